This design comes from an exercise in tuning for small area on the open sky130 flow, not from production work. In this exercise RTL edits were held to simulation tests only and were not proved equivalent to the original. Order is by start time. A run may have started before the one above it ended, and the first run may already hold edits. Some runs may be left out. An edit can pass the tests and still lose a function that they never use. The clock cells of runs 4 to 8 come from the design's own scripts or RTL, not from TritonCTS. The flow treats the clock pin as an ideal source. Dropping or thinning the clock tree relies on that and would not hold on a real chip. Power is estimated from default activity; no workload was simulated.

==> flow/design.v <==
module pingpang (rst,play1,play2,light,sel,dig,HSE);
input rst;          			 
input play1,play2;  			 
input HSE;              	 
output [7:0]sel;   			 
output [7:0]dig; 				 
output [15:0]light;       	 
localparam DIV_SYS  = 3;	 
localparam DIV_SCAN = 0;	 
reg [7:0]sel;
reg [7:0]dig;
wire rst,HSE;
wire play1,play2;
reg clk;					 
reg clk_1khz;			 
reg [15:0]light;
reg [3:0]sum1,sum2;	 
reg [2:0]counter;	 
reg [0:0]counter1;	 
reg [6:0]cnt1,cnt2; 	 
reg [7:0]led_p11,led_p12,led_p21,led_p22;		 
reg [7:0]led_j1,led_j2;								 
reg [2:0]jushu_p1,jushu_p2;						 
reg [2:0]cnt;                                 
wire clk_tick  = (counter  > DIV_SYS)  & ~clk;		 
wire scan_tick = (counter1 > DIV_SCAN) & ~clk_1khz;	 
always@(posedge HSE or negedge rst)  
begin
	if(!rst)
		begin counter<=0; clk<=1'b0; end
	else
	begin
		if(counter>DIV_SYS)
			begin counter<=0; clk<=~clk;end
		else
			counter<=counter+1;
	end
end
always@(posedge HSE or negedge rst) 
begin
	if(!rst)
		begin counter1<=0; clk_1khz<=1'b0; end
	else if(counter1 > DIV_SCAN)
		begin counter1<=0;clk_1khz<=~clk_1khz; end
	else counter1<=counter1+1;
end
always @ (posedge HSE or negedge rst)    
if (!rst)
   cnt1<=0;
else if (clk_tick) 
   begin 
	if(cnt1>7'b010_0111) 
		cnt1<=0;
	else 
		cnt1<=cnt1+1'b1;
	end 
always @ (posedge HSE or negedge rst)    
if (!rst)
   cnt2<=0;
else if (clk_tick) 
   begin 
	if(cnt2>7'b100_1111) 
	cnt2<=0;
	else 
	cnt2<=cnt2+1'b1;
	end 
parameter
s_0=4'b0000,
s_1=4'b0001,
s_2=4'b0010, 
s_3=4'b0011, 
s_4=4'b0100,
s_5=4'b0101, 
s_6=4'b0110, 
s_7=4'b0111,
s_8=4'b1000,
s_9=4'b1001,
s_10=4'b1010,
s_11=4'b1011,
s_12=4'b1100;
reg [3:0]stage;
always @ (posedge HSE or negedge rst)
if (!rst)
   begin 
	stage<=s_0;
	sum1<=0;
	sum2<=0;
	jushu_p1<=0;
	jushu_p2<=0;
	light<=16'b0000_0000_0000_0000;
	end 
else if (clk_tick) case(stage)
s_0:begin
   light<=16'b1000_0000_0000_0001;
	if(!play1)
   stage<=s_1;
   else if (!play2)
   stage<=s_8;
   else stage<=s_0;
   end 
s_1:begin 
   light<=16'b0000_0000_0000_0001;
   stage<=s_2;
   end 
s_2:if(cnt1==7'b010_0111)	 
   light<=(light<<1);
    else if(light==16'b0000_0000_0000_1000)
	stage<=s_3;
    else stage<=s_2;
s_3:if(cnt2==7'b100_1111)	 
   light<=(light<<1);
	else if (light==16'b0000_1000_0000_0000)
	stage<=s_4;
	else stage<=s_3;
s_4:if(cnt1==7'b010_0111)	 
   light<=(light<<1);
	else if(light<=16'b1000_0000_0000_0000)
	begin 
	stage <=s_4;
	if (light<16'b1000_0000_0000_0000&&!play2)
	stage<=s_5;
	else if (light==16'b1000_0000_0000_0000)
	stage<=s_9;
	end 
s_5:if(cnt1==7'b010_0111)	 
   light<=(light>>1);
	else if (light==16'b0001_0000_0000_0000)
	stage<=s_6;
	else stage<=s_5;
s_6:if(cnt2==7'b100_0111)	 
   light<=(light>>1);
	else if(light==16'b0000_0000_0001_0000)
	stage<=s_7;
	else stage<=s_6;
s_7:if(cnt1==6'b010_0111)	 
   light<=(light>>1);
	else if (light>=16'b0000_0000_0000_0001)
	begin 
	stage<=s_7;
	if(light>16'b0000_0000_0000_0001&&!play1)
	stage<=s_2;
	else if (light==16'b0000_0000_0000_0001)
	stage<=s_10;
	end 
s_8:begin 
   light<=16'b1000_0000_0000_0000;
	stage<=s_5;
	end 
s_9:begin
   sum1<=sum1+1'b1;
		stage<=s_11;
	end 
s_10:begin 
   sum2<=sum2+1'b1;
	stage<=s_12;
	end 
s_11:begin 
  	if (sum1==4'b1011&sum2<4'b1001)
		begin jushu_p1<=jushu_p1+1'b1;sum1<=4'b0000; sum2<=4'b0000;stage<=s_0;end
	else if (sum2==4'b1011&sum1<4'b1001)
		begin	jushu_p2<=jushu_p2+1'b1;sum1<=4'b0000; sum2<=4'b0000;stage<=s_0;end
	else if(sum1>4'b1011&((sum1-sum2)>1))
		begin jushu_p1<=jushu_p1+1'b1;sum1<=4'b0000; sum2<=4'b0000;stage<=s_0;end
	else if(sum2>4'b1011&((sum2-sum1))>1)
		begin jushu_p2<=jushu_p2+1'b1;sum1<=4'b0000; sum2<=4'b0000;stage<=s_0;end
	else
	begin
	if(!play1)
		stage<=s_1;
	else
		 stage<=s_11;
	end
	end	
s_12:begin 
 	if (sum1==4'b1011&sum2<4'b1001)
		begin jushu_p1<=jushu_p1+1'b1;sum1<=4'b0000; sum2<=4'b0000;stage<=s_0;end
	else if (sum2==4'b1011&sum1<4'b1001)
		begin	jushu_p2<=jushu_p2+1'b1;sum1<=4'b0000; sum2<=4'b0000;stage<=s_0;end
	else if(sum1>4'b1011&((sum1-sum2)>1))
		begin jushu_p1<=jushu_p1+1'b1;sum1<=4'b0000; sum2<=4'b0000;stage<=s_0;end
	else if(sum2>4'b1011&((sum2-sum1))>1)
		begin jushu_p2<=jushu_p2+1'b1;sum1<=4'b0000; sum2<=4'b0000;stage<=s_0;end
	else 
  begin
	if(!play2)
		stage<=s_8;
	else
		 stage<=s_12;
	end
	end
endcase 
always@(posedge HSE or negedge rst) 
if (!rst)
	cnt<=0;
else if (scan_tick)
	cnt<=cnt+1'b1;
always @(*)  
case(cnt)
	3'b000:dig=8'b0111_1111;
	3'b001:dig=8'b1011_1111;
	3'b010:dig=8'b1101_1111;
	3'b011:dig=8'b1110_1111;
	3'b100:dig=8'b1111_0111;
	3'b101:dig=8'b1111_1011;
	3'b110:dig=8'b1111_1101;
	3'b111:dig=8'b1111_1110;	
endcase 
always@(*)
case (dig)
8'b0111_1111:sel=led_j1;  					 
8'b1011_1111:sel=led_j2;					 
8'b1101_1111:sel=8'b1111_1111;			 
8'b1110_1111:sel=led_p12;					 
8'b1111_0111:sel=led_p11;					 
8'b1111_1011:sel=8'b1111_1111;			 
8'b1111_1101:sel=led_p22;					 
8'b1111_1110:sel=led_p21;					 
default:sel=8'b1111_1111;				 
endcase
always@(posedge HSE or negedge rst)
if (!rst)
	led_j1<=8'b1100_0000;
else if (clk_tick)
case (jushu_p1)
3'b000:led_j1<=8'b1100_0000; 
3'b001:led_j1<=8'b1111_1001; 
3'b010:led_j1<=8'b1010_0100; 
3'b011:led_j1<=8'b1011_0000; 
3'b100:led_j1<=8'b1001_1001; 
endcase 
always@(posedge HSE or negedge rst)
if (!rst)
	led_j2<=8'b1100_0000;
else if (clk_tick)
case (jushu_p2)
3'b000:led_j2<=8'b1100_0000; 
3'b001:led_j2<=8'b1111_1001; 
3'b010:led_j2<=8'b1010_0100; 
3'b011:led_j2<=8'b1011_0000; 
3'b100:led_j2<=8'b1001_1001; 
endcase 
always@(*)
case (sum1)
4'b0000: 
begin
led_p11=8'b1100_0000; 
led_p12=8'b1100_0000; 
end 
4'b0001: 
begin
led_p11=8'b1111_1001; 
led_p12=8'b1100_0000; 
end 
4'b0010: 
begin
led_p11=8'b1010_0100; 
led_p12=8'b1100_0000; 
end 
4'b0011: 
begin
led_p11=8'b1011_0000; 
led_p12=8'b1100_0000; 
end 	
4'b0100: 
begin
led_p11=8'b1001_1001; 
led_p12=8'b1100_0000; 
end 	
4'b0101: 
begin
led_p11=8'b1001_0010; 
led_p12=8'b1100_0000; 
end 	
4'b0110: 
begin
led_p11=8'b1000_0010; 
led_p12=8'b1100_0000; 
end 	
4'b0111: 
begin
led_p11=8'b1111_1000; 
led_p12=8'b1100_0000; 
end 	
4'b1000: 
begin
led_p11=8'b1000_0000; 
led_p12=8'b1100_0000; 
end 	
4'b1001: 
begin
led_p11=8'b1001_0000; 
led_p12=8'b1100_0000; 
end
4'b1010: 
begin
led_p11=8'b1100_0000; 
led_p12=8'b1111_1001; 
end 	
4'b1011: 
begin
led_p11=8'b1111_1001; 
led_p12=8'b1111_1001; 
end 	
4'b1100: 
begin
led_p11=8'b1010_0100; 
led_p12=8'b1111_1001; 
end 
4'b1101: 
begin
led_p11=8'b1011_0000; 
led_p12=8'b1111_1001; 
end 		
4'b1110: 
begin
led_p11=8'b1001_1001; 
led_p12=8'b1111_1001; 
end 		
4'b1111: 
begin
led_p11=8'b1001_0010; 
led_p12=8'b1111_1001; 
end 		
endcase 
always@(*)
case (sum2)
4'b0000: 
begin
led_p21=8'b1100_0000; 
led_p22=8'b1100_0000; 
end 
4'b0001: 
begin
led_p21=8'b1111_1001; 
led_p22=8'b1100_0000; 
end 
4'b0010: 
begin
led_p21=8'b1010_0100; 
led_p22=8'b1100_0000; 
end 
4'b0011: 
begin
led_p21=8'b1011_0000; 
led_p22=8'b1100_0000; 
end 	
4'b0100: 
begin
led_p21=8'b1001_1001; 
led_p22=8'b1100_0000; 
end 	
4'b0101: 
begin
led_p21=8'b1001_0010; 
led_p22=8'b1100_0000; 
end 	
4'b0110: 
begin
led_p21=8'b1000_0010; 
led_p22=8'b1100_0000; 
end 	
4'b0111: 
begin
led_p21=8'b1111_1000; 
led_p22=8'b1100_0000; 
end 	
4'b1000: 
begin
led_p21=8'b1000_0000; 
led_p22=8'b1100_0000; 
end 	
4'b1001: 
begin
led_p21=8'b1001_0000; 
led_p22=8'b1100_0000; 
end 
4'b1010: 
begin
led_p21=8'b1100_0000; 
led_p22=8'b1111_1001; 
end 	
4'b1011: 
begin
led_p21=8'b1111_1001; 
led_p22=8'b1111_1001; 
end 	
4'b1100: 
begin
led_p21=8'b1010_0100; 
led_p22=8'b1111_1001; 
end 
4'b1101: 
begin
led_p21=8'b1011_0000; 
led_p22=8'b1111_1001; 
end 		
4'b1110: 
begin
led_p21=8'b1001_1001; 
led_p22=8'b1111_1001; 
end 		
4'b1111: 
begin
led_p21=8'b1001_0010; 
led_p22=8'b1111_1001; 
end 		
endcase 
endmodule 
==> flow/run.sh <==
#!/bin/bash
# synth_recipe.tcl (not shown) runs the flow's synth.tcl, then flattens the netlist and writes it again
# the make line also repeats each setting of config.mk as NAME=value (left out here)
make -C /OpenROAD-flow-scripts/flow DESIGN_CONFIG=/design/flow/config.mk WORK_HOME=/design/flow/orfs CLKGATE_MAP_FILE= SYNTH_SCRIPT=/design/flow/synth_recipe.tcl finish
==> flow/config.mk <==
export PLATFORM = sky130hd
export DESIGN_NAME = pingpang
export DESIGN_NICKNAME = pingpang
export VERILOG_FILES = /design/flow/design.v
export SDC_FILE = /design/flow/constraint.sdc
export NUM_CORES = 4
export LEC_CHECK = 0
export CAP_MARGIN = 20
export CORE_MARGIN = 2
export CORE_UTILIZATION = 35
export PLACE_DENSITY = 0.6
export SLEW_MARGIN = 20
==> flow/constraint.sdc <==
create_clock -name core_clock -period 10.0 [get_ports {HSE}]
set_input_delay 2.0000 -clock core_clock [delete_from_list [all_inputs] [get_ports {HSE}]]
set_output_delay 2.0000 -clock core_clock [all_outputs]
set_load 0.01 [all_outputs]
==> results of run 1 <==
## flip-flops by register name, indices dropped and copies added (netlist names)
| signal | count |
|---|---|
| light | 16 |
| cnt1 | 7 |
| cnt2 | 7 |
| led_j1 | 5 |
| led_j2 | 5 |
| stage | 4 |
| sum1 | 4 |
| sum2 | 4 |
| cnt | 3 |
| counter | 3 |
| jushu_p1 | 3 |
| jushu_p2 | 3 |
| clk | 1 |
| clk_1khz | 1 |
| counter1 | 1 |
## final timing paths
| kind | from | slack [ps] | depth (start not counted) | endpoint |
|---|---|---|---|---|
| worst max-delay path | cnt[1]$_DFFE_PN0P_ | 5210 | 7 | sel[5] |
| worst min-delay path | counter1$_DFF_PN0_ | 460 | 1 | counter1$_DFF_PN0_ |
| worst max register to register | sum1[2]$_DFFE_PN0P_ | 6620 | 9 | stage[2]$_DFFE_PN0P_ |
| worst min register to register | counter1$_DFF_PN0_ | 460 | 1 | counter1$_DFF_PN0_ |
| max in group asynchronous | rst | 7570 | 2 | sum2[0]$_DFFE_PN0P_ |
| min in group asynchronous | rst | 1850 | 2 | light[9]$_DFFE_PN0P_ |
## cells in the final DEF (no fill, tap or decap), types with 5 or more instances in the layout
master,instances
nand3_1,13
o221ai_1,5
o21ai_0,51
o31ai_1,6
and3_1,8
mux2i_1,5
mux2_2,5
a22oi_1,21
nor2_1,40
nand2_1,61
a21o_1,9
nand2b_1,15
nor3_1,19
o2bb2ai_1,7
clkbuf_16,9
a211oi_1,11
clkdlybuf4s50_1,33
ha_1,41
a31oi_1,6
nor2b_1,13
dfrtp_1,65
or3_1,7
inv_1,25
nor4_1,5
a21oi_1,48
## where the power goes
group | total, uW | switching, uW | internal, uW | leakage, uW
combinational | 266 | 151 | 114 | 0.00141
clock | 288 | 114 | 174 | 0.000133
sequential | 338 | 51.8 | 286 | 0.000847
total | 892 | 317 | 575 | 0.00239
## worst register-to-register path, stage by stage, from the launching register on
cell      delay, ps
dfrtp_1         620
clkinv_1        360
ha_1            460
nor2_1           60
a21oi_1         160
mux2_2          350
a211oi_1        450
nor2_1          200
a311o_1         360
mux2_2          260
## cell families (layout without fill, tap and decap cells)
group           count (synthesis)  in the layout  share of synthesized area [%]
simple gates                  208            208                           21.2
compound gates                198            198                           25.2
flops                          67             67                           33.2
buf+inv                        63             81                           5.83
fa+ha+maj                      43             43                           10.9
mux                            11             11                           2.40
xor+xnor                        7              7                           1.21
other cells                     1              1                         0.0741
## through the flow
step	power (uW)	worst slack (ps)
after floorplan	533	5990
after global placement	600	5600
after detailed placement	602	5570
after CTS	895	5200
after global routing	951	4980
final	892	5210
## layout make-up
type / count / area [sq um]
clock buffer: 12 / 246
fill: 1372 / 8240
timing repair buffer: 37 / 358
sequential: 67 / 1680
multi-input combinational: 468 / 3110
inverter: 28 / 105
tap: 180 / 225
clock inverter: 4 / 26.3
## metal layers
layer | share of wire (%) | wire length [um] | GRT usage [%] | vias to the layer above
met5 | 0 | 0 | 0 | -
met4 | 1.7 | 200 | 5.02 | 0
met3 | 3.6 | 425 | 3.05 | 16
met2 | 46 | 5470 | 24.7 | 102
met1 | 49 | 5760 | 21.7 | 2105
li1 | - | - | - | 2225
==> flow_summary.json, run 1 <==
{
  "outcome": "no timing/DRC/antenna violations",
  "clk_latency_ps": 330,
  "critPathTopFamily": "simple AND/OR/NAND/NOR gates",
  "ctsResizeCount": 0,
  "die_y_um": 124,
  "final-setup-viol-count": 0,
  "cp-end-kind": "output pin",
  "die_area_sq_um": 15400,
  "cts_tree": "done",
  "utilization_pct": 41.1,
  "synthCells": 598,
  "maxSlewViolCount": 0,
  "antenna_cells": 0,
  "leakage_uw": 0.00239,
  "fin_cells": 796,
  "fp-row-count": 43,
  "grt_pass1_wl_um": 20500,
  "clockBufferDepth": 2,
  "io_buffers": 34,
  "synthTopCellsByArea": "dfrtp_1 32%, ha_1 10%, o21ai_0 5.0%",
  "synthesis.area_sq_um": 5060,
  "placed_area_sq_um": 5470,
  "grt_max_degree": 68,
  "grt_setup_unrepaired": "false",
  "wl_per_cell_um": 14.9,
  "hold_path.class": "flop to flop",
  "critPathBufInv": 2,
  "ant_nets": 0,
  "first_pass_iters": 5,
  "vias": 4448,
  "pin_count": 36,
  "grt_antenna_before_repair": 0,
  "relSlewSlack_pct": 30.5,
  "drc_errors": 0,
  "whs_ps": 457,
  "finalSetupTns_ps": 0,
  "cts_setup_buffers": 0,
  "viasPerCell": 5.59,
  "timing.final.crit_period_ps": 4790,
  "peakVddDrop_v": 0.0000775,
  "ys_warn_count": 1,
  "tightest_slew_ps": 1040,
  "core_sq_um": 14000,
  "yosysSeqAreaShare_pct": 33.2,
  "max_stage_delay_ps": 590,
  "fin_crit_sh_pct": 47.9,
  "drive_gt1_share_pct": 6.17,
  "synthArstFlopShare_pct": 100,
  "cp_cell_sequence": "inv_1 > ha_1 > nor2b_1 > a22oi_1 > nor3_1 > or4_1 > clkdlybuf4s50_1",
  "gr-total-overflow": 0,
  "timing.fmax_ghz": 0.209,
  "cts_htree_levels": 3,
  "fin_nets": 658,
  "synth_cell_type_count": 66,
  "start_util_pct": 36.2,
  "hold_buffers": 0,
  "cp_slowest_cell": "dfrtp_1",
  "fin_worst_skew_ps": 7.72,
  "grt_pass1_vias": 4203,
  "synth.avg_cell_area_sq_um": 8.47,
  "place.gp.congestion": 0.884,
  "power_density_nw_per_um2": 155,
  "syn_nets": 645,
  "dpl.cell_count": 780,
  "wirelength_um": 11900,
  "ys_ff_latch": 67,
  "synthTopCellsByCount": "65 x dfrtp_1, 61 x nand2_1, 51 x o21ai_0",
  "critPathKind": "flop to output pin",
  "cp.arrival_ps": 2790,
  "clkTransAtPathRegs_ps": 50,
  "die_x_um": 124,
  "dp_hpwl_um": 8310,
  "finalHoldViolCount": 0,
  "numCtsBuffers": 9,
  "synth_top_area_share_pct": 32.1,
  "cts_num_sinks": 67,
  "drt_iter0_markers": 397,
  "synth_most_common_cell": "dfrtp_1",
  "cp.required_ps": 8000,
  "yosysTopAreaCell": "dfrtp_1",
  "cts_root_buf": "clkbuf_16",
  "syn_to_final_growth_pct": 13.6,
  "max_cap_violations": 0,
  "crit_path_max_fanout": 15,
  "synth-edff-count": 0,
  "synthFlopType": "dfrtp_1",
  "grt_usage_pct": 15.7,
  "startpoint_type": "flop",
  "fin_area_sq_um": 5750
}
==> run 2, diff against run 1 <==
==> flow/design.v (replaced) <==
module pingpang (rst,play1,play2,light,sel,dig,HSE);
input rst;
input play1,play2;
input HSE;
output [7:0] sel;
output [7:0] dig;
output [15:0] light;
reg [2:0] f5;
reg [1:0] q;
reg [2:0] cnt;
wire tick = f5[2] & ~f5[1] & ~(q[1] ^ q[0]);
wire scan = ~q[1] & q[0];
always @(posedge HSE or negedge rst)
if (!rst) begin
	f5 <= 3'b000;
	q <= 2'b00;
end
else begin
	f5 <= {f5[1], f5[0], ~(f5[1] | f5[2])};
	q <= {q[0], ~q[1]};
end
always @(posedge HSE or negedge rst)
if (!rst) cnt <= 3'd0;
else if (scan) cnt <= {cnt[2] ^ (cnt[1] & cnt[0]), cnt[1] ^ cnt[0], ~cnt[0]};
reg [5:0] cnt1;
reg [6:0] cnt2;
wire c1_39 = cnt1[5] & cnt1[2] & cnt1[1] & cnt1[0];
wire c1_40 = cnt1[5] & cnt1[3];
wire c2_lo = cnt2[6] & cnt2[2] & cnt2[1] & cnt2[0];
wire c2_79 = c2_lo & cnt2[3];
wire c2_71 = c2_lo & ~cnt2[3];
wire c2_80 = cnt2[6] & cnt2[4];
wire [5:0] c1_t = {&cnt1[4:0], &cnt1[3:0], &cnt1[2:0], &cnt1[1:0], cnt1[0], 1'b1};
wire [6:0] c2_t = {&cnt2[5:0], &cnt2[4:0], &cnt2[3:0], &cnt2[2:0], &cnt2[1:0], cnt2[0], 1'b1};
always @(posedge HSE or negedge rst)
if (!rst) cnt1 <= 6'd0;
else if (tick) cnt1 <= c1_40 ? 6'd0 : cnt1 ^ c1_t;
always @(posedge HSE or negedge rst)
if (!rst) cnt2 <= 7'd0;
else if (tick) cnt2 <= c2_80 ? 7'd0 : cnt2 ^ c2_t;
localparam [2:0] ID = 3'd0, SV = 3'd1, SC = 3'd2, CK = 3'd3, F1 = 3'd4, SL = 3'd5, W = 3'd6;
reg [2:0] ph;
reg dir;
reg off;             
reg [3:0] pos;       
reg [3:0] sum1, sum2;
reg [2:0] jushu_p1, jushu_p2;
wire [15:0] ball;
genvar gi;
generate for (gi = 0; gi < 16; gi = gi + 1) begin : g_ball
	assign ball[gi] = ~off & (pos == gi);
end endgenerate
wire [3:0] rel = pos ^ {4{dir}};
wire at_end = ~off & (&rel);
wire [3:0] stp_p = pos ^ {rel[2] & rel[1] & rel[0], rel[1] & rel[0], rel[0], 1'b1};
wire step = ~off & ((ph == SL) ? (dir ? c2_71 : c2_79) : c1_39);
wire to_sl = dir ? ball[12] : ball[3];
wire to_w  = dir ? ball[4] : ball[11];
wire hit   = dir ? ~play1 : ~play2;       
wire serve = dir ? ~play2 : ~play1;       
wire a11 = (sum1 == 4'd11), a12 = (sum1 == 4'd12), a13 = (sum1 == 4'd13);
wire b11 = (sum2 == 4'd11), b12 = (sum2 == 4'd12), b13 = (sum2 == 4'd13);
wire a_le8 = ~sum1[3] | (sum1 == 4'd8);
wire b_le8 = ~sum2[3] | (sum2 == 4'd8);
wire a_9_10 = (sum1 == 4'd9) | (sum1 == 4'd10);
wire b_9_10 = (sum2 == 4'd9) | (sum2 == 4'd10);
wire win1 = (a11 & b_le8) | (a12 & (b_9_10 | b13)) | (a13 & b11);
wire win2 = (b11 & a_le8) | (b12 & (a_9_10 | a13)) | (b13 & a11);
wire [3:0] s1_t = {&sum1[2:0], &sum1[1:0], sum1[0], 1'b1};
wire [3:0] s2_t = {&sum2[2:0], &sum2[1:0], sum2[0], 1'b1};
wire [2:0] j1_t = {&jushu_p1[1:0], jushu_p1[0], 1'b1};
wire [2:0] j2_t = {&jushu_p2[1:0], jushu_p2[0], 1'b1};
always @(posedge HSE or negedge rst)
if (!rst) begin
	ph <= ID;
	dir <= 1'b0;
	off <= 1'b1;
	pos <= 4'd0;
	sum1 <= 4'd0;
	sum2 <= 4'd0;
	jushu_p1 <= 3'd0;
	jushu_p2 <= 3'd0;
end
else if (tick) case (ph)
ID: begin
	if (!off) begin
		if (dir) jushu_p2 <= jushu_p2 ^ j2_t;
		else jushu_p1 <= jushu_p1 ^ j1_t;
	end
	off <= 1'b1;
	pos <= 4'd1;
	if (!play1) begin ph <= SV; dir <= 1'b0; end
	else if (!play2) begin ph <= SV; dir <= 1'b1; end
end
SV: begin
	off <= 1'b0;
	pos <= {4{dir}};
	ph <= F1;
end
F1: if (step) begin
		if (at_end) begin off <= 1'b1; pos <= 4'd0; end
		else pos <= stp_p;
	end
	else if (to_sl) ph <= SL;
SL: if (step) pos <= stp_p;
	else if (to_w) ph <= W;
W: if (step) pos <= stp_p;
	else if (at_end) ph <= SC;
	else if (hit) begin ph <= F1; dir <= ~dir; end
SC: begin
	if (dir) sum2 <= sum2 ^ s2_t;
	else sum1 <= sum1 ^ s1_t;
	ph <= CK;
end
CK: if (win1 | win2) begin
		sum1 <= 4'd0;
		sum2 <= 4'd0;
		ph <= ID;
		dir <= win2;
	end
	else if (serve) ph <= SV;
default: ;
endcase
assign light[14:1] = ball[14:1];
assign light[0]  = ball[0]  | (off & pos[0]);
assign light[15] = ball[15] | (off & pos[0]);
assign dig = ~(8'b1000_0000 >> cnt);
wire [2:0] jv1 = jushu_p1[2] ? 3'd4 : jushu_p1;
wire [2:0] jv2 = jushu_p2[2] ? 3'd4 : jushu_p2;
wire t1 = sum1[3] & (sum1[2] | sum1[1]);
wire t2 = sum2[3] & (sum2[2] | sum2[1]);
wire [3:0] u1 = t1 ? {2'b00, sum1[2], sum1[0]} : sum1;
wire [3:0] u2 = t2 ? {2'b00, sum2[2], sum2[0]} : sum2;
reg [3:0] v;
reg blank;
always @(*) begin
	blank = 1'b0;
	case (cnt)
	3'd0: v = {1'b0, jv1};
	3'd1: v = {1'b0, jv2};
	3'd3: v = {3'b000, t1};
	3'd4: v = u1;
	3'd6: v = {3'b000, t2};
	3'd7: v = u2;
	default: begin v = 4'd0; blank = 1'b1; end
	endcase
end
reg [6:0] seg;
always @(*)
case (v)
4'd0: seg = 7'b100_0000;
4'd1: seg = 7'b111_1001;
4'd2: seg = 7'b010_0100;
4'd3: seg = 7'b011_0000;
4'd4: seg = 7'b001_1001;
4'd5: seg = 7'b001_0010;
4'd6: seg = 7'b000_0010;
4'd7: seg = 7'b111_1000;
4'd8: seg = 7'b000_0000;
4'd9: seg = 7'b001_0000;
default: seg = 7'b111_1111;
endcase
assign sel = {1'b1, seg | {7{blank}}};
endmodule
==> run 2 against run 1 <==
  * Still clean on timing, DRC and antenna
  * Clock skew grew 11 ps
  * Sequential share of layout area is 0.36 points lower
  * Global-route usage fell by 0.42 points
  * Routed wire length fell by 36%
  * Die area down 33%
  * Total power decreased by 11%
  * Count of clock-buffer cells in the layout down 6
  * Synthesized cell count down 32%
  * Synthesized area shrank 34%
  * Critical path type unchanged
  * Largest power group is now combinational cells
==> flow_summary.json, run 2 <==
{
  "synthFlopType": "dfrtp_1",
  "synthArstFlopShare_pct": 100,
  "power_density_nw_per_um2": 206,
  "relSlewSlack_pct": 52.4,
  "clk_latency_ps": 300,
  "worst_slack_ps": 4740,
  "die_area_sq_um": 10300,
  "grt_setup_unrepaired": "false",
  "pin_count": 36,
  "cp_slowest_cell": "clkdlybuf4s50_1",
  "cts_root_buf": "clkbuf_8",
  "io_buffers": 34,
  "final_cell_mix": "64 x nand2_1, 43 x dfrtp_1, 40 x nor2_1",
  "top_register": "cnt2",
  "peakVddDrop_v": 0.0000588,
  "ys_ff_latch": 44,
  "hold_buffers": 0,
  "synth.avg_cell_area_sq_um": 8.23,
  "max_stage_delay_ps": 510,
  "grt_antenna_before_repair": 0,
  "start_util_pct": 36.0,
  "muxShareOfSynthArea_pct": 3.50,
  "cp_cell_sequence": "inv_1 > ha_1 > nor3b_1 > a22o_1 > a211oi_1 > or2_2 > inv_1 > ha_1 > or2_2 > a21oi_1 > o21ai_0 > clkdlybuf4s50_1",
  "core_sq_um": 9240,
  "viasPerCell": 5.24,
  "hold_path.class": "flop to flop",
  "startpoint": "cnt[0]$_DFFE_PN0P_",
  "syn_to_final_growth_pct": 15.0,
  "cts_num_sinks": 44,
  "gr-total-overflow": 0,
  "ys_warn_count": 1,
  "die_y_um": 101,
  "synth_top_area_share_pct": 32.4,
  "crit_path_max_fanout": 5,
  "largest_registers": "cnt2: 7 flops, cnt1: 6 flops",
  "synthAdderAreaFrac_pct": 11.3,
  "wirelength_um": 7570,
  "synth_compound_gate_area_share_pct": 19.2,
  "cp.required_ps": 8000,
  "fp-row-count": 35,
  "synth_most_common_cell": "nand2_1",
  "die_x_um": 101,
  "placed_area_sq_um": 3710,
  "largest_reg_flops": 7,
  "leakage_uw": 0.00164,
  "max_cap_violations": 0,
  "fin_crit_sh_pct": 52.6,
  "cp-end-kind": "output pin",
  "synthCells": 404,
  "grt_pass1_wl_um": 12900,
  "yosysSeqAreaShare_pct": 33.2,
  "timing.final.crit_period_ps": 5260,
  "fin_worst_skew_ps": 18.4,
  "cts_htree_levels": 2,
  "yosysTopAreaCell": "dfrtp_1",
  "dp_hpwl_um": 5460,
  "r2r_start": "sum1[1]$_DFFE_PN0P_",
  "whs_ps": 359,
  "maxSlewViolCount": 0,
  "cts_setup_buffers": 0,
  "wl_per_cell_um": 13.7,
  "first_pass_iters": 4,
  "drt_iter0_markers": 99,
  "vias": 2890,
  "startpoint_type": "flop",
  "layout_commonest_cell": "nand2_1",
  "numCtsBuffers": 5,
  "drc_errors": 0,
  "finalHoldViolCount": 0,
  "syn_nets": 438,
  "ant_nets": 0,
  "synth-edff-count": 0,
  "pre_cts_ws_ps": 5070,
  "synthTopCellsByArea": "dfrtp_1 32%, ha_1 11%, nand2_1 7.2%",
  "clkTransAtPathRegs_ps": 90,
  "timing.fmax_ghz": 0.190,
  "fin_area_sq_um": 3820,
  "hp-start": "f5[0]$_DFF_PN0_",
  "cp.arrival_ps": 3260,
  "place.gp.congestion": 0.827,
  "utilization_pct": 41.4,
  "outcome": "no timing/DRC/antenna violations",
  "critPathBufInv": 3,
  "synth_top_family_by_area": "simple AND/OR/NAND/NOR gates",
  "synth-xor-area-share_pct": 2.37,
  "tightest_slew_ps": 714,
  "ctsResizeCount": 0,
  "grt_max_degree": 45,
  "finalSetupTns_ps": 0,
  "synth_cell_type_count": 56,
  "critPathKind": "flop to output pin",
  "clockBufferDepth": 2,
  "cts_tree": "done",
  "synthTopCellsByCount": "64 x nand2_1, 43 x dfrtp_1, 40 x nor2_1",
  "final-setup-viol-count": 0,
  "antenna_cells": 0,
  "drive_gt1_share_pct": 5.67,
  "grt_pass1_vias": 2712,
  "synthSimpleGateAreaFrac_pct": 24.1,
  "synthesis.area_sq_um": 3320,
  "fin_nets": 456,
  "critPathTopFamily": "compound AO/OA/AOI/OAI gates",
  "grt_usage_pct": 15.2
}
==> run 2: changes by cell type in the layout (fill, tap and decap cells not counted), moves of 7 or more <==
cell / previous run / this run
a21oi_1: 48 / 13
a22oi_1: 21 / 2
clkbuf_16: 9 / 0
dfrtp_1: 65 / 43
ha_1: 41 / 30
nand2b_1: 15 / 8
nor2b_1: 13 / 6
nor3_1: 19 / 11
o211ai_1: 1 / 9
o21ai_0: 51 / 19
o2bb2ai_1: 7 / 0
==> run 2: power by group <==
group | switching [uW] | internal, uW
logic | 184 | 166
clock network | 62.5 | 74.3
registers | 93.8 | 209
==> run 2: worst reg2reg max path, cell delays in order (launching register included) <==
cell	delay, ps
dfrtp_1	490
inv_1	130
ha_1	240
nor2b_1	130
o2111ai_1	210
o211ai_1	200
o211ai_1	470
buf_4	270
nor4_1	60
a311o_1	290
==> run 2: path summary, 6_finish.rpt <==
| path | endpoint | slack (ps) | depth (start not counted) |
|---|---|---|---|
| max | sel[0] | 4740 | 12 |
| min | f5[1]$_DFF_PN0_ | 360 | 0 |
| max reg2reg | sum2[3]$_DFFE_PN0P_ | 7410 | 9 |
| min reg2reg | f5[1]$_DFF_PN0_ | 360 | 0 |
| max in group asynchronous | cnt[2]$_DFFE_PN0P_ | 7910 | 1 |
| min in group asynchronous | ph[0]$_DFFE_PN0P_ | 1690 | 1 |
==> run 2: per-stage QoR <==
step	total power (uW)	instances
2_1_floorplan	539	404
6_report	789	552
3_3_place_gp	645	543
3_5_place_dp	654	543
5_1_grt	855	552
4_1_cts	792	551
==> run 2: layout make-up <==
cell class	instances	area [sq um]
Inverter	23	86.3
Sequential cell	44	1100
Fill cell	945	5420
Clock buffer	6	72.6
Multi-Input combinational cell	312	2010
Tap cell	129	161
Clock inverter	2	35.0
Timing Repair Buffer	36	353
==> run 2: per-layer routing <==
layer,wire [um],GRT usage [%],up-vias
met5,0,0,-
met3,186,2.35,6
li1,-,-,1452
met4,65,4.26,0
met2,3670,25.6,44
met1,3650,20.4,1388
==> run 2: cells by family after synthesis <==
| family | count (synthesis) |
|---|---|
| AOI/OAI and AO/OA | 90 |
| xor gates and xnor gates | 9 |
| muxes | 11 |
| DFF | 44 |
| buffers and inverters | 48 |
| other | 1 |
| adders and majority gates | 30 |
| and+or+nand+nor | 171 |
==> run 3, diff against run 2 <==
==> flow/flow/run.sh (new file) <==
#!/bin/bash
# Layout flow: the standard ORFS flow (standard.sh) with
#  - synthesis: the standard script, but ABC maps with an area script and
#    Yosys's adder extraction is skipped (ADDER_MAP_FILE empty);
#  - port buffers: the smallest buffer, sky130_fd_sc_hd__buf_1.
# Each tool's output goes to flow.log here; ORFS's own per-step logs stay in orfs/logs.
set -euo pipefail
W=$(pwd)
export AREA_ABC_SCRIPT=$W/flow/area.abc
export FLOW_SYNTH_TCL=$W/synth_recipe.tcl
bash "$W/standard.sh" \
  SYNTH_SCRIPT="$W/flow/synth.tcl" \
  ADDER_MAP_FILE= \
  "BUFFER_PORTS_ARGS=-buffer_cell sky130_fd_sc_hd__buf_1" \
  finish > "$W/flow.log" 2>&1
==> flow/flow/area.abc (new file) <==
strash
&get -n
&fraig -x
&put
scorr
dc2
strash
&get -n
&deepsyn -T 60
&dch -f
&nf -R 1000
&put
==> flow/flow/synth.tcl (new file) <==
# The standard synthesis (synth_recipe.tcl) with one change: the final
# technology mapping runs ABC with an area-oriented script (area.abc).
proc abc {args} {
  set i [lsearch -exact $args -script]
  if {$i >= 0} {
    set args [lreplace $args $i [expr {$i + 1}] -script $::env(AREA_ABC_SCRIPT)]
  }
  yosys abc {*}$args
}
source $::env(FLOW_SYNTH_TCL)
==> flow/standard.sh (new file) <==
#!/bin/bash
# synth_recipe.tcl (not shown) runs the flow's synth.tcl, then flattens the netlist and writes it again
# the make line also repeats each setting of config.mk as NAME=value (left out here)
make -C /OpenROAD-flow-scripts/flow DESIGN_CONFIG=/design/flow/config.mk WORK_HOME=/design/flow/orfs CLKGATE_MAP_FILE= SYNTH_SCRIPT=/design/flow/synth_recipe.tcl "${@:-finish}"
removed: flow/run.sh
==> run 3 against run 2 <==
  * Critical path depth fell by 3
  * First-iteration DRC count increased by 120%
  * Hold slack worse by 4.7 ps
  * Cell area fell by 26%
  * Final cell count fell by 22%
==> flow_summary.json, run 3 <==
{
  "drt_iter0_markers": 217,
  "max_cap_violations": 0,
  "numCtsBuffers": 5,
  "synthesis.area_sq_um": 2470,
  "drc_errors": 0,
  "cts_setup_buffers": 0,
  "largest_registers": "cnt2: 7 flops, cnt1: 6 flops",
  "crit_path_max_fanout": 11,
  "cts_num_sinks": 44,
  "final-setup-viol-count": 0,
  "cts_tree": "done",
  "core_sq_um": 6790,
  "synth_cell_type_count": 42,
  "first_pass_iters": 4,
  "grt_antenna_before_repair": 0,
  "clkTransAtPathRegs_ps": 80,
  "die_y_um": 88.0,
  "timing.fmax_ghz": 0.213,
  "fill_cells": 662,
  "fin_crit_sh_pct": 46.8,
  "io_buffers": 34,
  "cp.arrival_ps": 2680,
  "antenna_cells": 0,
  "finalSetupTns_ps": 0,
  "synth-edff-count": 0,
  "r2r_cells": 11,
  "clockBufferDepth": 2,
  "largest_reg_flops": 7,
  "synthArstFlopShare_pct": 100,
  "grt_usage_pct": 14.9,
  "top_register": "cnt2",
  "grt_pass1_vias": 2060,
  "dpl.cell_count": 421,
  "ys_warn_count": 1,
  "critPathKind": "flop to output pin",
  "multiInputGateArea_sq_um": 1320,
  "maxSlewViolCount": 0,
  "cts_htree_levels": 2,
  "synth.avg_cell_area_sq_um": 8.48,
  "wl_per_cell_um": 12.6,
  "hold_buffers": 0,
  "startpoint_type": "flop",
  "hold_depth": 0,
  "dp_hpwl_um": 3890,
  "syn_nets": 295,
  "yosysTopAreaCell": "dfrtp_1",
  "place.gp.congestion": 0.851,
  "gr-total-overflow": 0,
  "cp-end-kind": "output pin",
  "synthCells": 291,
  "start_util_pct": 36.3,
  "finalHoldViolCount": 0,
  "relSlewSlack_pct": 55.5,
  "seq_area_sq_um": 1100,
  "tightest_slew_ps": 668,
  "grt_setup_unrepaired": "false",
  "final_cell_mix": "47 x nor2_1, 43 x dfrtp_1, 33 x buf_1",
  "die_area_sq_um": 7740,
  "outcome": "no timing/DRC/antenna violations",
  "cts_root_buf": "clkbuf_8",
  "timing.final.crit_period_ps": 4680,
  "vias": 2258,
  "grt_max_degree": 45,
  "layout_commonest_cell": "nor2_1",
  "clk_latency_ps": 290,
  "ctsResizeCount": 0,
  "viasPerCell": 5.26,
  "wirelength_um": 5420,
  "ys_ff_latch": 44,
  "hold_path.class": "flop to flop",
  "drive_gt1_share_pct": 3.30,
  "synthTopCellsByCount": "47 x nor2_1, 43 x dfrtp_1, 27 x nand2_1",
  "synth_top_area_share_pct": 43.6,
  "synthFlopType": "dfrtp_1",
  "synthTopCellsByArea": "dfrtp_1 44%, nor2_1 7.1%, xnor2_1 5.3%",
  "fp-row-count": 30,
  "pin_count": 36,
  "fin_nets": 336,
  "fin_cells": 429,
  "ant_nets": 0,
  "yosysSeqAreaShare_pct": 44.7,
  "synth_most_common_cell": "nor2_1",
  "fin_worst_skew_ps": 5.09,
  "die_x_um": 88.0,
  "syn_to_final_growth_pct": 15.0,
  "cp.required_ps": 8000,
  "grt_pass1_wl_um": 9430
}
## run 3: cell types whose count changed in the layout (fill, tap and decap cells not counted), moves of 5 or more
cell,before,now
xnor2_1,6,15
nand2_1,64,27
buf_1,0,33
nor3_1,11,18
and3_1,2,12
mux2i_1,6,0
a21oi_1,13,20
nor2_1,40,47
clkinv_1,0,11
clkdlybuf4s50_1,33,0
mux2_2,5,0
inv_1,23,0
ha_1,30,0
## run 3: layer usage
metal  vias up  track usage, %  wire, um
met5         -               0         0
met4         0            3.78        19
met3         2            2.73       181
met2        36            24.2      2650
met1      1090            20.8      2570
li1       1130               -         -
## run 3: stage by stage
stage	util [%]	setup WS [ps]	cell area, sq um	hold WS [ps]
after floorplan	-	5690	2470	331
after global placement	40.0	5710	2720	335
after detailed placement	40.0	5640	2720	338
after CTS	41.8	5300	2840	358
after global routing	41.8	5100	2840	363
final	41.8	5320	2840	354
## run 3: logic make-up after synthesis
family / Yosys count / share of synthesized area, %
compound gates: 65 / 16.6
xor+xnor: 18 / 6.39
buf+inv: 12 / 1.98
flops: 44 / 44.7
other cells: 1 / 0.152
simple gates: 151 / 30.3
## run 3: area by class of cell
cell class | instances | area share, %
clock inverter | 2 | 1.37
multi-input combinational | 235 | 46.4
tap | 96 | 4.23
sequential | 44 | 38.8
clock buffer | 6 | 2.91
timing repair buffer | 35 | 4.80
inverter | 11 | 1.45
## run 3: worst max-delay path, cell delays in order (launching register included)
cell and delay, ps:
dfrtp_1 480, or3_1 450, nor2_1 140, nand2_1 80, nand4_1 180, nor2_1 90, or4_1 520, a22oi_1 180
nand2b_1 130, buf_1 150
## run 3: worst paths after layout
kind	startpoint	endpoint	slack, ps
hold reg to reg	f5[0]$_DFF_PN0_	f5[1]$_DFF_PN0_	350
max in group asynchronous	rst	off$_DFFE_PN1P_	7840
setup / recovery	cnt[0]$_DFFE_PN0P_	sel[3]	5320
min in group asynchronous	rst	q[0]$_DFF_PN0_	1770
hold / removal	f5[0]$_DFF_PN0_	f5[1]$_DFF_PN0_	350
setup reg to reg	dir$_DFFE_PN0P_	pos[3]$_DFFE_PN0P_	7290
Power of run 3 is not shown: the default activity estimate is doubtful for this run.
==> run 4, diff against run 3 <==
--- a/flow/flow/run.sh
+++ b/flow/flow/run.sh
@@ -8,8 +8,12 @@
 W=$(pwd)
 export AREA_ABC_SCRIPT=$W/flow/area.abc
 export FLOW_SYNTH_TCL=$W/synth_recipe.tcl
+export FLOW_CLOCK_PORT=HSE
+export CLK_GROUPS=${CLK_GROUPS:-4}
+export CLK_BUF=${CLK_BUF:-sky130_fd_sc_hd__clkbuf_4}
 bash "$W/standard.sh" \
   SYNTH_SCRIPT="$W/flow/synth.tcl" \
   ADDER_MAP_FILE= \
+  PRE_CTS_TCL="$W/flow/cts.tcl" \
   "BUFFER_PORTS_ARGS=-buffer_cell sky130_fd_sc_hd__buf_1" \
-  finish > "$W/flow.log" 2>&1
+  "$@" ${TARGET:-finish} > "$W/flow.log" 2>&1
==> flow/flow/cts.tcl (new file) <==
proc clk_split {items axis n} {
  if {$n <= 1 || [llength $items] <= 1} { return [list $items] }
  set idx [expr {$axis eq "x" ? 1 : 2}]
  set sorted [lsort -integer -index $idx $items]
  set na [expr {$n / 2}]
  set cut [expr {int(round([llength $sorted] * double($na) / $n))}]
  set next [expr {$axis eq "x" ? "y" : "x"}]
  return [concat [clk_split [lrange $sorted 0 [expr {$cut - 1}]] $next $na] \
                 [clk_split [lrange $sorted $cut end] $next [expr {$n - $na}]]]
}

proc clock_tree_synthesis {args} {
  set block [ord::get_db_block]
  set db [ord::get_db]
  set n $::env(CLK_GROUPS)
  set master [$db findMaster $::env(CLK_BUF)]
  set port [$block findBTerm $::env(FLOW_CLOCK_PORT)]
  set clk [$port getNet]
  set items {}
  foreach it [$clk getITerms] {
    set inst [$it getInst]
    set loc [$inst getLocation]
    lappend items [list $it [lindex $loc 0] [lindex $loc 1]]
  }
  puts "manual clock tree: [llength $items] sinks, $n groups of $::env(CLK_BUF)"
  set g 0
  foreach grp [clk_split $items x $n] {
    set sx 0; set sy 0
    foreach e $grp { incr sx [lindex $e 1]; incr sy [lindex $e 2] }
    set cx [expr {$sx / [llength $grp]}]
    set cy [expr {$sy / [llength $grp]}]
    set buf [odb::dbInst_create $block $master "clkbuf_leaf_$g"]
    set net [odb::dbNet_create $block "clknet_leaf_$g"]
    $net setSigType CLOCK
    foreach e $grp {
      set it [lindex $e 0]
      $it disconnect
      $it connect $net
    }
    [$buf findITerm A] connect $clk
    [$buf findITerm X] connect $net
    $buf setLocation $cx $cy
    $buf setPlacementStatus PLACED
    puts "  clkbuf_leaf_$g: [llength $grp] sinks at ($cx, $cy)"
    incr g
  }
  $clk setSigType CLOCK
}
--- a/flow/config.mk
+++ b/flow/config.mk
@@ -7,6 +7,6 @@
 export LEC_CHECK = 0
 export CAP_MARGIN = 20
 export CORE_MARGIN = 2
-export CORE_UTILIZATION = 35
-export PLACE_DENSITY = 0.6
+export CORE_UTILIZATION = 60
+export PLACE_DENSITY = 0.75
 export SLEW_MARGIN = 20
==> run 4 against run 3 <==
  * Synthesized area is the same
  * Register-to-register slack is essentially flat
  * Sequential share of layout area grew 2.2 points
  * Global-route usage grew 7.2 points
  * Largest cell class unchanged
  * Utilization grew 26 points
  * Critical path type unchanged
  * Flip-flop and latch count is the same
  * Via count shrank 1.3%
  * Die area shrank 40%
  * Final cell count shrank 12%
  * Hold slack gained 8.8 ps
  * Clock skew grew 8.9 ps
==> flow_summary.json, run 4 <==
{
  "cp-end-kind": "output pin",
  "viasPerCell": 5.90,
  "multiInputGateArea_sq_um": 1320,
  "synthesis.area_sq_um": 2470,
  "outcome": "no timing/DRC/antenna violations",
  "hold_path.class": "flop to flop",
  "tightest_slew_ps": 711,
  "fin_crit_sh_pct": 45.9,
  "place.gp.congestion": 0.931,
  "r2r_cells": 11,
  "drc_errors": 0,
  "synth_most_common_cell": "nor2_1",
  "layout_commonest_cell": "nor2_1",
  "ant_nets": 0,
  "first_pass_iters": 5,
  "io_buffers": 34,
  "synth_cell_type_count": 42,
  "hold_buffers": 0,
  "grt_max_degree": 45,
  "synthTopCellsByCount": "47 x nor2_1, 43 x dfrtp_1, 27 x nand2_1",
  "syn_to_final_growth_pct": 8.77,
  "syn_nets": 295,
  "rrSetupSlack_ps": 7280,
  "clk_latency_ps": 170,
  "max_cap_violations": 0,
  "antenna_cells": 0,
  "hold_depth": 0,
  "synthFlopType": "dfrtp_1",
  "fin_worst_skew_ps": 14.0,
  "die_y_um": 68.1,
  "grt_usage_pct": 22.1,
  "placed_area_sq_um": 2650,
  "drt_iter0_markers": 128,
  "yosysTopAreaCell": "dfrtp_1",
  "fin_nets": 334,
  "synth.avg_cell_area_sq_um": 8.48,
  "cp.arrival_ps": 2590,
  "vias": 2229,
  "ys_ff_latch": 44,
  "synthTopCellsByArea": "dfrtp_1 44%, nor2_1 7.1%, xnor2_1 5.3%",
  "timing.fmax_ghz": 0.218,
  "relSlewSlack_pct": 52.2,
  "r2r_start": "dir$_DFFE_PN0P_",
  "hold_path_end": "f5[1]$_DFF_PN0_",
  "fill_cells": 332,
  "yosysSeqAreaShare_pct": 44.7,
  "seq_area_sq_um": 1100,
  "grt_setup_unrepaired": "false",
  "timing.final.crit_period_ps": 4590,
  "die_x_um": 68.1,
  "final-setup-viol-count": 0,
  "crit_path_max_fanout": 11,
  "hp-start": "f5[0]$_DFF_PN0_",
  "cts_setup_buffers": 0,
  "final_cell_mix": "47 x nor2_1, 43 x dfrtp_1, 33 x buf_1",
  "core_sq_um": 3970,
  "top_register": "cnt2",
  "clkTransAtPathRegs_ps": 120,
  "largest_reg_flops": 7,
  "drive_gt1_share_pct": 1.83,
  "reg2reg_to": "pos[3]$_DFFE_PN0P_",
  "synthCells": 291,
  "maxSlewViolCount": 0,
  "synth_top_area_share_pct": 43.6,
  "pin_count": 36,
  "ctsResizeCount": 0,
  "cp.required_ps": 8000,
  "synth-edff-count": 0,
  "fp-row-count": 23,
  "start_util_pct": 62.2,
  "wl_per_cell_um": 13.4,
  "grt_pass1_wl_um": 8280,
  "wirelength_um": 5070,
  "dp_hpwl_um": 3640,
  "ys_warn_count": 1,
  "critPathKind": "flop to output pin",
  "largest_registers": "cnt2: 7 flops, cnt1: 6 flops",
  "synthArstFlopShare_pct": 100,
  "gr-total-overflow": 0,
  "grt_pass1_vias": 1910,
  "grt_antenna_before_repair": 0,
  "die_area_sq_um": 4640,
  "fin_area_sq_um": 2690,
  "startpoint_type": "flop",
  "finalSetupTns_ps": 0,
  "finalHoldViolCount": 0
}
## run 4: cell counts after synthesis
No cell type changed its count.
## run 4: how the worst max path moves through the flow
stage,startpoint,to,depth (start not counted)
final,cnt[0]$_DFFE_PN0P_,sel[3],9
after global routing,cnt[0]$_DFFE_PN0P_,sel[3],9
after CTS,cnt[0]$_DFFE_PN0P_,sel[3],9
after detailed placement,cnt[0]$_DFFE_PN0P_,sel[3],9
after global placement,cnt[0]$_DFFE_PN0P_,sel[3],9
after floorplan,cnt[0]$_DFFE_PN0P_,sel[3],8
## run 4: critical path, stage by stage, from the launching register on
cell      delay, ps
dfrtp_1         500
or3_1           450
nor2_1          140
nand2_1          70
nand4_1         180
nor2_1           80
or4_1           530
a22oi_1         180
nand2b_1        130
buf_1           150
## run 4: final cells by class
cell class	instances	area share, %
Buffer	4	1.12
Inverter	11	1.54
Tap cell	50	2.33
Timing Repair Buffer	34	4.89
Multi-Input combinational cell	235	49.1
Sequential cell	44	41.1
## run 4: logic make-up after synthesis
logic type,after synthesis,share of synthesized area (%)
AND/OR/NAND/NOR,151,30.3
XOR/XNOR,18,6.39
AO/OA/AOI/OAI,65,16.6
flip-flops,44,44.7
other,1,0.152
buffers and inverters,12,1.98
## run 4: metrics by stage
step                hold WS (ps)  utilization (%)  worst slack [ps]  instances
floorplan                    331                -              5690        291
global placement             335             66.8              5710        374
detailed placement           340             66.8              5630        374
CTS                          340             67.5              5630        378
global route                 375             67.6              5230        378
finish                       363             67.6              5410        378
## run 4: layer usage
metal | global-route usage [%] | vias up | share of wire (%)
met5 | 0 | - | 0
met2 | 38.8 | 59 | 47
li1 | - | 1125 | -
met3 | 1.15 | 7 | 4.1
met1 | 30.6 | 1038 | 47
met4 | 4.25 | 0 | 1.5
Power of run 4 is not shown: the default activity estimate is doubtful for this run.
==> run 5, diff against run 4 <==
==> flow/design.v (replaced) <==
module pingpang (rst,play1,play2,light,sel,dig,HSE);
input rst;
input play1,play2;
input HSE;
output [7:0] sel;
output [7:0] dig;
output [15:0] light;
reg [2:0] f5;
reg [1:0] q;
reg [2:0] slot;
wire tick = f5[2] & ~f5[1] & ~(q[1] ^ q[0]);
wire scan = ~q[1] & q[0];
always @(posedge HSE or negedge rst)
if (!rst) begin
	f5 <= 3'b000;
	q <= 2'b00;
end
else begin
	f5 <= {f5[1], f5[0], ~(f5[1] | f5[2])};
	q <= {q[0], ~q[1]};
end
always @(posedge HSE or negedge rst)
if (!rst) slot <= 3'd0;
else if (scan) case (slot)
	3'd0: slot <= 3'd1;
	3'd1: slot <= 3'd7;
	3'd7: slot <= 3'd3;
	3'd3: slot <= 3'd6;
	3'd6: slot <= 3'd5;
	3'd5: slot <= 3'd2;
	3'd2: slot <= 3'd4;
	default: slot <= 3'd0;
endcase
reg [5:0] cnt1;
reg [6:0] cnt2;
wire c1_39 = cnt1[5] & cnt1[2] & cnt1[1] & cnt1[0];
wire c2_lo = cnt2[6] & cnt2[2] & cnt2[1] & cnt2[0];
wire c2_79 = c2_lo & cnt2[3];
wire c2_71 = c2_lo & ~cnt2[3];
wire w1 = tick & cnt1[5] & cnt1[3];
wire w2 = tick & cnt2[6] & cnt2[4];
wire [5:0] t1;
wire [6:0] t2;
assign t1[0] = tick;
assign t2[0] = tick;
genvar gi;
generate for (gi = 1; gi < 7; gi = gi + 1) begin : g_t
	if (gi < 6) begin : g_t1
		assign t1[gi] = t1[gi-1] & cnt1[gi-1];
	end
	assign t2[gi] = t2[gi-1] & cnt2[gi-1];
end endgenerate
always @(posedge HSE or negedge rst)
if (!rst) begin
	cnt1 <= 6'd0;
	cnt2 <= 7'd0;
end
else begin
	cnt1 <= cnt1 ^ {t1[5] | w1, t1[4], t1[3] | w1, t1[2], t1[1], t1[0] & ~w1};
	cnt2 <= cnt2 ^ {t2[6] | w2, t2[5], t2[4] | w2, t2[3], t2[2], t2[1], t2[0] & ~w2};
end
localparam [2:0] ID = 3'd0, SV = 3'd1, ST = 3'd2, SC = 3'd3, F1 = 3'd4, SL = 3'd5, W = 3'd6, CK = 3'd7;
reg [2:0] ph;
reg dir;
reg [3:0] pos;
reg [3:0] sum1, sum2;
reg [2:0] jushu_p1, jushu_p2;
wire [15:0] ball;
generate for (gi = 0; gi < 16; gi = gi + 1) begin : g_ball
	assign ball[gi] = (pos == gi);
end endgenerate
wire [3:0] rel = pos ^ {4{dir}};
wire at_end = &rel;
wire [3:0] stp_p = pos ^ {rel[2] & rel[1] & rel[0], rel[1] & rel[0], rel[0], 1'b1};
wire step = (ph == SL) ? (dir ? c2_71 : c2_79) : c1_39;
wire to_sl = dir ? ball[12] : ball[3];
wire to_w  = dir ? ball[4] : ball[11];
wire hit   = dir ? ~play1 : ~play2;       
wire serve = dir ? ~play2 : ~play1;       
wire hiA = sum1[3] & (sum1[2] | (sum1[1] & sum1[0]));     
wire hiB = sum2[3] & (sum2[2] | (sum2[1] & sum2[0]));
wire le8A = ~(sum1[3] & (sum1[1] | sum1[0]));             
wire le8B = ~(sum2[3] & (sum2[1] | sum2[0]));
wire a13 = sum1[2] & sum1[0];                             
wire b13 = sum2[2] & sum2[0];
wire win = hiA ? (hiB ? (a13 | b13) : (sum1[2] | le8B)) : (hiB & (sum2[2] | le8A));
wire win2 = win & (hiA ? (hiB & (b13 ? ~sum1[2] : sum2[2])) : 1'b1);
wire [3:0] s1_t = {&sum1[2:0], &sum1[1:0], sum1[0], 1'b1};
wire [3:0] s2_t = {&sum2[2:0], &sum2[1:0], sum2[0], 1'b1};
wire [2:0] j1_t = {&jushu_p1[1:0], jushu_p1[0], 1'b1};
wire [2:0] j2_t = {&jushu_p2[1:0], jushu_p2[0], 1'b1};
always @(posedge HSE or negedge rst)
if (!rst) begin
	ph <= ID;
	dir <= 1'b0;
	pos <= 4'd2;
	sum1 <= 4'd0;
	sum2 <= 4'd0;
	jushu_p1 <= 3'd0;
	jushu_p2 <= 3'd0;
end
else if (tick) case (ph)
ID: begin
	if (pos[0] == pos[1]) begin
		if (dir) jushu_p2 <= jushu_p2 ^ j2_t;
		else jushu_p1 <= jushu_p1 ^ j1_t;
	end
	pos <= 4'd1;
	if (!play1) begin ph <= SV; dir <= 1'b0; end
	else if (!play2) begin ph <= SV; dir <= 1'b1; end
end
SV: begin
	pos <= {4{dir}};
	ph <= F1;
end
F1: if (step) begin
		if (at_end) begin ph <= ST; pos <= 4'd2; end
		else pos <= stp_p;
	end
	else if (to_sl) ph <= SL;
SL: if (step) pos <= stp_p;
	else if (to_w) ph <= W;
W: if (step) pos <= stp_p;
	else if (at_end) ph <= SC;
	else if (hit) begin ph <= F1; dir <= ~dir; end
SC: begin
	if (dir) sum2 <= sum2 ^ s2_t;
	else sum1 <= sum1 ^ s1_t;
	ph <= CK;
end
CK: if (win) begin
		sum1 <= 4'd0;
		sum2 <= 4'd0;
		ph <= ID;
		dir <= win2;
	end
	else if (serve) ph <= SV;
default: ;
endcase
wire both = ((ph == ID) | (ph == SV)) & ball[1];
wire dark = (ph == ID) | (ph == ST);
assign light[14:3] = ball[14:3];
assign light[2] = ball[2] & ~dark;
assign light[1] = ball[1] & ~both;
assign light[0] = ball[0] | both;
assign light[15] = ball[15] | both;
reg [7:0] dig_r;
always @(*)
case (slot)
	3'd0: dig_r = 8'b0111_1111;
	3'd1: dig_r = 8'b1011_1111;
	3'd7: dig_r = 8'b1101_1111;
	3'd3: dig_r = 8'b1110_1111;
	3'd6: dig_r = 8'b1111_0111;
	3'd5: dig_r = 8'b1111_1011;
	3'd2: dig_r = 8'b1111_1101;
	default: dig_r = 8'b1111_1110;
endcase
assign dig = dig_r;
reg pl;
reg [1:0] kd;
always @(*)
case (slot)
	3'd0: begin pl = 1'b0; kd = 2'd0; end
	3'd1: begin pl = 1'b1; kd = 2'd0; end
	3'd7: begin pl = 1'b0; kd = 2'd3; end
	3'd3: begin pl = 1'b0; kd = 2'd1; end
	3'd6: begin pl = 1'b0; kd = 2'd2; end
	3'd5: begin pl = 1'b1; kd = 2'd3; end
	3'd2: begin pl = 1'b1; kd = 2'd1; end
	default: begin pl = 1'b1; kd = 2'd2; end
endcase
wire [3:0] sm = pl ? sum2 : sum1;
wire [2:0] jj = pl ? jushu_p2 : jushu_p1;
wire tn = sm[3] & (sm[2] | sm[1]);
wire [3:0] un = tn ? {2'b00, sm[2], sm[0]} : sm;
reg [3:0] v;
reg blank;
always @(*) begin
	blank = 1'b0;
	case (kd)
	2'd0: v = jj[2] ? 4'd4 : {1'b0, jj};
	2'd1: v = {3'b000, tn};
	2'd2: v = un;
	default: begin v = 4'd0; blank = 1'b1; end
	endcase
end
reg [6:0] seg;
always @(*)
case (v)
4'd0: seg = 7'b100_0000;
4'd1: seg = 7'b111_1001;
4'd2: seg = 7'b010_0100;
4'd3: seg = 7'b011_0000;
4'd4: seg = 7'b001_1001;
4'd5: seg = 7'b001_0010;
4'd6: seg = 7'b000_0010;
4'd7: seg = 7'b111_1000;
4'd8: seg = 7'b000_0000;
4'd9: seg = 7'b001_0000;
default: seg = 7'b111_1111;
endcase
assign sel = {1'b1, seg | {7{blank}}};
endmodule
==> flow/flow/run.sh (replaced) <==
#!/bin/bash
# Layout flow: the standard ORFS flow (standard.sh) with
#  - synthesis: the standard script, but ABC maps with an area script (best
#    of several deepsyn seeds) and Yosys's adder extraction is skipped
#    (ADDER_MAP_FILE empty);
#  - port buffers: the smallest buffer, sky130_fd_sc_hd__buf_1;
#  - clock tree: cts.tcl, one level of CLK_GROUPS buffers from the clock port.
# Each tool's output goes to flow.log here; ORFS's own per-step logs stay in orfs/logs.
set -euo pipefail
W=$(pwd)
export AREA_ABC_SCRIPT=$W/flow/area.abc
export FLOW_SYNTH_TCL=$W/synth_recipe.tcl
export FLOW_CLOCK_PORT=HSE
export ABC_SEEDS=${ABC_SEEDS:-"1 2 3 4"}
export ABC_TIME=${ABC_TIME:-60}
export ABC_WORK=$W
export CLK_GROUPS=${CLK_GROUPS:-4}
export CLK_BUF=${CLK_BUF:-sky130_fd_sc_hd__clkbuf_4}
bash "$W/standard.sh" \
  SYNTH_SCRIPT="$W/flow/synth.tcl" \
  ADDER_MAP_FILE= \
  PRE_CTS_TCL="$W/flow/cts.tcl" \
  "BUFFER_PORTS_ARGS=-buffer_cell sky130_fd_sc_hd__buf_1" \
  "$@" ${TARGET:-finish} > "$W/flow.log" 2>&1
==> flow/flow/area.abc (replaced) <==
strash
&get -n
&fraig -x
&put
scorr
dc2
strash
&get -n
&deepsyn -T @TIME@ -S @SEED@
&dch -f
&nf -R 1000
&put
==> flow/flow/synth.tcl (replaced) <==
# The standard synthesis (synth_recipe.tcl) with one change: the final
# technology mapping runs ABC with an area-oriented script (area.abc), once
# per seed in ABC_SEEDS, and keeps the mapping with the smallest cell area.
proc abc {args} {
  set i [lsearch -exact $args -script]
  set lib [lindex $args [expr {[lsearch -exact $args -liberty] + 1}]]
  set tmpl [read [open $::env(AREA_ABC_SCRIPT)]]
  yosys design -save pre_abc
  set best_area -1
  set best_seed -1
  foreach seed $::env(ABC_SEEDS) {
    set script $::env(ABC_WORK)/area_seed$seed.abc
    set f [open $script w]
    puts $f [string map [list @SEED@ $seed @TIME@ $::env(ABC_TIME)] $tmpl]
    close $f
    set a [lreplace $args $i [expr {$i + 1}] -script $script]
    yosys design -load pre_abc
    yosys abc {*}$a
    yosys opt_clean
    set rpt $::env(ABC_WORK)/area_seed$seed.txt
    yosys tee -q -o $rpt stat -liberty $lib
    set area -1
    foreach line [split [read [open $rpt]] "\n"] {
      if {[regexp {Chip area for module .*: ([0-9.]+)} $line -> v]} { set area $v }
    }
    puts "ABC seed $seed: area $area"
    yosys design -save abc_seed$seed
    if {$area >= 0 && ($best_area < 0 || $area < $best_area)} {
      set best_area $area
      set best_seed $seed
    }
  }
  puts "ABC best seed $best_seed: area $best_area"
  yosys design -load abc_seed$best_seed
}
source $::env(FLOW_SYNTH_TCL)
==> run 5 against run 4 <==
  * Still clean
  * Sequential share of layout area increased by 0.60 points
  * First-iteration DRC count increased by 81%
  * Clock skew decreased by 3.5 ps
  * Synthesized area decreased by 3.8%
  * Synthesized cell count decreased by 4.1%
  * Register-to-register slack got worse by 270 ps
==> flow_summary.json, run 5 <==
{
  "hold_path_end": "f5[1]$_DFF_PN0_",
  "vias": 2154,
  "finalSetupTns_ps": 0,
  "start_util_pct": 63.4,
  "timing.final.crit_period_ps": 4990,
  "cp_cell_sequence": "nor2b_1 > nand2_1 > o22ai_1 > nor3b_1 > a222oi_1 > a21boi_0 > nand2_1 > a21boi_0 > nand2b_1 > o21ai_0 > buf_1",
  "largest_reg_flops": 7,
  "maxSlewViolCount": 0,
  "tightest_slew_ps": 931,
  "synthesis.area_sq_um": 2370,
  "reg2reg_to": "ph[2]$_DFFE_PN0P_",
  "grt_antenna_before_repair": 0,
  "max_stage_delay_ps": 520,
  "fin_nets": 322,
  "viasPerCell": 5.92,
  "ys_warn_count": 1,
  "synth_top_area_share_pct": 44.3,
  "cp-end-kind": "output pin",
  "synthTopCellsByArea": "dfrtp_1 44%, a21oi_1 7.2%, nand2_1 5.8%",
  "hold_buffers": 0,
  "cp.required_ps": 8000,
  "max_cap_violations": 0,
  "grt_pass1_vias": 1883,
  "syn_nets": 283,
  "r2r_start": "pos[1]$_DFFE_PN1P_",
  "yosysSeqAreaShare_pct": 45.4,
  "ctsResizeCount": 0,
  "top_layer_used": "met4",
  "synthFlopType": "dfrtp_1",
  "relSlewSlack_pct": 37.9,
  "synth-edff-count": 0,
  "first_pass_iters": 5,
  "gr-total-overflow": 0,
  "r2r_cells": 10,
  "synthCells": 279,
  "wirelength_um": 5290,
  "hold_depth": 0,
  "fin_worst_skew_ps": 10.6,
  "fp-row-count": 22,
  "die_x_um": 66.9,
  "final_cell_mix": "42 x dfrtp_1, 37 x nand2_1, 34 x nor2_1, 34 x a21oi_1, 33 x buf_1",
  "layout_commonest_cell": "dfrtp_1",
  "yosysTopAreaCell": "dfrtp_1",
  "core_sq_um": 3740,
  "io_buffers": 34,
  "drt_iter0_markers": 232,
  "synth_most_common_cell": "dfrtp_1",
  "met1Wirelength_um": 2500,
  "grt_max_degree": 44,
  "wl_met2_um": 2470,
  "grt_pass1_wl_um": 8800,
  "fill_cells": 323,
  "rrSetupSlack_ps": 7010,
  "ant_nets": 0,
  "startpoint_type": "flop",
  "die_area_sq_um": 4480,
  "finalHoldViolCount": 0,
  "synthArstFlopShare_pct": 100,
  "seq_area_sq_um": 1080,
  "timing.fmax_ghz": 0.200,
  "multiInputGateArea_sq_um": 1240,
  "hold_path.class": "flop to flop",
  "cp.arrival_ps": 2990,
  "cp_slowest_cell": "dfrtp_1",
  "cts_setup_buffers": 0,
  "ys_ff_latch": 43,
  "drive_gt1_share_pct": 1.90,
  "met3_length_um": 272,
  "drc_errors": 0,
  "pin_count": 36,
  "crit_path_max_fanout": 11,
  "critPathKind": "flop to output pin",
  "place.gp.congestion": 0.891,
  "grt_setup_unrepaired": "false",
  "hp-start": "f5[0]$_DFF_PN0_",
  "fin_crit_sh_pct": 49.9,
  "dp_hpwl_um": 3910,
  "outcome": "no timing/DRC/antenna violations",
  "syn_to_final_growth_pct": 8.90,
  "synth.avg_cell_area_sq_um": 8.51,
  "grt_usage_pct": 24.5,
  "die_y_um": 66.9,
  "synth_cell_type_count": 44,
  "final-setup-viol-count": 0,
  "clk_latency_ps": 170,
  "antenna_cells": 0,
  "clkTransAtPathRegs_ps": 110,
  "top_register": "cnt2",
  "wl_per_cell_um": 14.5,
  "largest_registers": "cnt2: 7 flops, cnt1: 6 flops",
  "synthTopCellsByCount": "42 x dfrtp_1, 37 x nand2_1, 34 x a21oi_1, 34 x nor2_1, 17 x o21ai_0"
}
-- run 5: changes by cell type in the layout (fill, tap and decap cells not counted), sizes merged, moves of 6 or more --
cell,delta
a21oi,+14
a31oi,+6
nand2,+10
nand3b,-7
nor2,-13
nor3,-13
o211ai,-6
xnor2,-7
xor2,+6
-- run 5: kinds of logic (layout without fill, tap and decap cells) --
| kind of cell | Yosys count | in the layout | synth area share, % |
|---|---|---|---|
| AO/OA/AOI/OAI | 85 | 85 | 21.8 |
| XOR/XNOR | 17 | 17 | 6.27 |
| buffers and inverters | 15 | 52 | 2.53 |
| other | 1 | 1 | 0.158 |
| multiplexers | 3 | 3 | 1.32 |
| AND/OR/NAND/NOR | 115 | 115 | 22.6 |
| flip-flops | 43 | 43 | 45.4 |
-- run 5: critical path: cells and delay by family, from the launching register on --
family | cells | cell delay [ps]
flip-flops | 1 | 520
AND/OR/NAND/NOR | 5 | 800
AO/OA/AOI/OAI | 5 | 1350
buffers and inverters | 1 | 150
-- run 5: final cells by class --
class / instances / share of cell area, %
Inverter: 14 / 2.03
Tap cell: 48 / 2.32
Sequential cell: 43 / 41.7
Multi-Input combinational cell: 221 / 47.8
Timing Repair Buffer: 34 / 4.98
Buffer: 4 / 1.16
-- run 5: worst max path at each step --
stage,start,to,slack (ps),cells after the start
floorplan,slot[2]$_DFFE_PN0P_,sel[1],5430,10
global placement,slot[2]$_DFFE_PN0P_,sel[1],5450,11
detailed placement,slot[2]$_DFFE_PN0P_,sel[1],5250,11
CTS,slot[2]$_DFFE_PN0P_,sel[1],5260,11
global route,slot[2]$_DFFE_PN0P_,sel[1],4690,11
finish,slot[2]$_DFFE_PN0P_,sel[1],5010,11
-- run 5: through the flow --
step           hold slack [ps]  util [%]  std cells  cell area [sq um]  setup slack [ps]
2_1_floorplan              331         -        279               2370              5430
3_3_place_gp               333      68.3        360               2560              5450
3_5_place_dp               367      68.3        360               2560              5250
4_1_cts                    367      69.1        364               2590              5260
5_1_grt                    380      69.1        364               2590              4690
6_report                   385      69.1        364               2590              5010
-- run 5: metal layers --
metal / GRT usage, % / vias to the layer above
met3: 1.69 / 3
met1: 36.1 / 1010
met5: 0 / -
met2: 41.1 / 59
met4: 2.55 / 0
li1: - / 1082
Power of run 5 is not shown: the default activity estimate is doubtful for this run.
==> run 6, diff against run 5 <==
--- a/flow/flow/run.sh
+++ b/flow/flow/run.sh
@@ -11,7 +11,8 @@
 export AREA_ABC_SCRIPT=$W/flow/area.abc
 export FLOW_SYNTH_TCL=$W/synth_recipe.tcl
 export FLOW_CLOCK_PORT=HSE
-export ABC_SEEDS=${ABC_SEEDS:-"1 2 3 4"}
+export ABC_SEEDS=${ABC_SEEDS:-"1 2 3 4 5 6 7 8"}
+export ABC_JOBS=${ABC_JOBS:-4}
 export ABC_TIME=${ABC_TIME:-60}
 export ABC_WORK=$W
 export CLK_GROUPS=${CLK_GROUPS:-4}
==> flow/flow/synth.tcl (replaced) <==
# The standard synthesis (synth_recipe.tcl) with one change: the final
# technology mapping runs ABC with an area-oriented script (area.abc), once
# per seed in ABC_SEEDS (ABC_JOBS at a time, each in its own Yosys on a copy
# of the design), and keeps the mapping with the smallest cell area.
proc abc {args} {
  set i [lsearch -exact $args -script]
  set lib [lindex $args [expr {[lsearch -exact $args -liberty] + 1}]]
  set tmpl [read [open $::env(AREA_ABC_SCRIPT)]]
  set dir $::env(ABC_WORK)/abc_seeds
  file mkdir $dir
  yosys write_rtlil $dir/pre_abc.il
  set sh [open $dir/run.sh w]
  puts $sh "cd $dir"
  set n 0
  foreach seed $::env(ABC_SEEDS) {
    set script $dir/area_seed$seed.abc
    set f [open $script w]
    puts $f [string map [list @SEED@ $seed @TIME@ $::env(ABC_TIME)] $tmpl]
    close $f
    set a [lreplace $args $i [expr {$i + 1}] -script $script]
    set f [open $dir/seed$seed.ys w]
    puts $f "read_rtlil $dir/pre_abc.il"
    puts $f "abc $a"
    puts $f "opt_clean"
    puts $f "tee -q -o $dir/area_seed$seed.txt stat -liberty $lib"
    puts $f "write_rtlil $dir/post_seed$seed.il"
    close $f
    puts $sh "yosys -s $dir/seed$seed.ys > $dir/seed$seed.log 2>&1 &"
    incr n
    if {$n % $::env(ABC_JOBS) == 0} { puts $sh "wait" }
  }
  puts $sh "wait"
  close $sh
  exec bash $dir/run.sh
  set best_area -1
  set best_seed -1
  foreach seed $::env(ABC_SEEDS) {
    set area -1
    if {[file exists $dir/area_seed$seed.txt] && [file exists $dir/post_seed$seed.il]} {
      foreach line [split [read [open $dir/area_seed$seed.txt]] "\n"] {
        if {[regexp {Chip area for module .*: ([0-9.]+)} $line -> v]} { set area $v }
      }
    }
    puts "ABC seed $seed: area $area"
    if {$area >= 0 && ($best_area < 0 || $area < $best_area)} {
      set best_area $area
      set best_seed $seed
    }
  }
  puts "ABC best seed $best_seed: area $best_area"
  if {$best_seed < 0} { error "no ABC run finished" }
  yosys design -reset
  yosys read_rtlil $dir/post_seed$best_seed.il
}
source $::env(FLOW_SYNTH_TCL)
==> run 6 against run 5 <==
  * Cell area unchanged
  * Global-route usage unchanged
  * Register-to-register slack is essentially flat
  * Synthesized cell count stayed put
  * Critical endpoint unchanged
==> flow_summary.json, run 6 <==
{
  "outcome": "no timing/DRC/antenna violations",
  "cp-end-kind": "output pin",
  "cp.arrival_ps": 2990,
  "synthFlopType": "dfrtp_1",
  "hold_buffers": 0,
  "syn_nets": 283,
  "grt_max_degree": 44,
  "wl_per_cell_um": 14.5,
  "finalSetupTns_ps": 0,
  "fill_cells": 323,
  "startpoint_type": "flop",
  "critPathTopFamily": "compound AO/OA/AOI/OAI gates",
  "pin_count": 36,
  "layout_commonest_cell": "dfrtp_1",
  "drt_iter0_markers": 232,
  "ctsResizeCount": 0,
  "hold_path.class": "flop to flop",
  "cp_cell_sequence": "nor2b_1 > nand2_1 > o22ai_1 > nor3b_1 > a222oi_1 > a21boi_0 > nand2_1 > a21boi_0 > nand2b_1 > o21ai_0 > buf_1",
  "max_cap_violations": 0,
  "die_x_um": 66.9,
  "antenna_cells": 0,
  "startpoint": "slot[2]$_DFFE_PN0P_",
  "grt_setup_unrepaired": "false",
  "timing.fmax_ghz": 0.200,
  "fp-row-count": 22,
  "final_cell_mix": "42 x dfrtp_1, 37 x nand2_1, 34 x nor2_1, 34 x a21oi_1, 33 x buf_1",
  "fin_worst_skew_ps": 10.6,
  "top_register": "cnt2",
  "clkTransAtPathRegs_ps": 110,
  "r2r_start": "pos[1]$_DFFE_PN1P_",
  "yosysSeqAreaShare_pct": 45.4,
  "finalHoldViolCount": 0,
  "ys_warn_count": 1,
  "synthTopCellsByCount": "42 x dfrtp_1, 37 x nand2_1, 34 x a21oi_1, 34 x nor2_1, 17 x o21ai_0",
  "die_area_sq_um": 4480,
  "relSlewSlack_pct": 37.9,
  "synthesis.area_sq_um": 2370,
  "cp_slowest_cell": "dfrtp_1",
  "crit_path_max_fanout": 11,
  "first_pass_iters": 5,
  "place.gp.congestion": 0.891,
  "ant_nets": 0,
  "reg2reg_to": "ph[2]$_DFFE_PN0P_",
  "gr-total-overflow": 0,
  "grt_antenna_before_repair": 0,
  "rrSetupSlack_ps": 7010,
  "maxSlewViolCount": 0,
  "fin_crit_sh_pct": 49.9,
  "clk_latency_ps": 170,
  "critPathBufInv": 1,
  "drive_gt1_share_pct": 1.90,
  "synth_top_area_share_pct": 44.3,
  "ys_ff_latch": 43,
  "r2r_cells": 10,
  "syn_to_final_growth_pct": 8.90,
  "fin_nets": 322,
  "multiInputGateArea_sq_um": 1240,
  "tightest_slew_ps": 931,
  "max_stage_delay_ps": 520,
  "timing.final.crit_period_ps": 4990,
  "grt_usage_pct": 24.5,
  "largest_registers": "cnt2: 7 flops, cnt1: 6 flops",
  "grt_pass1_vias": 1883,
  "dp_hpwl_um": 3910,
  "synth_most_common_cell": "dfrtp_1",
  "wirelength_um": 5290,
  "seq_area_sq_um": 1080,
  "worst-path-stages": 11,
  "drc_errors": 0,
  "final-setup-viol-count": 0,
  "yosysTopAreaCell": "dfrtp_1",
  "start_util_pct": 63.4,
  "core_sq_um": 3740,
  "viasPerCell": 5.92,
  "synthArstFlopShare_pct": 100,
  "vias": 2154,
  "grt_pass1_wl_um": 8800,
  "largest_reg_flops": 7,
  "synthTopCellsByArea": "dfrtp_1 44%, a21oi_1 7.2%, nand2_1 5.8%",
  "critPathKind": "flop to output pin",
  "synth-edff-count": 0,
  "io_buffers": 34,
  "crit_end": "sel[1]",
  "synth.avg_cell_area_sq_um": 8.51,
  "synthCells": 279,
  "cp.required_ps": 8000,
  "die_y_um": 66.9,
  "hp-start": "f5[0]$_DFF_PN0_",
  "cts_setup_buffers": 0,
  "synth_cell_type_count": 44
}
## run 6: cell counts in the layout (fill, tap and decap cells not counted)
Identical to the previous run, type by type.
## run 6: how the worst min path moves through the flow
| stage | end | slack [ps] | cells past startpoint |
|---|---|---|---|
| finish | f5[1]$_DFF_PN0_ | 380 | 0 |
| global route | f5[1]$_DFF_PN0_ | 380 | 0 |
| CTS | f5[1]$_DFF_PN0_ | 370 | 0 |
| detailed placement | f5[1]$_DFF_PN0_ | 370 | 0 |
| global placement | f5[1]$_DFF_PN0_ | 330 | 0 |
| floorplan | f5[1]$_DFF_PN0_ | 330 | 0 |
## run 6: layout make-up
cell class / instances / area share (%)
repair buffers: 34 / 4.98
multi-input cells: 221 / 47.8
well taps: 48 / 2.32
flip-flops and latches: 43 / 41.7
inverters: 14 / 2.03
plain buffers: 4 / 1.16
## run 6: metal layers
| layer | GRT usage [%] | vias up | part of all wire (%) |
|---|---|---|---|
| met5 | 0 | - | 0 |
| met4 | 2.55 | 0 | 0.96 |
| met3 | 1.69 | 3 | 5.1 |
| met2 | 41.1 | 59 | 47 |
| met1 | 36.1 | 1010 | 47 |
| li1 | - | 1082 | - |
## run 6: metrics by stage
stage                     worst slack, ps  hold slack (ps)  instances  instance area [sq um]  util [%]
after floorplan                      5430              331        279                   2370         -
after detailed placement             5250              367        360                   2560      68.3
after global routing                 4690              380        364                   2590      69.1
after CTS                            5260              367        364                   2590      69.1
final                                5010              385        364                   2590      69.1
after global placement               5450              333        360                   2560      68.3
## run 6: cell families after synthesis
group	after synthesis	synth area share, %
AO/OA/AOI/OAI	85	21.8
XOR/XNOR	17	6.27
buffers and inverters	15	2.53
flip-flops	43	45.4
multiplexers	3	1.32
other	1	0.158
AND/OR/NAND/NOR	115	22.6
Power of run 6 is not shown: the default activity estimate is doubtful for this run.
==> run 7, diff against run 6 <==
==> flow/flow/run.sh (replaced) <==
#!/bin/bash
# Layout flow: the standard ORFS flow (standard.sh) with
#  - synthesis: the standard script, but ABC maps with an area script (best
#    of several deepsyn seeds and mapping options) and Yosys's adder
#    extraction is skipped (ADDER_MAP_FILE empty);
#  - port buffers: the smallest buffer, sky130_fd_sc_hd__buf_1;
#  - clock tree: cts.tcl, one level of CLK_GROUPS buffers from the clock port.
#    After the routed layout is finished, check_clk.tcl measures the slew at
#    the flip-flop clock pins; a group above CLK_SLEW_PS gets the next larger
#    buffer and the layout is redone from the clock tree on.
# The make output goes to flow.log here, each clock check to check_clk_N.log;
# ORFS's own per-step logs stay in orfs/logs.
set -euo pipefail
W=$(pwd)
export AREA_ABC_SCRIPT=$W/flow/area.abc
export FLOW_SYNTH_TCL=$W/synth_recipe.tcl
export FLOW_CLOCK_PORT=HSE
export ABC_SEEDS=${ABC_SEEDS:-"1 2 3 4 5 6 7 8"}
export ABC_JOBS=${ABC_JOBS:-4}
export ABC_MAPS=${ABC_MAPS:-"-R 1000;-R 1000 -p -E 100 -F 8 -A 8 -C 32"}
export ABC_TIME=${ABC_TIME:-60}
export ABC_WORK=$W
export CLK_GROUPS=${CLK_GROUPS:-4}
export CLK_BUF=${CLK_BUF:-sky130_fd_sc_hd__clkbuf_4}
CLK_SLEW_PS=${CLK_SLEW_PS:-115}
bufs=()
for ((g = 0; g < CLK_GROUPS; g++)); do bufs+=("$CLK_BUF"); done
export CLK_BUFS="${bufs[*]}"
R=$W/orfs/results/sky130hd/pingpang/base
run_flow() {
  bash "$W/standard.sh" \
    SYNTH_SCRIPT="$W/flow/synth.tcl" \
    ADDER_MAP_FILE= \
    PRE_CTS_TCL="$W/flow/cts.tcl" \
    "BUFFER_PORTS_ARGS=-buffer_cell sky130_fd_sc_hd__buf_1" \
    "$@" ${TARGET:-finish} >> "$W/flow.log" 2>&1
}
run_flow "$@"
[[ "${TARGET:-finish}" == finish ]] || exit 0
for iter in 1 2 3; do
  CHECK_ODB=$R/6_final.odb CHECK_SDC=$R/6_final.sdc CHECK_SPEF=$R/6_final.spef \
  CHECK_LIB=$FLOW_HOME/platforms/sky130hd/lib/sky130_fd_sc_hd__tt_025C_1v80.lib \
  PLATFORM_DIR=$FLOW_HOME/platforms/sky130hd CLK_SLEW_PS=$CLK_SLEW_PS \
  CHECK_OUT=$W/slow_groups.txt \
    openroad -no_init -exit "$W/flow/check_clk.tcl" > "$W/check_clk_$iter.log" 2>&1
  slow=$(cat "$W/slow_groups.txt")
  [[ -z "$slow" ]] && break
  changed=0
  for g in $slow; do
    case "${bufs[$g]}" in
      sky130_fd_sc_hd__clkbuf_2) bufs[$g]=sky130_fd_sc_hd__clkbuf_4; changed=1 ;;
      sky130_fd_sc_hd__clkbuf_4) bufs[$g]=sky130_fd_sc_hd__clkbuf_8; changed=1 ;;
      sky130_fd_sc_hd__clkbuf_8) bufs[$g]=sky130_fd_sc_hd__clkbuf_16; changed=1 ;;
    esac
  done
  [[ $changed == 0 ]] && break
  export CLK_BUFS="${bufs[*]}"
  echo "clock groups above $CLK_SLEW_PS ps: $slow; redoing from the clock tree with $CLK_BUFS" >> "$W/flow.log"
  rm -f "$R"/4_* "$R"/5_* "$R"/6_* "$W/out/final.def"
  run_flow "$@"
done
==> flow/flow/area.abc (replaced) <==
strash
&get -n
&fraig -x
&put
scorr
dc2
strash
&get -n
&deepsyn -T @TIME@ -S @SEED@
&dch -f
@MAP@
&put
==> flow/flow/check_clk.tcl (new file) <==
# Reports, per leaf clock net of cts.tcl, the largest slew at its flip-flop
# clock pins in the routed layout (extracted parasitics, propagated clock,
# larger of early/late on either edge), and lists the groups above CLK_SLEW_PS.
read_db $::env(CHECK_ODB)
read_liberty $::env(CHECK_LIB)
read_sdc $::env(CHECK_SDC)
source $::env(PLATFORM_DIR)/setRC.tcl
read_spef $::env(CHECK_SPEF)
set_propagated_clock [all_clocks]
array set worst {}
foreach pin [all_registers -clock_pins -edge_triggered] {
  set net [get_full_name [get_nets -of_objects $pin]]
  set w 0
  foreach edge {rise fall} {
    foreach analysis {min max} {
      set s [get_property $pin slew_${analysis}_$edge]
      if {[string is double -strict $s]} { set w [expr {max($w, $s * 1e3)}] }
    }
  }
  if {![info exists worst($net)] || $w > $worst($net)} { set worst($net) $w }
}
set slow {}
foreach net [lsort [array names worst]] {
  puts [format "clock net %s: worst flip-flop clock slew %.2f ps" $net $worst($net)]
  if {[regexp {clknet_leaf_(\d+)} $net -> g] && $worst($net) > $::env(CLK_SLEW_PS)} { lappend slow $g }
}
set f [open $::env(CHECK_OUT) w]
puts $f $slow
close $f
--- a/flow/flow/cts.tcl
+++ b/flow/flow/cts.tcl
@@ -13,7 +13,7 @@
   set block [ord::get_db_block]
   set db [ord::get_db]
   set n $::env(CLK_GROUPS)
-  set master [$db findMaster $::env(CLK_BUF)]
+  set bufs [expr {[info exists ::env(CLK_BUFS)] ? $::env(CLK_BUFS) : {}}]
   set port [$block findBTerm $::env(FLOW_CLOCK_PORT)]
   set clk [$port getNet]
   set items {}
@@ -22,14 +22,16 @@
     set loc [$inst getLocation]
     lappend items [list $it [lindex $loc 0] [lindex $loc 1]]
   }
-  puts "manual clock tree: [llength $items] sinks, $n groups of $::env(CLK_BUF)"
+  puts "manual clock tree: [llength $items] sinks, $n groups"
   set g 0
   foreach grp [clk_split $items x $n] {
     set sx 0; set sy 0
     foreach e $grp { incr sx [lindex $e 1]; incr sy [lindex $e 2] }
     set cx [expr {$sx / [llength $grp]}]
     set cy [expr {$sy / [llength $grp]}]
-    set buf [odb::dbInst_create $block $master "clkbuf_leaf_$g"]
+    set cell [lindex $bufs $g]
+    if {$cell eq ""} { set cell $::env(CLK_BUF) }
+    set buf [odb::dbInst_create $block [$db findMaster $cell] "clkbuf_leaf_$g"]
     set net [odb::dbNet_create $block "clknet_leaf_$g"]
     $net setSigType CLOCK
     foreach e $grp {
@@ -41,7 +43,7 @@
     [$buf findITerm X] connect $net
     $buf setLocation $cx $cy
     $buf setPlacementStatus PLACED
-    puts "  clkbuf_leaf_$g: [llength $grp] sinks at ($cx, $cy)"
+    puts "  clkbuf_leaf_$g: $cell, [llength $grp] sinks at ($cx, $cy)"
     incr g
   }
   $clk setSigType CLOCK
--- a/flow/flow/synth.tcl
+++ b/flow/flow/synth.tcl
@@ -1,7 +1,8 @@
 # The standard synthesis (synth_recipe.tcl) with one change: the final
 # technology mapping runs ABC with an area-oriented script (area.abc), once
-# per seed in ABC_SEEDS (ABC_JOBS at a time, each in its own Yosys on a copy
-# of the design), and keeps the mapping with the smallest cell area.
+# per seed in ABC_SEEDS and mapping option set in ABC_MAPS (ABC_JOBS at a
+# time, each in its own Yosys on a copy of the design), and keeps the mapping
+# with the smallest cell area.
 proc abc {args} {
   set i [lsearch -exact $args -script]
   set lib [lindex $args [expr {[lsearch -exact $args -liberty] + 1}]]
@@ -12,10 +13,19 @@
   set sh [open $dir/run.sh w]
   puts $sh "cd $dir"
   set n 0
-  foreach seed $::env(ABC_SEEDS) {
+  set runs {}
+  foreach s $::env(ABC_SEEDS) {
+    set mi 0
+    foreach map [split $::env(ABC_MAPS) ";"] {
+      lappend runs [list ${s}_$mi $s $map]
+      incr mi
+    }
+  }
+  foreach run $runs {
+    lassign $run seed s map
     set script $dir/area_seed$seed.abc
     set f [open $script w]
-    puts $f [string map [list @SEED@ $seed @TIME@ $::env(ABC_TIME)] $tmpl]
+    puts $f [string map [list @SEED@ $s @TIME@ $::env(ABC_TIME) @MAP@ "&nf $map"] $tmpl]
     close $f
     set a [lreplace $args $i [expr {$i + 1}] -script $script]
     set f [open $dir/seed$seed.ys w]
@@ -34,7 +44,8 @@
   exec bash $dir/run.sh
   set best_area -1
   set best_seed -1
-  foreach seed $::env(ABC_SEEDS) {
+  foreach run $runs {
+    set seed [lindex $run 0]
     set area -1
     if {[file exists $dir/area_seed$seed.txt] && [file exists $dir/post_seed$seed.il]} {
       foreach line [split [read [open $dir/area_seed$seed.txt]] "\n"] {
==> run 7 against run 6 <==
  * Still clean
  * Worst setup slack barely moved
  * Routed wire length grew 0.64%
  * Final cell count unchanged
  * Utilization grew 0.17 points
  * Critical path depth stayed put
  * Clock skew is 19 ps higher
  * Via count increased by 0.37%
  * Cell area rose by 0.24%
==> flow_summary.json, run 7 <==
{
  "outcome": "no timing/DRC/antenna violations",
  "clkTransAtPathRegs_ps": 110,
  "vias": 2162,
  "clk_latency_ps": 170,
  "drc_errors": 0,
  "startpoint_type": "flop",
  "viasPerCell": 5.94,
  "tightest_slew_ps": 931,
  "first_pass_iters": 4,
  "die_x_um": 66.9,
  "synth_most_common_cell": "dfrtp_1",
  "cp.required_ps": 8000,
  "largest_registers": "cnt2: 7 flops, cnt1: 6 flops",
  "largest_reg_flops": 7,
  "fin_worst_skew_ps": 29.9,
  "dp_hpwl_um": 3910,
  "hold_buffers": 0,
  "ys_warn_count": 1,
  "final-setup-viol-count": 0,
  "wirelength_um": 5330,
  "place.gp.congestion": 0.891,
  "max_cap_violations": 0,
  "yosysSeqAreaShare_pct": 45.4,
  "grt_pass1_wl_um": 8800,
  "utilization_pct": 69.3,
  "synthTopCellsByArea": "dfrtp_1 44%, a21oi_1 7.2%, nand2_1 5.8%",
  "syn_nets": 283,
  "synthesis.area_sq_um": 2370,
  "synthCells": 279,
  "cts_setup_buffers": 0,
  "grt_pass1_vias": 1882,
  "fp-row-count": 22,
  "grt_max_degree": 44,
  "fin_nets": 322,
  "timing.fmax_ghz": 0.200,
  "pre_cts_ws_ps": 5250,
  "ctsResizeCount": 0,
  "drive_gt1_share_pct": 1.90,
  "synthFlopType": "dfrtp_1",
  "pin_count": 36,
  "worst_slack_ps": 5010,
  "synthTopCellsByCount": "42 x dfrtp_1, 37 x nand2_1, 34 x a21oi_1, 34 x nor2_1, 17 x o21ai_0",
  "io_buffers": 34,
  "start_util_pct": 63.4,
  "seq_area_sq_um": 1080,
  "synth_cell_type_count": 44,
  "critPathKind": "flop to output pin",
  "synthArstFlopShare_pct": 100,
  "yosysTopAreaCell": "dfrtp_1",
  "syn_to_final_growth_pct": 9.17,
  "die_area_sq_um": 4480,
  "synth.avg_cell_area_sq_um": 8.51,
  "antenna_cells": 0,
  "final_cell_mix": "42 x dfrtp_1, 37 x nand2_1, 34 x nor2_1, 34 x a21oi_1, 33 x buf_1",
  "grt_usage_pct": 24.5,
  "drt_iter0_markers": 221,
  "cp.arrival_ps": 2990,
  "wl_per_cell_um": 14.6,
  "cp-end-kind": "output pin",
  "core_sq_um": 3740,
  "multiInputGateArea_sq_um": 1240,
  "top_register": "cnt2",
  "relSlewSlack_pct": 37.9,
  "grt_setup_unrepaired": "false",
  "finalHoldViolCount": 0,
  "gr-total-overflow": 0,
  "maxSlewViolCount": 0,
  "synth-edff-count": 0,
  "synth_top_area_share_pct": 44.3,
  "fill_cells": 324,
  "layout_commonest_cell": "dfrtp_1",
  "ant_nets": 0,
  "ys_ff_latch": 43,
  "crit_path_max_fanout": 11,
  "timing.final.crit_period_ps": 4990,
  "hold_path.class": "flop to flop",
  "finalSetupTns_ps": 0,
  "fin_crit_sh_pct": 49.9,
  "grt_antenna_before_repair": 0,
  "die_y_um": 66.9
}
==> run 7: worst paths after layout <==
kind	cells after the start	to	start	slack, ps
setup / recovery	11	sel[1]	slot[2]$_DFFE_PN0P_	5010
hold / removal	0	f5[1]$_DFF_PN0_	f5[0]$_DFF_PN0_	380
setup reg to reg	10	ph[2]$_DFFE_PN0P_	pos[1]$_DFFE_PN1P_	7000
hold reg to reg	0	f5[1]$_DFF_PN0_	f5[0]$_DFF_PN0_	380
max in group asynchronous	1	jushu_p2[0]$_DFFE_PN0P_	rst	7430
min in group asynchronous	1	q[1]$_DFF_PN0_	rst	1960
==> run 7: cell type report <==
| class | instances | area share [%] |
|---|---|---|
| multi-input cells | 221 | 47.7 |
| flip-flops and latches | 43 | 41.6 |
| well taps | 48 | 2.32 |
| plain buffers | 4 | 1.40 |
| repair buffers | 34 | 4.97 |
| inverters | 14 | 2.03 |
==> run 7: critical path, stage by stage (launching register included) <==
cell,delay [ps]
dfrtp_1,520
nor2b_1,300
nand2_1,130
o22ai_1,250
nor3b_1,110
a222oi_1,510
a21boi_0,290
nand2_1,110
a21boi_0,230
nand2b_1,150
o21ai_0,70
buf_1,150
==> run 7: cells by family (layout without fill, tap and decap cells) <==
family	count (synthesis)	count (layout)	share of synthesized area [%]
compound gates	85	85	21.8
xor+xnor	17	17	6.27
buf+inv	15	52	2.53
flops	43	43	45.4
mux	3	3	1.32
other cells	1	1	0.158
simple gates	115	115	22.6
==> run 7: routing by layer <==
metal	global-route usage, %	wire [um]	up-vias
met1	36.2	2530	1017
met4	2.55	51	0
met3	1.69	270	3
met2	41.1	2470	65
met5	0	0	-
li1	-	-	1077
==> run 7: per-stage QoR <==
| step | std cells | hold WS (ps) | cell area, sq um |
|---|---|---|---|
| 3_5_place_dp | 360 | 367 | 2560 |
| 3_3_place_gp | 360 | 333 | 2560 |
| 5_1_grt | 364 | 380 | 2590 |
| 4_1_cts | 364 | 367 | 2590 |
| 6_report | 364 | 385 | 2590 |
| 2_1_floorplan | 279 | 331 | 2370 |
Power of run 7 is not shown: the default activity estimate is doubtful for this run.
==> run 8, diff against run 7 <==
--- a/flow/flow/run.sh
+++ b/flow/flow/run.sh
@@ -17,7 +17,7 @@
 export FLOW_CLOCK_PORT=HSE
 export ABC_SEEDS=${ABC_SEEDS:-"1 2 3 4 5 6 7 8"}
 export ABC_JOBS=${ABC_JOBS:-4}
-export ABC_MAPS=${ABC_MAPS:-"-R 1000;-R 1000 -p -E 100 -F 8 -A 8 -C 32"}
+export ABC_MAPS=${ABC_MAPS:-"-R 1000;-R 1000 -E 40"}
 export ABC_TIME=${ABC_TIME:-60}
 export ABC_WORK=$W
 export CLK_GROUPS=${CLK_GROUPS:-4}
==> run 8 against run 7 <==
  * Still clean on timing, DRC and antenna
  * Routed wire length is 3.5% lower
  * Via count is 1.3% higher
  * Worst setup slack better by 410 ps
  * Synthesized area fell by 0.53%
  * Register-to-register slack better by 70 ps
  * Critical path depth is 1 lower
  * Global-route usage increased by 0.48 points
  * Clock skew is 20 ps lower
  * Sequential share of layout area is 0.30 points higher
  * Synthesized cell count increased by 0.36%
  * First-iteration DRC count fell by 30%
  * Critical endpoint unchanged
  * Largest cell class unchanged
==> flow_summary.json, run 8 <==
{
  "io_buffers": 34,
  "hold_path.class": "flop to flop",
  "fin_crit_sh_pct": 45.8,
  "die_x_um": 66.7,
  "finalHoldViolCount": 0,
  "synthTopCellsByArea": "dfrtp_1 44%, a21oi_1 7.2%, nand2_1 6.0%",
  "drive_gt1_share_pct": 1.89,
  "die_y_um": 66.7,
  "pin_count": 36,
  "synth_cell_type_count": 37,
  "cts_setup_buffers": 0,
  "grt_pass1_wl_um": 8930,
  "placed_area_sq_um": 2540,
  "top_register": "cnt2",
  "ys_ff_latch": 43,
  "clk_latency_ps": 170,
  "start_util_pct": 63.6,
  "hold_buffers": 0,
  "timing.final.crit_period_ps": 4580,
  "dp_hpwl_um": 3880,
  "synth_top_area_share_pct": 44.5,
  "ys_warn_count": 1,
  "wl_per_cell_um": 14.1,
  "die_area_sq_um": 4450,
  "antenna_cells": 0,
  "yosysSeqAreaShare_pct": 45.6,
  "largest_reg_flops": 7,
  "max_cap_violations": 0,
  "fin_nets": 323,
  "finalSetupTns_ps": 0,
  "synthArstFlopShare_pct": 100,
  "yosysTopAreaCell": "dfrtp_1",
  "vias": 2190,
  "drt_iter0_markers": 154,
  "maxSlewViolCount": 0,
  "syn_nets": 284,
  "grt_antenna_before_repair": 0,
  "synth.avg_cell_area_sq_um": 8.44,
  "place.gp.congestion": 0.867,
  "outcome": "no timing/DRC/antenna violations",
  "viasPerCell": 6.00,
  "fin_area_sq_um": 2570,
  "ctsResizeCount": 0,
  "wirelength_um": 5140,
  "synthFlopType": "dfrtp_1",
  "startpoint_type": "flop",
  "first_pass_iters": 4,
  "grt_max_degree": 44,
  "synthCells": 280,
  "final_cell_mix": "42 x dfrtp_1, 38 x nand2_1, 35 x nor2_1",
  "crit_path_max_fanout": 11,
  "timing.fmax_ghz": 0.218,
  "layout_commonest_cell": "dfrtp_1",
  "fp-row-count": 22,
  "drc_errors": 0,
  "ant_nets": 0,
  "gr-total-overflow": 0,
  "grt_usage_pct": 25.0,
  "relSlewSlack_pct": 39.0,
  "synthTopCellsByCount": "42 x dfrtp_1, 38 x nand2_1, 35 x nor2_1",
  "cp.arrival_ps": 2580,
  "synth_most_common_cell": "dfrtp_1",
  "core_sq_um": 3720,
  "cp-end-kind": "output pin",
  "syn_to_final_growth_pct": 8.95,
  "clkTransAtPathRegs_ps": 110,
  "fin_worst_skew_ps": 9.77,
  "grt_pass1_vias": 1984,
  "final-setup-viol-count": 0,
  "synth-edff-count": 0,
  "synthesis.area_sq_um": 2360,
  "largest_registers": "cnt2: 7 flops, cnt1: 6 flops",
  "cp.required_ps": 8000,
  "critPathKind": "flop to output pin",
  "grt_setup_unrepaired": "false",
  "tightest_slew_ps": 915
}
==> run 8: changes by cell type after synthesis, sizes merged, moves of 3 or more <==
cell,delta
nand2b,-4
a21boi,-3
nor3,+3
o211ai,+3
==> run 8: final cells by class <==
cell class	instances	area [sq um]
multi-input combinational	224	1230
fill	339	1140
sequential	43	1080
timing repair buffer	34	129
tap	48	60.1
inverter	12	45.0
buffer	4	30.0
==> run 8: path summary, 6_finish.rpt <==
kind / endpoint / slack, ps / depth (start not counted) / startpoint
hold reg to reg: f5[1]$_DFF_PN0_ / 380 / 0 / f5[0]$_DFF_PN0_
setup / recovery: sel[1] / 5420 / 10 / slot[1]$_DFFE_PN0P_
max in group asynchronous: jushu_p2[0]$_DFFE_PN0P_ / 7470 / 1 / rst
setup reg to reg: ph[2]$_DFFE_PN0P_ / 7070 / 10 / pos[1]$_DFFE_PN1P_
hold / removal: f5[1]$_DFF_PN0_ / 380 / 0 / f5[0]$_DFF_PN0_
min in group asynchronous: slot[0]$_DFFE_PN0P_ / 1940 / 1 / rst
==> run 8: logic make-up after synthesis <==
logic type	after synthesis	share of synthesized area, %
and+or+nand+nor	117	22.5
AOI/OAI and AO/OA	86	21.9
DFF	43	45.6
xor gates and xnor gates	18	6.67
buffers and inverters	13	2.22
muxes	2	0.953
other	1	0.159
==> run 8: stage by stage <==
stage / util, % / setup slack [ps] / instances / hold slack (ps)
2_1_floorplan: - / 5750 / 280 / 331
3_3_place_gp: 68.5 / 5840 / 361 / 335
3_5_place_dp: 68.5 / 5640 / 361 / 363
4_1_cts: 69.3 / 5630 / 365 / 355
5_1_grt: 69.3 / 5190 / 365 / 395
6_report: 69.3 / 5420 / 365 / 382
==> run 8: worst max-delay path, stage by stage, from the launching register on <==
cell and delay [ps]:
dfrtp_1 500, nor2b_1 270, nand2_1 120, o22a_1 230
a31oi_1 370, o21ai_0 250, nor2_1 180, o21a_1 140
nand2b_1 130, o21ai_0 70, buf_1 140
==> run 8: per-layer routing <==
layer  GRT usage (%)  wire [um]  up-vias
met3            1.86        177        4
li1                -          -     1087
met2            43.1       2480       40
met4            2.55         40        0
met1            35.9       2440     1059
met5               0          0        -
Power of run 8 is not shown: the default activity estimate is doubtful for this run.

-- separate check: timing with driven ports --
No port has a modelled driver above. Below, the same layouts with a new extraction and two added sets of constraints. Step 1 (the two cells are an assumption about what drives the block):
set clk [get_ports {HSE}]
set_driving_cell -lib_cell sky130_fd_sc_hd__clkbuf_16 $clk
set_driving_cell -lib_cell sky130_fd_sc_hd__buf_2 [delete_from_list [all_inputs] $clk]
Step 2 adds t to the input delays and takes it off the output delays; t is the mean of the earliest and latest rising clock arrival at the registers after step 1. Input paths then give back, and output paths get back, about the clock's delay inside the block. Three values: no drivers, after step 1, after step 2; two values: the first two.
run	shift t [ns]	slack for setup (ns)	cell pins on the clock port's net
run 1	0.363	5.209 / 5.169 / 5.532	1
run 2	0.320	4.738 / 4.708 / 5.028	1
run 3	0.312	5.316 / 5.290 / 5.603	1
run 4	0.212	5.407 / 5.363 / 5.575	4
run 5	0.220	5.008 / 4.958 / 5.177	4
run 6	0.220	5.008 / 4.958 / 5.177	4
run 7	0.205	5.009 / 4.956 / 5.161	4
run 8	0.215	5.423 / 5.373 / 5.589	4
After both steps setup and hold are still met in every run listed.
